This is an optimization exercise on Yosys and OpenROAD, whose aim is small area, not a production implementation. In this exercise RTL edits were held to simulation tests only and were not proved equivalent to the original. The runs stand in the order in which they began. Some may have run side by side, so a run need not build on the results above it, and the first need not be the original design. Some runs may be left out. An edit can pass the tests and still lose a function that they never use. The clock cells of runs 5 to 18 come from the design's own scripts or RTL, not from TritonCTS. The clock input has no modelled driver; a real chip could not lean on it and would need a root buffer or a full tree. No activity file was given, so power comes from the tool's default toggle rates.

==> design/flow/run.sh <==
#!/bin/bash
# synth_recipe.tcl (not shown) runs the flow's synth.tcl, then flattens the netlist and writes it again
# the make line also repeats each setting of config.mk as NAME=value (left out here)
make -C /OpenROAD-flow-scripts/flow DESIGN_CONFIG=/design/flow/config.mk WORK_HOME=/design/flow/orfs CLKGATE_MAP_FILE= SYNTH_SCRIPT=/design/flow/synth_recipe.tcl finish
==> design/flow/config.mk <==
export PLATFORM = sky130hd
export DESIGN_NAME = piano_master
export DESIGN_NICKNAME = piano_master
export VERILOG_FILES = /design/flow/design.v
export SDC_FILE = /design/flow/constraint.sdc
export NUM_CORES = 4
export LEC_CHECK = 0
export CAP_MARGIN = 20
export CORE_MARGIN = 2
export CORE_UTILIZATION = 40
export PLACE_DENSITY = 0.6
export SLEW_MARGIN = 20
==> design/flow/constraint.sdc <==
create_clock -name core_clock -period 10.0 [get_ports {i_Clock}]
set_input_delay 2.0000 -clock core_clock [delete_from_list [all_inputs] [get_ports {i_Clock}]]
set_output_delay 2.0000 -clock core_clock [all_outputs]
set_load 0.01 [all_outputs]
==> design/flow/design.v <==
`timescale 1ns / 1ps
module UART_RX
  #(parameter CLKS_PER_BIT = 217)
  (
   input        i_Clock,
   input        i_Reset,
   input        i_RX_Serial,
   output       o_RX_DV,
   output [7:0] o_RX_Byte
   );
  localparam IDLE         = 3'b000;
  localparam RX_START_BIT = 3'b001;
  localparam RX_DATA_BITS = 3'b010;
  localparam RX_STOP_BIT  = 3'b011;
  localparam CLEANUP      = 3'b100;
  reg [9:0] r_Clock_Count;
  reg [2:0] r_Bit_Index  ;  
  reg [7:0] r_RX_Byte    ;
  reg       r_RX_DV      ;
  reg [2:0] r_SM_Main    ;
  always @(posedge i_Clock)
  begin
    if (i_Reset)
    begin
      r_Clock_Count <= 0;
      r_Bit_Index   <= 0;
      r_RX_Byte     <= 0;
      r_RX_DV       <= 1'b0;
      r_SM_Main     <= IDLE;
    end
    else
    case (r_SM_Main)
      IDLE :
        begin
          r_RX_DV       <= 1'b0;
          r_Clock_Count <= 0;
          r_Bit_Index   <= 0;
          if (i_RX_Serial == 1'b0)           
            r_SM_Main <= RX_START_BIT;
          else
            r_SM_Main <= IDLE;
        end
      RX_START_BIT :
        begin
          if (r_Clock_Count == (CLKS_PER_BIT-1)/2)
          begin
            if (i_RX_Serial == 1'b0)
            begin
              r_Clock_Count <= 0;   
              r_SM_Main     <= RX_DATA_BITS;
            end
            else
              r_SM_Main <= IDLE;
          end
          else
          begin
            r_Clock_Count <= r_Clock_Count + 1;
            r_SM_Main     <= RX_START_BIT;
          end
        end  
      RX_DATA_BITS :
        begin
          if (r_Clock_Count < CLKS_PER_BIT-1)
          begin
            r_Clock_Count <= r_Clock_Count + 1;
            r_SM_Main     <= RX_DATA_BITS;
          end
          else
          begin
            r_Clock_Count          <= 0;
            r_RX_Byte[r_Bit_Index] <= i_RX_Serial;
            if (r_Bit_Index < 7)
            begin
              r_Bit_Index <= r_Bit_Index + 1;
              r_SM_Main   <= RX_DATA_BITS;
            end
            else
            begin
              r_Bit_Index <= 0;
              r_SM_Main   <= RX_STOP_BIT;
            end
          end
        end  
      RX_STOP_BIT :
        begin
          if (r_Clock_Count < CLKS_PER_BIT-1)
          begin
            r_Clock_Count <= r_Clock_Count + 1;
     	    r_SM_Main     <= RX_STOP_BIT;
          end
          else
          begin
       	    r_RX_DV       <= 1'b1;
            r_Clock_Count <= 0;
            r_SM_Main     <= CLEANUP;
          end
        end  
      CLEANUP :
        begin
          r_SM_Main <= IDLE;
          r_RX_DV   <= 1'b0;
        end
      default :
        r_SM_Main <= IDLE;
    endcase
  end    
  assign o_RX_DV   = r_RX_DV;
  assign o_RX_Byte = r_RX_Byte;
endmodule  
`timescale 1ns / 1ps
module UART_TX 
  #(parameter CLKS_PER_BIT = 217)
  (
   input       i_Clock,
   input       i_Reset,
   input       i_TX_DV,
   input [7:0] i_TX_Byte, 
   output      o_TX_Active,
   output reg  o_TX_Serial,
   output      o_TX_Done
   );
  localparam IDLE         = 3'b000;
  localparam TX_START_BIT = 3'b001;
  localparam TX_DATA_BITS = 3'b010;
  localparam TX_STOP_BIT  = 3'b011;
  localparam CLEANUP      = 3'b100;
  reg [2:0] r_SM_Main    ;
  reg [9:0] r_Clock_Count;
  reg [2:0] r_Bit_Index  ;
  reg [7:0] r_TX_Data    ;
  reg       r_TX_Done    ;
  reg       r_TX_Active  ;
  always @(posedge i_Clock)
  begin
    if (i_Reset)
    begin
      o_TX_Serial   <= 1'b1;
      r_SM_Main     <= IDLE;
      r_Clock_Count <= 0;
      r_Bit_Index   <= 0;
      r_TX_Data     <= 0;
      r_TX_Done     <= 1'b0;
      r_TX_Active   <= 1'b0;
    end
    else
    case (r_SM_Main)
      IDLE :
        begin
          o_TX_Serial   <= 1'b1;          
          r_TX_Done     <= 1'b0;
          r_Clock_Count <= 0;
          r_Bit_Index   <= 0;
          if (i_TX_DV == 1'b1)
          begin
            r_TX_Active <= 1'b1;
            r_TX_Data   <= i_TX_Byte;
            r_SM_Main   <= TX_START_BIT;
          end
          else
            r_SM_Main <= IDLE;
        end  
      TX_START_BIT :
        begin
          o_TX_Serial <= 1'b0;
          if (r_Clock_Count < CLKS_PER_BIT-1)
          begin
            r_Clock_Count <= r_Clock_Count + 1;
            r_SM_Main     <= TX_START_BIT;
          end
          else
          begin
            r_Clock_Count <= 0;
            r_SM_Main     <= TX_DATA_BITS;
          end
        end  
      TX_DATA_BITS :
        begin
          o_TX_Serial <= r_TX_Data[r_Bit_Index];
          if (r_Clock_Count < CLKS_PER_BIT-1)
          begin
            r_Clock_Count <= r_Clock_Count + 1;
            r_SM_Main     <= TX_DATA_BITS;
          end
          else
          begin
            r_Clock_Count <= 0;
            if (r_Bit_Index < 7)
            begin
              r_Bit_Index <= r_Bit_Index + 1;
              r_SM_Main   <= TX_DATA_BITS;
            end
            else
            begin
              r_Bit_Index <= 0;
              r_SM_Main   <= TX_STOP_BIT;
            end
          end 
        end  
      TX_STOP_BIT :
        begin
          o_TX_Serial <= 1'b1;
          if (r_Clock_Count < CLKS_PER_BIT-1)
          begin
            r_Clock_Count <= r_Clock_Count + 1;
            r_SM_Main     <= TX_STOP_BIT;
          end
          else
          begin
            r_TX_Done     <= 1'b1;
            r_Clock_Count <= 0;
            r_SM_Main     <= CLEANUP;
            r_TX_Active   <= 1'b0;
          end 
        end  
      CLEANUP :
        begin
          r_TX_Done <= 1'b1;
          r_SM_Main <= IDLE;
        end
      default :
        r_SM_Main <= IDLE;
    endcase
  end
  assign o_TX_Active = r_TX_Active;
  assign o_TX_Done   = r_TX_Done;
endmodule
`timescale 1ns / 1ps
module piano_master #(parameter CLKS_PER_BIT = 16)
    (
        input i_Clock,
        input i_Reset,
        input i_RX_Serial,
        output o_TX_Serial
    );
 localparam prompt_size = 3;
 localparam prompt_data = "A\r\n";
 localparam flag_size = 21;
 localparam flag_data = "Py5er1al_is_aw9s0Me\r\n";
 localparam data_size = (prompt_size > flag_size) ? prompt_size : flag_size;
 localparam prompt_pad = (data_size - prompt_size)*8;
 localparam flag_pad = (data_size - flag_size)*8;
 localparam counter_size = $clog2(data_size);
 wire       rx_done;        
 wire [7:0] rx_data;        
 reg        tx_begin;      
 wire       tx_active;     
 wire       tx_done;       
 reg  [7:0] tx_data;      
 reg  [1:0] state;         
 reg  [7:0] recv_chr;
 reg  [counter_size-1:0] counter;
 reg  [counter_size-1:0] counter_max;
 reg  [4:0] note_counter;
 reg  [11:0] streak_counter;
 reg  [data_size*8-1:0] data;
 reg  [7:0] prompt_data_old;
 wire [(prompt_size*8)-1:0] prompt_data_wire;
 wire new_bit = note_counter[4] ^ note_counter[2] ^ 1;
 assign prompt_data_wire = {(8'd64+note_counter),"\r\n"};
 localparam SHOW = 2'b00;
 localparam ACTV = 2'b01;
 localparam TRNS = 2'b10;
 localparam RECV = 2'b11;
 UART_RX #(.CLKS_PER_BIT(CLKS_PER_BIT)) receiver
  (
   .i_Clock(i_Clock),
   .i_Reset(i_Reset),
   .i_RX_Serial(i_RX_Serial),
   .o_RX_DV(rx_done),
   .o_RX_Byte(rx_data)
   );
 UART_TX #(.CLKS_PER_BIT(CLKS_PER_BIT)) transmitter
  (
   .i_Clock(i_Clock),
   .i_Reset(i_Reset),
   .i_TX_DV(tx_begin),
   .i_TX_Byte(tx_data), 
   .o_TX_Active(tx_active),
   .o_TX_Serial(o_TX_Serial),
   .o_TX_Done(tx_done)
   );
always @(posedge i_Clock) begin
    if (i_Reset) begin
        state <= SHOW;
        tx_begin <= 1'b0;
        tx_data <= 8'd0;
        recv_chr <= 8'd0;
        counter <= {counter_size{1'b0}};
        counter_max <= {counter_size{1'b0}};
        note_counter <= 5'd0;
        streak_counter <= 12'd0;
        data <= {(data_size*8){1'b0}};
        prompt_data_old <= 8'd0;
    end else
        case (state)
            SHOW : begin
                state <= ACTV;
                tx_begin <= 1'b1;
                tx_data <= data[(data_size*8)-1:(data_size*8)-8];
				counter <= counter + 1'd1;     
				data <= data << 8;   
            end
            ACTV: begin         
                tx_begin <= 1'b0;   
                if(tx_begin == 1'b1) begin
                    state <= TRNS;
                end
                else begin
					if(counter <= counter_max) begin
						state <= SHOW;
					end
					else begin
                    	if(rx_done == 1'b1) begin
                        	state <= RECV;
                        	recv_chr <= rx_data;
                    	end
                    	else begin
                        	state <= ACTV;
                    	end
                	end
            	end
            end
            TRNS : begin
                if(tx_done == 1'b1) begin
                    state <= ACTV;
                end
                else begin
                    state <= TRNS;
                end
            end
            RECV : begin
                state <= SHOW;
                tx_begin <= 1'b0;
                tx_data <= 8'd0;
				counter <= counter_size*{1'd0};
                if(recv_chr == prompt_data_old) begin
                    if(streak_counter == 12'b1111_1111_1111) begin
                        data[(data_size*8)-1:flag_pad] <= flag_data;
					    counter_max <= flag_size;
					    note_counter <= 5'b10000;
					    streak_counter <= 4'd0;
                    end
                    else begin
					    data[(data_size*8)-1:prompt_pad] <= prompt_data_wire;
					    counter_max <= prompt_size;
					    note_counter <= {new_bit, note_counter[4:1]};
					    streak_counter <= streak_counter + 12'd1;
					    prompt_data_old <= prompt_data_wire[(prompt_size*8)-1:(prompt_size*8)-8];
                    end
                end
                else begin
                    data[(data_size*8)-1:prompt_pad] <= prompt_data_wire;
					counter_max <= prompt_size;
					note_counter <= 5'b10000;
					streak_counter <= 4'd0;
					prompt_data_old <= prompt_data_wire[(prompt_size*8)-1:(prompt_size*8)-8];
                end
            end
            default : begin
                state <= SHOW;
                tx_begin <= 1'b0;
                tx_data <= 8'd0;
				recv_chr <= 8'd0;
				counter <= counter_size*{1'd0};		
				data[(data_size*8)-1:prompt_pad] <= prompt_data_wire;
				counter_max <= prompt_size;
				note_counter <= 5'b10000;
				streak_counter <= 4'd0;
				prompt_data_old <= prompt_data_wire[(prompt_size*8)-1:(prompt_size*8)-8];
            end
        endcase
    end
endmodule
==> results of run 1 <==
-- how the worst min path moves through the flow --
stage,endpoint,depth (start not counted)
detailed placement,transmitter.r_TX_Data[2],2
floorplan,transmitter.r_TX_Data[0],2
global route,transmitter.r_TX_Data[3],2
finish,transmitter.r_TX_Data[2],2
CTS,transmitter.r_TX_Data[2],2
global placement,transmitter.r_TX_Data[2],2
-- final cells by class --
cell class	count	area share, %
Sequential cell	219	44.6
Clock buffer	35	7.35
Clock inverter	9	1.07
Multi-Input combinational cell	604	41.7
Timing Repair Buffer	11	0.890
Tap cell	280	3.56
Inverter	23	0.890
-- per-stage QoR --
stage               hold WS, ns  cell area [um2]
floorplan                 0.432             8830
global placement          0.441             9000
detailed placement        0.443             9010
CTS                       0.452             9840
global route              0.478             9840
finish                    0.450             9840
-- where the power goes --
part | leakage, nW | switching (mW) | internal [mW] | total (mW)
clock network | 0.409 | 0.354 | 0.555 | 0.908
logic | 1.51 | 0.0887 | 0.0596 | 0.148
registers | 1.78 | 0.0268 | 0.918 | 0.945
-- registers in the layout (all words and copies together), names as in the netlist, 5 cells and up --
signal and count:
data 120, streak_counter 12, receiver.r_Clock_Count 10, transmitter.r_Clock_Count 10, receiver.r_RX_Byte 8, recv_chr 8
transmitter.r_TX_Data 7, tx_data 7, prompt_data_old 6, counter 5, note_counter 5
-- per-layer routing --
metal / up-vias / share of wire (%) / GRT usage [%]
li1: 3308 / - / -
met1: 3106 / 50 / 20.5
met2: 87 / 45 / 23.8
met3: 31 / 3.2 / 2.45
met4: 0 / 2.2 / 4.14
met5: - / 0 / 0
-- cells in the mapped netlist, types with 7 or more instances --
cell type,count,area [um2]
xnor2_1,15,131
nor2b_1,11,68.8
inv_1,22,82.6
and3_1,25,156
nand4_1,7,43.8
xor2_1,11,96.3
a21oi_1,46,230
a31o_2,19,166
a22oi_1,18,135
buf_2,12,60.1
o21ai_0,18,90.1
clkbuf_1,46,173
o22ai_1,9,56.3
o221a_2,57,642
a32o_1,12,120
o32ai_1,7,61.3
nor2_1,93,349
nand3b_1,9,67.6
dfxtp_1,219,4380
mux2i_1,20,200
a31oi_1,7,43.8
nand2_1,80,300
buf_1,7,26.3
a221oi_1,9,78.8
nor3_1,18,90.1
nand3_1,27,135
ha_1,16,200
-- cell families (layout without fill, tap and decap cells) --
kind of cell / Yosys count / after routing / share of synthesized area, %
flops: 219 / 219 / 49.6
compound gates: 231 / 231 / 21.5
xor+xnor: 26 / 26 / 2.58
mux: 22 / 22 / 2.65
simple gates: 309 / 309 / 17.3
buf+inv: 90 / 78 / 4.12
fa+ha+maj: 16 / 16 / 2.27
==> flow_metrics.tcl, run 1 <==
set metrics [dict create \
    routed_wirelength_um 17400 \
    dp_hpwl_um 10000 \
    power.density_mw_per_mm2 203 \
    dp_slack_ns 6.11 \
    antenna_cells 0 \
    postCtsHoldBufs 0 \
    synthCells 913 \
    slew_headroom_pct 29.0 \
    initial_core_util_pct 40.6 \
    setup_viol 0 \
    yosysSeqAreaShare_pct 49.6 \
    post-cts-setup-buffers 0 \
    rows 54 \
    grt_pass1_vias 6065 \
    timing.final.ws_setup_ns 6.64 \
    cp-endpoint "o_TX_Serial" \
    port_buffers 3 \
    drt-vias-per-instance 5.53 \
    hold_violations 0 \
    cts_tree "yes" \
    fin_crit_ns 3.36 \
    track_usage_pct 14.8 \
    cts-root-buf "clkbuf_16" \
    syn-num-nets 932 \
    io_pins 4 \
    layout_commonest_cell "dfxtp_1" \
    rr_startpoint "state[1]" \
    synthFlopType "dfxtp_1" \
    worstPathBufferInverterCount 1 \
    crit_chain "clkdlybuf4s50_1" \
    post_cts_resized 0 \
    rrSetupSlack_ns 7.12 \
    finalSetupTns_ns 0 \
    power_mw 2.00 \
    synth_seq_cells 219 \
    clockBufferDepth 3 \
    seqCellArea_mm2 0.00438 \
    syn_area_mm2 0.00883 \
    crit_required_ns 8.00 \
    min_path_type "flop to flop" \
    drtAntennaViolNets 0 \
    clk-insertion-delay-late_ns 0.51 \
    nNetsFinal 902 \
    grt_max_degree 114 \
    drt_iter0_markers 511 \
    outcome "no timing/DRC/antenna violations" \
    maxCapViolations 0 \
    drive_gt1_share_pct 16.3 \
    crit_family "buffers and inverters" \
    drcViolationCount 0 \
    finalCritPeriodShare_pct 33.6 \
    synth.distinct_cells 64 \
    cp_slowest_cell "clkdlybuf4s50_1" \
    synthArstFlopShare_pct 0 \
    postSynthAreaPerCell_um2 9.68 \
    wl_per_cell_um 14.7 \
    worstPathArrival_ns 1.36 \
    area_growth_pct 11.3 \
    place_inst 1137 \
    worstSetupStartpoint "transmitter.o_TX_Serial" \
    power_leakage_nw 3.70 \
    worstMarginPinSlew_ns 1.07 \
    cp_max_fo 2 \
    grt_pass1_wl_um 30100 \
    crit_path_end_kind "output pin" \
    finalNonFillerCells 1181 \
    finClkSkew_ns 0.00882 \
    grt_setup_unrepaired "no" \
    slew_violations 0 \
    critPathMaxStageDelay_ns 0.53 \
    via_count 6532 \
    die_y_um 153 \
    fmax_mhz 297 \
    yosysWarnings 3 \
    multi_input_area_mm2 0.00410 \
    cp.depth 1 \
    min_from "transmitter.r_TX_Data[2]" \
    chipWidth_um 153 \
    dieArea_mm2 0.0233 \
    vdd_drop_max_mv 0.0958 \
    startpoint_type "flop" \
    grt.overflow.total 0 \
    routabilityCongestion 0.760 \
    most-common-layout-cells "dfxtp_1, nor2_1, nand2_1, o221a_2, a21oi_1" \
    first_pass_iters 5 \
    reg2reg_depth 5 \
    htreeDepth 1 \
    clk_pin_slew_worst_paths_ns 0.06 \
    utilization_pct 45.2 \
    r2r-end "data[146]" \
    cts_buffers 24 \
    fill_cells 2080 \
    core_area_mm2 0.0218 \
    synth_edf_count 0 \
    cts.sinks 219 \
    antenna_found_initial 0 \
    path_class "flop to output pin" \
]
==> inputs of run 2 (changes only) <==
==> design/flow/design.v (replaced) <==
`timescale 1ns / 1ps
module piano_master #(parameter CLKS_PER_BIT = 16)
    (
        input  i_Clock,
        input  i_Reset,
        input  i_RX_Serial,
        output o_TX_Serial
    );
    reg  [7:0] rp;
    reg        rm;                   
    wire r_idle  = rp[7] & ~rp[6] & rp[4] &  rp[0];
    wire r_done  = rp[7] & ~rp[6] & rp[4] & ~rp[0];
    wire r_stend = rp[7] &  rp[6] & rp[2] & rp[1] & rp[0];
    wire r_samp  = ~rp[7] & rp[3] & rp[2] & rp[1] & rp[0];
    reg  [4:0]  P;                   
    reg         z;                   
    reg         a;                   
    reg  [11:0] L;                   
    wire [7:0]  expb = {1'b0, ~z, 1'b0, P};
    wire [4:0]  note = a ? {~(P[4] ^ P[2]), P[4:1]} : 5'b10000;
    always @(posedge i_Clock) begin
        if (i_Reset)
            rp <= 8'd145;
        else if (r_idle)
            rp <= i_RX_Serial ? 8'd145 : 8'd248;
        else if (r_stend & i_RX_Serial)
            rp <= 8'd145;
        else
            rp <= rp + 8'd1;
        rm <= ~r_idle & (rm | (r_samp & (i_RX_Serial ^ expb[rp[6:4]])));
    end
    reg  [7:0] tc;
    reg  [4:0] tj;                   
    reg        tf;                   
    wire t_wait = tc[7] & ~tc[6] & tc[4] & ~tc[0];
    wire t_recv = tc[7] & ~tc[6] & tc[4] &  tc[0];
    wire t_end  = (tj == 5'd21);
    wire [12:0] tinc = {tj, tc} + 13'd1;
    reg [7:0] rom;
    always @* begin
        case (tj)
            5'd0:  rom = 8'h50; 5'd1:  rom = 8'h79; 5'd2:  rom = 8'h35; 5'd3:  rom = 8'h65;
            5'd4:  rom = 8'h72; 5'd5:  rom = 8'h31; 5'd6:  rom = 8'h61; 5'd7:  rom = 8'h6c;
            5'd8:  rom = 8'h5f; 5'd9:  rom = 8'h69; 5'd10: rom = 8'h73; 5'd11: rom = 8'h5f;
            5'd12: rom = 8'h61; 5'd13: rom = 8'h77; 5'd14: rom = 8'h39; 5'd15: rom = 8'h73;
            5'd16: rom = 8'h30; 5'd17: rom = 8'h4d; 5'd18: rom = tf ? 8'h65 : {3'b010, P};
            5'd19: rom = 8'h0d; 5'd20: rom = 8'h0a;
            default: rom = 8'h00;
        endcase
    end
    assign o_TX_Serial = tc[7] ? ~(tc[6] & tc[5] & tc[4]) : rom[tc[6:4]];
    wire correct = ~rm;
    wire term    = correct & (L == 12'd0) & a & (|P[3:0]);
    wire Lfb     = ~(L[11] ^ L[5] ^ L[3] ^ L[0]);
    always @(posedge i_Clock) begin
        if (i_Reset) begin
            tc <= 8'd237;
            tj <= 5'd20;
            z  <= 1'b1;
            a  <= 1'b0;
            L  <= 12'd0;
            P  <= 5'd0;
        end else begin
            if (t_recv | (t_wait & ~t_end))
                tc <= 8'd237;
            else if (t_wait & ~r_done)
                tc <= 8'd144;
            else
                {tj, tc} <= tinc;
            if (t_recv) begin
                tj <= term ? 5'd31 : 5'd17;
                tf <= term;
                z  <= 1'b0;
                a  <= correct & ~term;
                L  <= (correct & ~term) ? {L[10:0], Lfb} : 12'd0;
                if (~term)
                    P <= z ? 5'd0 : note;
            end
        end
    end
endmodule
==> flow_metrics.tcl, run 2 <==
set metrics [dict create \
    fmax_mhz 206 \
    layout_commonest_cell "dfxtp_1" \
    dieArea_mm2 0.00673 \
    synth_most_common_cell "dfxtp_1" \
    drt_iter0_markers 92 \
    yosysWarnings 1 \
    dpl_cell_area_mm2 0.00244 \
    crit_required_ns 8.00 \
    synthArstFlopShare_pct 0 \
    postCtsHoldBufs 0 \
    drive_gt1_share_pct 7.22 \
    syn-num-nets 293 \
    path_class "flop to output pin" \
    power_leakage_nw 0.835 \
    grt_pass1_vias 1794 \
    grt_use_met1_pct 24.5 \
    combPwrFrac_pct 9.6 \
    postSynthAreaPerCell_um2 8.46 \
    post-cts-setup-buffers 0 \
    power.density_mw_per_mm2 135 \
    die_y_um 82.0 \
    dp_slack_ns 5.48 \
    clk_pin_slew_worst_paths_ns 0.08 \
    drt-vias-per-instance 5.74 \
    hold_depth 1 \
    worstMarginPinSlew_ns 0.912 \
    routabilityCongestion 0.830 \
    via_count 2019 \
    slew_violations 0 \
    htreeDepth 2 \
    antenna_cells 0 \
    syn_area_mm2 0.00244 \
    setup_viol 0 \
    synthFlopType "dfxtp_1" \
    worstPathArrival_ns 2.86 \
    nNetsFinal 281 \
    utilization_pct 43.1 \
    finalNonFillerCells 352 \
    synth_edf_count 1 \
    outcome "no timing/DRC/antenna violations" \
    core_area_mm2 0.00592 \
    wl_per_cell_um 14.6 \
    cts-root-buf "clkbuf_8" \
    area_growth_pct 4.83 \
    most-common-layout-cells "dfxtp_1, nand2_1, nand3_1, o21ai_0" \
    largest_reg_flops 12 \
    synth.distinct_cells 59 \
    grt_use_met3_pct 3.08 \
    hold_violations 0 \
    vdd_drop_max_mv 0.0705 \
    initial_core_util_pct 41.1 \
    synthTopCellsByArea "dfxtp_1, a22o_1, nand3_1, nand2_1, xnor2_1" \
    cts_buffers 5 \
    min_path_type "flop to flop" \
    busiest_layer "met1" \
    antenna_found_initial 0 \
    reg.largest.list "L: 12 flops, rp: 8 flops, tc: 8 flops" \
    synth_top_area_share_pct 33.7 \
    reg2reg_depth 4 \
    finalSetupTns_ns 0 \
    track_usage_pct 16.7 \
    dp_hpwl_um 3470 \
    p_int_uw 259 \
    clockBufferDepth 2 \
    startpoint_type "flop" \
    power_frac_seq_pct 53.5 \
    synthCells 288 \
    p_clk_share_pct 37.0 \
    yosysSeqAreaShare_pct 34.9 \
    place_inst 344 \
    first_pass_iters 4 \
    clk-insertion-delay-late_ns 0.30 \
    grt_setup_unrepaired "no" \
    drtAntennaViolNets 0 \
    finalCritPeriodShare_pct 48.6 \
    ys_top_cells_by_count "dfxtp_1, nand2_1, nand3_1, o21ai_0" \
    io_pins 4 \
    grt_pass1_wl_um 8730 \
    routed_wirelength_um 5150 \
    synth_seq_cells 42 \
    drcViolationCount 0 \
    cts_tree "yes" \
    timing.final.ws_setup_ns 5.14 \
    sw_frac_of_total_pct 24.5 \
    cts.sinks 42 \
    top_register "L" \
    cp_max_fo 24 \
    chipWidth_um 82.0 \
    holdWs_ns 0.503 \
    grt_max_degree 25 \
    rows 28 \
    design_area_mm2 0.00255 \
    finClkSkew_ns 0.00759 \
    slew_headroom_pct 39.0 \
    port_buffers 3 \
    post_cts_resized 0 \
    maxCapViolations 0 \
    crit_path_end_kind "output pin" \
    grt.met2_usage_pct 24.4 \
    fin_crit_ns 4.86 \
    grt.overflow.total 0 \
    switchingPower_uw 84.3 \
    power_uw 344 \
    synth_area_leader_cell "dfxtp_1" \
]
[run 2: metal layers]
layer / part of all wire [%] / vias to the layer above
met4: 1.4 / 0
met3: 3.6 / 7
met2: 44 / 35
li1: - / 1037
met5: 0 / -
met1: 51 / 940
[run 2: area by class of cell]
cell class                 instances  area (um2)
fill                             596        3370
sequential                        42         851
inverter                           4        15.0
multi-input combinational        220        1450
tap                               75        93.8
timing repair buffer               3        30.0
clock buffer                       8         110
[run 2: path summary, 6_finish.rpt]
| check | startpoint | endpoint | slack (ns) |
|---|---|---|---|
| setup / recovery | tj[2] | o_TX_Serial | 5.14 |
| hold / removal | L[10] | L[11] | 0.50 |
| setup reg to reg | tc[4] | L[0] | 7.65 |
| hold reg to reg | L[10] | L[11] | 0.50 |
[run 2: kinds of logic (layout without fill, tap and decap cells)]
logic type / Yosys count / in the layout / share of synthesized area (%)
AO/OA/AOI/OAI: 87 / 87 / 24.7
buffers and inverters: 26 / 15 / 5.39
flip-flops: 42 / 42 / 34.9
adder cells (fa/ha/maj): 2 / 2 / 1.03
XOR/XNOR: 18 / 18 / 6.47
multiplexers: 2 / 2 / 0.873
AND/OR/NAND/NOR: 111 / 111 / 26.6
[run 2: power groups by stage]
stage	Sequential, mW	Combinational, mW	Clock [mW]
detailed placement	0.187	0.0329	0
CTS	0.184	0.0332	0.130
floorplan	0.181	0.0308	0
finish	0.184	0.0329	0.127
global placement	0.187	0.0325	0
global route	0.185	0.0379	0.137
[run 2: worst max-delay path: stages (launching register included)]
cell and delay [ns]:
dfxtp_1 0.89, nand2_2 0.22, xor2_1 0.21, a2bb2oi_1 0.15
o21ai_0 0.18, a211oi_1 0.07, o31ai_1 0.27, clkdlybuf4s50_1 0.58
==> inputs of run 3 (changes only) <==
--- a/design/flow/config.mk
+++ b/design/flow/config.mk
@@ -10,2 +10,5 @@
 export CORE_UTILIZATION = 40
+export CTS_BUF_LIST = sky130_fd_sc_hd__clkbuf_8
+export CTS_CLUSTER_DIAMETER = 300
+export CTS_CLUSTER_SIZE = 60
 export PLACE_DENSITY = 0.6
==> flow_metrics.tcl, run 3 <==
set metrics [dict create \
    p_int_uw 259 \
    grt_setup_unrepaired "no" \
    drt_iter0_markers 92 \
    synth_edf_count 1 \
    layout_commonest_cell "dfxtp_1" \
    slew_violations 0 \
    power_leakage_nw 0.835 \
    power_frac_seq_pct 53.5 \
    synth_most_common_cell "dfxtp_1" \
    wl_per_cell_um 14.6 \
    outcome "no timing/DRC/antenna violations" \
    nNetsFinal 281 \
    worstSetupStartpoint "tj[2]" \
    grt.overflow.total 0 \
    finClkSkew_ns 0.00759 \
    synth_top_area_share_pct 33.7 \
    synthArstFlopShare_pct 0 \
    htreeDepth 2 \
    reg.largest.list "L: 12 flops, rp: 8 flops, tc: 8 flops" \
    ys_top_cells_by_count "dfxtp_1, nand2_1, nand3_1, o21ai_0" \
    path_class "flop to output pin" \
    finalSetupTns_ns 0 \
    synth_area_leader_cell "dfxtp_1" \
    routabilityCongestion 0.830 \
    initial_core_util_pct 41.1 \
    die_y_um 82.0 \
    antenna_found_initial 0 \
    cts_buffers 5 \
    dp_hpwl_um 3470 \
    multi_input_area_mm2 0.00145 \
    postCtsHoldBufs 0 \
    min_path_type "flop to flop" \
    sw_frac_of_total_pct 24.5 \
    area_growth_pct 4.83 \
    grt_pass1_vias 1794 \
    clk-insertion-delay-late_ns 0.30 \
    postSynthAreaPerCell_um2 8.46 \
    maxCapViolations 0 \
    dpl_cell_area_mm2 0.00244 \
    p_clk_share_pct 37.0 \
    power.density_mw_per_mm2 135 \
    finalCritPeriodShare_pct 48.6 \
    clockBufferDepth 2 \
    synth.distinct_cells 59 \
    hold_depth 1 \
    startpoint_type "flop" \
    antenna_cells 0 \
    synthFlopType "dfxtp_1" \
    drtAntennaViolNets 0 \
    place_inst 344 \
    worstMarginPinSlew_ns 0.912 \
    crit_path_end_kind "output pin" \
    synthCells 288 \
    clk_pin_slew_worst_paths_ns 0.08 \
    finalNonFillerCells 352 \
    drcViolationCount 0 \
    hold_violations 0 \
    drive_gt1_share_pct 7.22 \
    chipWidth_um 82.0 \
    grt_max_degree 25 \
    switchingPower_uw 84.3 \
    drt-vias-per-instance 5.74 \
    reg2reg_depth 4 \
    crit_required_ns 8.00 \
    routed_wirelength_um 5150 \
    fmax_mhz 206 \
    worstPathArrival_ns 2.86 \
    rows 28 \
    via_count 2019 \
    fin_crit_ns 4.86 \
    largest_reg_flops 12 \
    min_from "L[10]" \
    fill_cells 596 \
    dieArea_mm2 0.00673 \
    track_usage_pct 16.7 \
    synthTopCellsByArea "dfxtp_1, a22o_1, nand3_1, nand2_1, xnor2_1" \
    cts_tree "yes" \
    core_area_mm2 0.00592 \
    combPwrFrac_pct 9.6 \
    setup_viol 0 \
    top_register "L" \
    design_area_mm2 0.00255 \
    grt_pass1_wl_um 8730 \
    post_cts_resized 0 \
    port_buffers 3 \
    yosysSeqAreaShare_pct 34.9 \
    io_pins 4 \
    dp_slack_ns 5.48 \
    yosysWarnings 1 \
    first_pass_iters 4 \
    slew_headroom_pct 39.0 \
    timing.final.ws_setup_ns 5.14 \
    syn_area_mm2 0.00244 \
    cts.sinks 42 \
    rr_startpoint "tc[4]" \
    most-common-layout-cells "dfxtp_1, nand2_1, nand3_1, o21ai_0" \
    synth_seq_cells 42 \
    cts-root-buf "clkbuf_8" \
    syn-num-nets 293 \
    vdd_drop_max_mv 0.0705 \
    post-cts-setup-buffers 0 \
    seqCellArea_um2 851 \
    cp_max_fo 24 \
]
## run 3: cell counts in the layout (fill, tap and decap cells not counted)
No cell type changed its count.
## run 3: path summary, 6_finish.rpt
path / to / slack (ns)
worst min register to register: L[11] / 0.50
worst min-delay path: L[11] / 0.50
worst max-delay path: o_TX_Serial / 5.14
worst max register to register: L[0] / 7.65
## run 3: cell type report
class / count / share of cell area, %
tap: 75 / 3.67
multi-input combinational: 220 / 56.9
inverter: 4 / 0.588
sequential: 42 / 33.3
timing repair buffer: 3 / 1.18
clock buffer: 8 / 4.31
## run 3: per-layer routing
metal / wire (um) / up-vias / track usage (%)
met5: 0 / - / 0
met4: 74 / 0 / 5.67
met3: 184 / 7 / 3.08
met2: 2260 / 35 / 24.4
met1: 2630 / 940 / 24.5
li1: - / 1037 / -
## run 3: cells by family (layout without fill, tap and decap cells)
| logic type | Yosys count | in the layout | synth area share (%) |
|---|---|---|---|
| simple gates | 111 | 111 | 26.6 |
| fa+ha+maj | 2 | 2 | 1.03 |
| buf+inv | 26 | 15 | 5.39 |
| flops | 42 | 42 | 34.9 |
| xor+xnor | 18 | 18 | 6.47 |
| compound gates | 87 | 87 | 24.7 |
| mux | 2 | 2 | 0.873 |
## run 3: metrics by stage
stage / util [%] / total power, mW / hold WS [ns]
global route: 43.1 / 0.360 / 0.520
global placement: 41.3 / 0.220 / 0.488
detailed placement: 41.3 / 0.220 / 0.487
floorplan: - / 0.212 / 0.465
CTS: 43.1 / 0.347 / 0.507
finish: 43.1 / 0.344 / 0.503
## run 3: worst max-delay path, cell delays in order, from the launching register on
cell,delay (ns)
dfxtp_1,0.89
nand2_2,0.22
xor2_1,0.21
a2bb2oi_1,0.15
o21ai_0,0.18
a211oi_1,0.07
o31ai_1,0.27
clkdlybuf4s50_1,0.58
## run 3: power by group through the flow
stage	clock network (mW)	logic [mW]	registers [mW]
after floorplan	0	0.0308	0.181
after global placement	0	0.0325	0.187
after detailed placement	0	0.0329	0.187
after CTS	0.130	0.0332	0.184
after global routing	0.137	0.0379	0.185
final	0.127	0.0329	0.184
==> inputs of run 4 (changes only) <==
--- a/design/flow/config.mk
+++ b/design/flow/config.mk
@@ -7,6 +7,6 @@
 export LEC_CHECK = 0
-export CAP_MARGIN = 20
+export CAP_MARGIN = 0
 export CORE_MARGIN = 2
 export CORE_UTILIZATION = 40
-export CTS_BUF_LIST = sky130_fd_sc_hd__clkbuf_8
+export CTS_BUF_LIST = sky130_fd_sc_hd__clkbuf_16
 export CTS_CLUSTER_DIAMETER = 300
@@ -14,2 +14,2 @@
 export PLACE_DENSITY = 0.6
-export SLEW_MARGIN = 20
+export SLEW_MARGIN = 0
==> flow_metrics.tcl, run 4 <==
set metrics [dict create \
    outcome "no timing/DRC/antenna violations" \
    dpl_cell_area_mm2 0.00244 \
    timing.final.ws_setup_ns 5.17 \
    drcViolationCount 0 \
    r2r-end "L[0]" \
    grt_pass1_wl_um 8650 \
    crit_path_end_kind "output pin" \
    crit_chain "nor3b_2 > nand4_1 > o2111ai_1 > o211ai_1 > o31ai_1 > clkdlybuf4s50_1" \
    finalSetupTns_ns 0 \
    chipWidth_um 82.0 \
    reg2reg_depth 4 \
    first_pass_iters 4 \
    top_register "L" \
    maxCapViolations 0 \
    antenna_found_initial 0 \
    vdd_drop_max_mv 0.0788 \
    dp_hpwl_um 3470 \
    synthCells 288 \
    synth_edf_count 1 \
    design_area_mm2 0.00258 \
    synth.distinct_cells 59 \
    reg.largest.list "L: 12 flops, rp: 8 flops, tc: 8 flops" \
    slew_violations 0 \
    antenna_cells 0 \
    dieArea_mm2 0.00673 \
    grt_max_degree 25 \
    worstMarginPinSlew_ns 0.892 \
    startpoint_type "flop" \
    postCtsHoldBufs 0 \
    postSynthAreaPerCell_um2 8.46 \
    area_growth_pct 5.91 \
    nNetsFinal 281 \
    grt_setup_unrepaired "no" \
    cp-endpoint "o_TX_Serial" \
    synth_top_area_share_pct 33.7 \
    holdWs_ns 0.498 \
    yosysWarnings 1 \
    synthTopCellsByArea "dfxtp_1, a22o_1, nand3_1, nand2_1, xnor2_1" \
    synth_area_leader_cell "dfxtp_1" \
    clk-insertion-delay-late_ns 0.28 \
    synthFlopType "dfxtp_1" \
    critPathMaxStageDelay_ns 0.75 \
    power_leakage_nw 0.844 \
    place_inst 344 \
    die_y_um 82.0 \
    path_class "flop to output pin" \
    synth_seq_cells 42 \
    power_uw 368 \
    min_path_type "flop to flop" \
    port_buffers 3 \
    syn-num-nets 293 \
    syn_area_mm2 0.00244 \
    worstSetupStartpoint "tj[4]" \
    drtAntennaViolNets 0 \
    clk_pin_slew_worst_paths_ns 0.06 \
    cp_max_fo 23 \
    rr_startpoint "tc[4]" \
    cts_buffers 5 \
    largest_reg_flops 12 \
    synth_most_common_cell "dfxtp_1" \
    setup_viol 0 \
    dp_slack_ns 5.48 \
    track_usage_pct 16.7 \
    io_pins 4 \
    rrSetupSlack_ns 7.65 \
    initial_core_util_pct 41.1 \
    fmax_mhz 207 \
    worstPathBufferInverterCount 1 \
    cts_tree "yes" \
    layout_commonest_cell "dfxtp_1" \
    drt-vias-per-instance 5.70 \
    fin_crit_ns 4.83 \
    ys_top_cells_by_count "dfxtp_1, nand2_1, nand3_1, o21ai_0" \
    drive_gt1_share_pct 6.14 \
    synthArstFlopShare_pct 0 \
    hold_violations 0 \
    worstPathArrival_ns 2.83 \
    via_count 2008 \
    yosysSeqAreaShare_pct 34.9 \
    cts.sinks 42 \
    crit_required_ns 8.00 \
    post_cts_resized 0 \
    core_area_mm2 0.00592 \
    htreeDepth 2 \
    grt_pass1_vias 1788 \
    post-cts-setup-buffers 0 \
    drt_iter0_markers 92 \
    grt.overflow.total 0 \
    cts-root-buf "clkbuf_16" \
    finalCritPeriodShare_pct 48.3 \
    power.density_mw_per_mm2 143 \
    most-common-layout-cells "dfxtp_1, nand2_1, nand3_1, o21ai_0" \
    slew_headroom_pct 40.3 \
    cp_slowest_cell "dfxtp_1" \
    finClkSkew_ns 0.00732 \
    clockBufferDepth 2 \
    routabilityCongestion 0.830 \
    wl_per_cell_um 14.5 \
    routed_wirelength_um 5100 \
    crit_family "flip-flops" \
    rows 28 \
    cp.depth 6 \
    utilization_pct 43.6 \
    finalNonFillerCells 352 \
]
## run 4: cell counts after synthesis
Identical to the previous run, type by type.
## run 4: area by class of cell
| class | instances | area [um2] |
|---|---|---|
| Fill cell | 595 | 3340 |
| Multi-Input combinational cell | 220 | 1450 |
| Inverter | 4 | 15.0 |
| Timing Repair Buffer | 3 | 30.0 |
| Tap cell | 75 | 93.8 |
| Clock inverter | 3 | 11.3 |
| Clock buffer | 5 | 125 |
| Sequential cell | 42 | 851 |
## run 4: logic make-up (layout without fill, tap and decap cells)
| group | after synthesis | after routing | synth area share [%] |
|---|---|---|---|
| compound gates | 87 | 87 | 24.7 |
| xor+xnor | 18 | 18 | 6.47 |
| fa+ha+maj | 2 | 2 | 1.03 |
| buf+inv | 26 | 15 | 5.39 |
| flops | 42 | 42 | 34.9 |
| mux | 2 | 2 | 0.873 |
| simple gates | 111 | 111 | 26.6 |
## run 4: layer usage
| layer | vias to the layer above | track usage (%) | routed length [um] | part of all wire, % |
|---|---|---|---|---|
| li1 | 1039 | - | - | - |
| met1 | 932 | 24.4 | 2600 | 51 |
| met2 | 31 | 24.1 | 2250 | 44 |
| met3 | 6 | 3.08 | 174 | 3.4 |
| met4 | 0 | 6.17 | 78 | 1.5 |
| met5 | - | 0 | 0 | 0 |
## run 4: how the worst min path moves through the flow
stage / startpoint / to / cells after the start
after global placement: L[10] / L[11] / 1
after CTS: L[10] / L[11] / 1
final: L[10] / L[11] / 1
after floorplan: L[2] / L[3] / 1
after global routing: L[10] / L[11] / 1
after detailed placement: L[6] / L[7] / 1
## run 4: worst reg2reg max path, stage by stage (launching register included)
cell and delay [ns]:
dfxtp_1 0.65, nand4b_1 0.59, nor4_4 0.74, a21o_1 0.19, a22o_1 0.12
## run 4: report_power, final
| part | switching (mW) | internal, mW | leakage, nW |
|---|---|---|---|
| clock network | 0.0613 | 0.0898 | 0.0663 |
| registers | 0.0105 | 0.173 | 0.342 |
| logic | 0.0164 | 0.0164 | 0.435 |
==> inputs of run 5 (changes only) <==
==> design/flow/flow/run.sh (new file) <==
#!/bin/bash
# Layout flow: the standard flow, with three changes.
#  1. After the standard synthesis, the combinational logic is re-mapped with a stronger ABC
#     script (flow/resyn.tcl); every register keeps its instance, name and cell.
#  2. Ports are buffered with buf_1 instead of the default buffer.
#  3. CTS is replaced by a few clock buffers driven by the clock port, each driving one cluster
#     of register clock pins (flow/cts_hook.tcl).
# Each tool's output goes to a log file of its own in this folder.
set -euo pipefail
F=$(pwd)
R=$F/orfs/results/$FLOW_PLATFORM/piano_master/base
LIB=$FLOW_HOME/platforms/$FLOW_PLATFORM/lib/sky130_fd_sc_hd__tt_025C_1v80.lib
CLKBUF_CELL=${CLKBUF_CELL:-sky130_fd_sc_hd__clkbuf_8}
CLKBUF_COUNT=${CLKBUF_COUNT:-3}
[ -f flow/clk.cfg ] && source flow/clk.cfg

bash standard.sh synth > log_1_synth.log 2>&1
cp $R/1_2_yosys.v $F/std_1_2_yosys.v
RESYN_LIB=$LIB RESYN_IN=$F/std_1_2_yosys.v RESYN_TOP=$FLOW_TOP \
  RESYN_SCRIPT=$F/flow/deep.script RESYN_DONTUSE="-dont_use sky130_fd_sc_hd__lpflow_*" \
  RESYN_OUT=$F/resyn_1_2_yosys.v yosys -c $F/flow/resyn.tcl > log_1_resyn.log 2>&1
cp $F/resyn_1_2_yosys.v $R/1_2_yosys.v
rm -f $R/1_synth.odb
bash standard.sh BUFFER_PORTS_ARGS="-buffer_cell sky130_fd_sc_hd__buf_1" \
  PRE_CTS_TCL=$F/flow/cts_hook.tcl CLKBUF_CELL=$CLKBUF_CELL CLKBUF_COUNT=$CLKBUF_COUNT \
  finish > log_2_layout.log 2>&1
==> design/flow/flow/clk.cfg (new file) <==
CLKBUF_CELL=sky130_fd_sc_hd__clkbuf_8; CLKBUF_COUNT=3
==> design/flow/flow/cts_hook.tcl (new file) <==
# Replace the H-tree by a few clock buffers, each driving one cluster of register clock pins
# directly from the clock port (every register sees exactly one buffer).
set cts_buf_cell [expr {[info exists ::env(CLKBUF_CELL)] ? $::env(CLKBUF_CELL) : "sky130_fd_sc_hd__clkbuf_4"}]
set nclu [expr {[info exists ::env(CLKBUF_COUNT)] ? $::env(CLKBUF_COUNT) : 3}]
set block [ord::get_db_block]
set clk_port_net [$block findNet i_Clock]
set master [[ord::get_db] findMaster $cts_buf_cell]
set sinks {}
foreach it [$clk_port_net getITerms] {
  set b [[$it getInst] getBBox]
  lappend sinks [list $it [expr {([$b xMin] + [$b xMax]) / 2.0}] [expr {([$b yMin] + [$b yMax]) / 2.0}]]
}
set sinks [lsort -real -index 1 $sinks]
set n [llength $sinks]
# k-means, seeded by splitting the x-sorted sinks into equal groups
set cent {}
for {set k 0} {$k < $nclu} {incr k} {
  set s [lindex $sinks [expr {int(($k + 0.5) * $n / $nclu)}]]
  lappend cent [list [lindex $s 1] [lindex $s 2]]
}
for {set iter 0} {$iter < 50} {incr iter} {
  set asg {}
  foreach s $sinks {
    set best 0; set bd 1e30
    for {set k 0} {$k < $nclu} {incr k} {
      set c [lindex $cent $k]
      set d [expr {abs([lindex $s 1] - [lindex $c 0]) + abs([lindex $s 2] - [lindex $c 1])}]
      if {$d < $bd} { set bd $d; set best $k }
    }
    lappend asg $best
  }
  set newc {}
  for {set k 0} {$k < $nclu} {incr k} {
    set sx 0; set sy 0; set m 0
    foreach s $sinks a $asg { if {$a == $k} { set sx [expr {$sx + [lindex $s 1]}]; set sy [expr {$sy + [lindex $s 2]}]; incr m } }
    if {$m > 0} { lappend newc [list [expr {$sx / $m}] [expr {$sy / $m}]] } else { lappend newc [lindex $cent $k] }
  }
  set cent $newc
}
for {set k 0} {$k < $nclu} {incr k} {
  set cbuf [odb::dbInst_create $block $master clkbuf_leaf_$k]
  set cnet [odb::dbNet_create $block clknet_leaf_$k]
  $cnet setSigType CLOCK
  set m 0
  foreach s $sinks a $asg {
    if {$a == $k} { set it [lindex $s 0]; $it disconnect; $it connect $cnet; incr m }
  }
  [$cbuf findITerm A] connect $clk_port_net
  [$cbuf findITerm X] connect $cnet
  set c [lindex $cent $k]
  $cbuf setLocation [expr {int([lindex $c 0])}] [expr {int([lindex $c 1])}]
  $cbuf setPlacementStatus PLACED
  puts "clock buffer $k: $cts_buf_cell drives $m clock pins"
}
proc clock_tree_synthesis { args } { puts "clock_tree_synthesis replaced by the clock buffers above: $args" }
set_propagated_clock [all_clocks]
==> design/flow/flow/deep.script (new file) <==
&get -n
&st
&deepsyn -T 30
&put
dch -f
map -a
topo
==> design/flow/flow/resyn.tcl (new file) <==
# Re-map the combinational logic of the standard synthesis netlist with a stronger ABC script.
# Registers (and every other sequential cell) stay as they are: same instances, names and cells.
yosys -import
set lib $::env(RESYN_LIB)
read_liberty -ignore_miss_func $lib
foreach m [yosys tee -q -s result.string select -list-mod =A:*] { }
set seq {}
foreach m [split [tee -q -s result.string select -list-mod =*] "\n"] {
  set m [string trim $m]
  if {[regexp {^sky130_fd_sc_hd__(df|edf|sdf|sedf|dl|sdl|lpflow_inputiso|lpflow_isobuf|conb)} $m]} { lappend seq $m }
}
foreach m $seq { blackbox $m }
read_verilog $::env(RESYN_IN)
hierarchy -top $::env(RESYN_TOP)
flatten
yosys rename -hide w:*.*
opt_clean -purge
opt -fast
tee -o $::env(RESYN_OUT).before.stat stat -liberty $lib
abc -script $::env(RESYN_SCRIPT) -liberty $lib {*}$::env(RESYN_DONTUSE)
opt_clean -purge
hilomap -singleton -hicell sky130_fd_sc_hd__conb_1 HI -locell sky130_fd_sc_hd__conb_1 LO
insbuf -buf sky130_fd_sc_hd__buf_4 A X
splitnets
opt_clean -purge
tee -o $::env(RESYN_OUT).after.stat stat -liberty $lib
select $::env(RESYN_TOP)
write_verilog -noattr -noexpr -nohex -nodec -selected $::env(RESYN_OUT)
==> design/flow/standard.sh (new file) <==
#!/bin/bash
# synth_recipe.tcl (not shown) runs the flow's synth.tcl, then flattens the netlist and writes it again
# the make line also repeats each setting of config.mk as NAME=value (left out here)
make -C /OpenROAD-flow-scripts/flow DESIGN_CONFIG=/design/flow/config.mk WORK_HOME=/design/flow/orfs CLKGATE_MAP_FILE= SYNTH_SCRIPT=/design/flow/synth_recipe.tcl "${@:-finish}"
==> design/flow/config.mk (replaced) <==
export PLATFORM = sky130hd
export DESIGN_NAME = piano_master
export DESIGN_NICKNAME = piano_master
export VERILOG_FILES = /design/flow/design.v
export SDC_FILE = /design/flow/constraint.sdc
export NUM_CORES = 4
export LEC_CHECK = 0
export CAP_MARGIN = 20
export CORE_MARGIN = 2
export CORE_UTILIZATION = 40
export PLACE_DENSITY = 0.6
export SLEW_MARGIN = 20
removed: design/flow/run.sh
==> flow_metrics.tcl, run 5 <==
set metrics [dict create \
    clk_pin_slew_worst_paths_ns 0.10 \
    min_from "rp[0]" \
    reg2reg_depth 10 \
    power.density_mw_per_mm2 131 \
    antenna_found_initial 0 \
    grt_setup_unrepaired "no" \
    finalNonFillerCells 349 \
    drtAntennaViolNets 0 \
    drcViolationCount 0 \
    postSynthAreaPerCell_um2 7.11 \
    track_usage_pct 16.2 \
    startpoint_type "flop" \
    core_area_mm2 0.00472 \
    cp_max_fo 7 \
    wl_per_cell_um 12.1 \
    dieArea_mm2 0.00548 \
    finClkSkew_ns 0.0192 \
    hold_depth 1 \
    synthCells 276 \
    slew_violations 0 \
    maxCapViolations 0 \
    syn-num-nets 279 \
    rr_startpoint "tc[4]" \
    post_cts_resized 0 \
    most-common-layout-cells "clkinv_1, nor2_1, dfxtp_1, nand2_1, o21ai_0" \
    worstPathArrival_ns 2.52 \
    crit_required_ns 8.00 \
    routed_wirelength_um 4210 \
    grt.overflow.total 0 \
    post-cts-setup-buffers 0 \
    rrSetupSlack_ns 7.28 \
    initial_core_util_pct 41.5 \
    chipWidth_um 74.0 \
    worstMarginPinSlew_ns 0.430 \
    drt-vias-per-instance 5.05 \
    fin_crit_ns 4.52 \
    grt_pass1_vias 1644 \
    r2r-end "P[0]" \
    largest_reg_flops 12 \
    yosysWarnings 1 \
    dp_hpwl_um 3330 \
    rows 25 \
    area_growth_pct 6.95 \
    path_class "flop to output pin" \
    top_register "L" \
    grt_pass1_wl_um 7250 \
    place_inst 346 \
    slew_headroom_pct 71.3 \
    crit_path_end_kind "output pin" \
    nNetsFinal 287 \
    min_to "rp[0]" \
    hold_violations 0 \
    outcome "no timing/DRC/antenna violations" \
    syn_area_mm2 0.00196 \
    min_path_type "flop to flop" \
    die_y_um 74.0 \
    via_count 1762 \
    finalCritPeriodShare_pct 45.2 \
    port_buffers 3 \
    setup_viol 0 \
    clk-insertion-delay-late_ns 0.16 \
    routabilityCongestion 0.913 \
    layout_commonest_cell "clkinv_1" \
    first_pass_iters 4 \
    drive_gt1_share_pct 1.77 \
    drt_iter0_markers 99 \
    postCtsHoldBufs 0 \
    grt_max_degree 17 \
    vdd_drop_max_mv 0.0704 \
    reg.largest.list "L: 12 flops, rp: 8 flops, tc: 8 flops" \
    antenna_cells 0 \
    fmax_mhz 221 \
    io_pins 4 \
    power_leakage_nw 0.733 \
    finalSetupTns_ns 0 \
]
-- run 5: worst max-delay path by stage --
stage / cells past startpoint / slack (ns) / endpoint / start
global route: 10 / 5.27 / o_TX_Serial / tj[4]
detailed placement: 10 / 5.67 / o_TX_Serial / tj[4]
floorplan: 9 / 6.08 / o_TX_Serial / tj[4]
CTS: 10 / 5.50 / o_TX_Serial / tj[4]
global placement: 10 / 5.60 / o_TX_Serial / tj[4]
finish: 10 / 5.48 / o_TX_Serial / tj[4]
-- run 5: worst max-delay path, cell delays in order, from the launching register on --
cell and delay [ns]:
dfxtp_1 0.46, clkinv_1 0.22, or2_2 0.33, nor3_1 0.29, clkinv_1 0.14, o221ai_1 0.20, a22oi_1 0.10, a221oi_1 0.26
nor3_1 0.09, a31oi_1 0.13, buf_1 0.16
-- run 5: per-layer routing --
metal	vias to the layer above	routed length, um	GRT usage, %
met5	-	0	0
li1	949	-	-
met3	15	123	1.49
met2	26	1900	27.4
met1	772	2050	22.1
met4	0	138	4.85
-- run 5: final cells by class --
class	instances	area [um2]
buffer	3	41.3
fill	501	2630
inverter	59	221
multi-input combinational	175	890
sequential	42	851
tap	67	83.8
timing repair buffer	3	11.3
-- run 5: power by group --
part	leakage, nW	total, mW	switching (mW)	internal, mW
registers	0.342	0.179	0.00547	0.173
clock network	0.0216	0.0692	0.0415	0.0276
logic	0.369	0.0261	0.0167	0.00932
-- run 5: per-stage QoR --
stage / utilization, % / area [um2] / hold slack, ns / total power, mW / setup slack, ns
finish: 44.4 / 2100 / 0.455 / 0.274 / 5.48
global placement: 43.5 / 2060 / 0.425 / 0.210 / 5.60
CTS: 44.4 / 2100 / 0.454 / 0.278 / 5.50
detailed placement: 43.5 / 2060 / 0.429 / 0.209 / 5.67
global route: 44.4 / 2100 / 0.490 / 0.290 / 5.27
floorplan: - / 1960 / 0.405 / 0.202 / 6.08
==> inputs of run 6 (changes only) <==
==> design/flow/design.v (replaced) <==
`timescale 1ns / 1ps
module piano_master #(parameter CLKS_PER_BIT = 16)
    (
        input  i_Clock,
        input  i_Reset,
        input  i_RX_Serial,
        output o_TX_Serial
    );
    reg  [7:0] rq;
    reg        rm;                   
    wire r_startchk = ~|{rq[7:4], rq[2:0]};             
    wire r_done     = rq[7] & rq[4] & rq[3] & rq[0];     
    wire r_samp     = (rq[3:0] == 4'b1000) & (rq[7] ? ~rq[4] : |rq[6:4]);
    reg  [4:0]  P;                   
    reg         z;                   
    reg         a;                   
    reg  [11:0] L;                   
    wire [7:0]  expsel = {~z, 1'b0, P, 1'b0};           
    wire        expbit = ~rq[7] & expsel[rq[6:4]];
    wire [4:0]  note = a ? {~(P[4] ^ P[2]), P[4:1]} : 5'b10000;
    always @(posedge i_Clock) begin
        if (i_Reset | (i_RX_Serial & r_startchk) | r_done)
            rq <= 8'd0;
        else
            rq <= rq + 8'd1;
        rm <= (rq != 8'd0) & (rm | (r_samp & (i_RX_Serial ^ expbit)));
    end
    reg  [7:0] tc;
    reg  [4:0] tj;
    wire t_wait = tc[7] & ~tc[6] & tc[4] & ~tc[0];
    wire t_recv = tc[7] & ~tc[6] & tc[4] &  tc[0];
    wire t_end  = ~tj[4] & ~tj[3] & tj[1] & ~tj[0];      
    wire [12:0] tinc = {tj, tc} + 13'd1;
    reg [7:0] rom;
    always @* begin
        case (tj)
            5'd0: rom = 8'h0d;
            5'd1: rom = 8'h0a;
            5'd3: rom = {3'b010, P};   
            5'd4: rom = 8'h0d;
            5'd5: rom = 8'h0a;
            5'd13: rom = 8'h50;
            5'd14: rom = 8'h79;
            5'd15: rom = 8'h35;
            5'd16: rom = 8'h65;
            5'd17: rom = 8'h72;
            5'd18: rom = 8'h31;
            5'd19: rom = 8'h61;
            5'd20: rom = 8'h6c;
            5'd21: rom = 8'h5f;
            5'd22: rom = 8'h69;
            5'd23: rom = 8'h73;
            5'd24: rom = 8'h5f;
            5'd25: rom = 8'h61;
            5'd26: rom = 8'h77;
            5'd27: rom = 8'h39;
            5'd28: rom = 8'h73;
            5'd29: rom = 8'h30;
            5'd30: rom = 8'h4d;
            5'd31: rom = 8'h65;
            default: rom = 8'h00;
        endcase
    end
    assign o_TX_Serial = tc[7] ? ~(tc[6] & tc[5] & tc[4]) : rom[tc[6:4]];
    wire correct = ~rm;
    wire term    = correct & (L == 12'd0) & a & (|P[3:0]);
    wire Lfb     = ~(L[11] ^ L[5] ^ L[3] ^ L[0]);
    always @(posedge i_Clock) begin
        if (i_Reset) begin
            tc <= 8'd237;
            tj <= 5'd5;
            z  <= 1'b1;
            a  <= 1'b0;
            L  <= 12'd0;
            P  <= 5'd0;
        end else begin
            if (t_recv | (t_wait & ~t_end))
                tc <= 8'd237;
            else if (t_wait & ~r_done)
                tc <= 8'd144;
            else
                {tj, tc} <= tinc;
            if (t_recv) begin
                tj <= term ? 5'd12 : 5'd2;
                z  <= 1'b0;
                a  <= correct & ~term;
                L  <= (correct & ~term) ? {L[10:0], Lfb} : 12'd0;
                if (~term)
                    P <= z ? 5'd0 : note;
            end
        end
    end
endmodule
==> design/flow/flow/deep.script (replaced) <==
&get -n
&st
&deepsyn -T 30
&put
dch -f
amap
topo
==> flow_metrics.tcl, run 6 <==
set metrics [dict create \
    reg.largest.list "L: 12 flops, rq: 8 flops, tc: 8 flops" \
    die_y_um 72.1 \
    syn_area_mm2 0.00186 \
    post_cts_resized 0 \
    port_buffers 3 \
    combPwrFrac_pct 7.5 \
    switchingPower_uw 57.7 \
    critPathMaxStageDelay_ns 0.46 \
    worstPathBufferInverterCount 2 \
    crit_required_ns 8.00 \
    largest_reg_flops 12 \
    drive_gt1_share_pct 1.19 \
    grt_max_degree 17 \
    p_clk_share_pct 26.7 \
    drt-vias-per-instance 5.44 \
    p_int_uw 202 \
    rows 24 \
    yosysWarnings 1 \
    dp_hpwl_um 2910 \
    dpl_cell_area_mm2 0.00193 \
    crit_chain "clkinv_1 > nor2_1 > a21oi_1 > a311oi_1 > a31oi_1 > nor2_1 > o32a_1 > nor2_1 > a311oi_1 > nor2_1 > a31oi_1 > buf_1" \
    power.density_mw_per_mm2 131 \
    dp_slack_ns 5.78 \
    power_leakage_nw 0.681 \
    finClkSkew_ns 0.0206 \
    nNetsFinal 258 \
    drcViolationCount 0 \
    finalSetupTns_ns 0 \
    postSynthAreaPerCell_um2 7.52 \
    most-common-layout-cells "clkinv_1, dfxtp_1, nor2_1, o21ai_0" \
    min_path_type "flop to flop" \
    grt_pass1_vias 1589 \
    power_frac_seq_pct 65.8 \
    post-cts-setup-buffers 0 \
    holdWs_ns 0.455 \
    slew_violations 0 \
    antenna_found_initial 0 \
    routed_wirelength_um 3850 \
    crit_family "compound AO/OA/AOI/OAI gates" \
    startpoint_type "flop" \
    hold_violations 0 \
    power_uw 259 \
    maxCapViolations 0 \
    worstMarginPinSlew_ns 0.695 \
    fin_crit_ns 4.48 \
    drtAntennaViolNets 0 \
    cp_slowest_cell "dfxtp_1" \
    drt_iter0_markers 108 \
    track_usage_pct 16.4 \
    top_register "L" \
    routabilityCongestion 0.974 \
    fill_cells 458 \
    path_class "flop to output pin" \
    grt_setup_unrepaired "no" \
    chipWidth_um 72.1 \
    finalCritPeriodShare_pct 44.8 \
    cp_max_fo 7 \
    grt.overflow.total 0 \
    antenna_cells 0 \
    design_area_mm2 0.00197 \
    initial_core_util_pct 42.1 \
    utilization_pct 44.7 \
    slew_headroom_pct 53.6 \
    core_area_mm2 0.00441 \
    worstPathArrival_ns 2.48 \
    clk_pin_slew_worst_paths_ns 0.10 \
    first_pass_iters 4 \
    timing.final.ws_setup_ns 5.52 \
    vdd_drop_max_mv 0.0961 \
    sw_frac_of_total_pct 22.2 \
    io_pins 4 \
    crit_top_cell "nor2_1" \
    outcome "no timing/DRC/antenna violations" \
    clk-insertion-delay-late_ns 0.15 \
    fmax_mhz 223 \
    synthCells 247 \
    via_count 1658 \
    setup_viol 0 \
    layout_commonest_cell "clkinv_1" \
    dieArea_mm2 0.00520 \
    crit_path_end_kind "output pin" \
    postCtsHoldBufs 0 \
    grt_pass1_wl_um 7220 \
    finalNonFillerCells 305 \
    place_inst 302 \
    wl_per_cell_um 12.6 \
    syn-num-nets 250 \
    area_growth_pct 6.33 \
]
[run 6: cell types whose count changed in the layout (fill, tap and decap cells not counted), moves of 4 or more]
| cell | delta |
|---|---|
| clkinv_1 | -13 |
| or2_0 | +4 |
| nor2_1 | -8 |
| o21ai_0 | -5 |
| nand3_1 | -4 |
| o31ai_1 | -4 |
| nand2_1 | -11 |
[run 6: final cells by class]
| type | count | area [um2] | share of cell area [%] |
|---|---|---|---|
| inverter | 46 | 173 | 8.75 |
| sequential | 41 | 821 | 41.6 |
| timing repair buffer | 3 | 11.3 | 0.570 |
| multi-input combinational | 160 | 863 | 43.7 |
| buffer | 3 | 41.3 | 2.09 |
| tap | 52 | 65.1 | 3.30 |
[run 6: final timing paths]
kind	endpoint	slack, ns	startpoint	depth (start not counted)
worst max register to register	a	7.21	L[0]	9
worst min register to register	L[9]	0.46	L[8]	2
worst max-delay path	o_TX_Serial	5.52	tj[0]	12
worst min-delay path	L[9]	0.46	L[8]	2
[run 6: power by group through the flow]
stage | clock network [mW] | registers, mW | logic (mW)
floorplan | 0 | 0.174 | 0.0151
global placement | 0 | 0.175 | 0.0193
detailed placement | 0 | 0.175 | 0.0193
CTS | 0.0730 | 0.171 | 0.0194
global route | 0.0782 | 0.172 | 0.0228
finish | 0.0693 | 0.171 | 0.0194
[run 6: metal layers]
metal | GRT usage [%] | up-vias | part of all wire (%)
met5 | 0 | - | 0
met4 | 1.47 | 0 | 1.3
met3 | 0.972 | 7 | 3.4
met2 | 27.9 | 36 | 46
met1 | 23.9 | 729 | 49
li1 | - | 886 | -
[run 6: worst reg2reg max path, cell delays in order, from the launching register on]
cell	delay (ns)
dfxtp_1	0.31
clkinv_1	0.07
nand2_1	0.07
or4_1	0.47
or4_1	0.41
o41ai_1	0.33
nor2_1	0.13
clkinv_1	0.12
or2_0	0.56
o21ai_0	0.18
==> inputs of run 7 (changes only) <==
--- a/design/flow/design.v
+++ b/design/flow/design.v
@@ -8,3 +8,11 @@
     );
-    reg  [7:0] rq;
+    localparam [7:0]  MQ = 8'h0;
+    localparam [7:0]  MC = 8'hff;
+    localparam [4:0]  MJ = 5'h1f;
+    localparam [4:0]  MP = 5'h0;
+    localparam [0:0]  MA = 1'h0;
+    localparam [0:0]  MZ = 1'h0;
+    localparam [11:0] ML = 12'hfff;
+    reg  [7:0] rq_s;
+    wire [7:0] rq = rq_s ^ MQ;
     reg        rm;                   
@@ -13,7 +21,10 @@
     wire r_samp     = (rq[3:0] == 4'b1000) & (rq[7] ? ~rq[4] : |rq[6:4]);
-    reg  [4:0]  P;                   
-    reg         z;                   
-    reg         a;                   
-    reg  [11:0] L;                   
-    wire [7:0]  expsel = {~z, 1'b0, P, 1'b0};           
+    reg  [4:0]  P_s;                 
+    reg         a_s;                 
+    reg  [11:0] L_s;                 
+    wire [4:0]  P = P_s ^ MP;
+    wire        z = (P == 5'd1);     
+    wire        a = a_s ^ MA;
+    wire [11:0] L = L_s ^ ML;
+    wire [7:0]  expsel = {~z, 1'b0, P[4:1], P[0] & ~z, 1'b0};   
     wire        expbit = ~rq[7] & expsel[rq[6:4]];
@@ -22,9 +33,11 @@
         if (i_Reset | (i_RX_Serial & r_startchk) | r_done)
-            rq <= 8'd0;
+            rq_s <= 8'd0 ^ MQ;
         else
-            rq <= rq + 8'd1;
+            rq_s <= (rq + 8'd1) ^ MQ;
         rm <= (rq != 8'd0) & (rm | (r_samp & (i_RX_Serial ^ expbit)));
     end
-    reg  [7:0] tc;
-    reg  [4:0] tj;
+    reg  [7:0] tc_s;
+    reg  [4:0] tj_s;
+    wire [7:0] tc = tc_s ^ MC;
+    wire [4:0] tj = tj_s ^ MJ;
     wire t_wait = tc[7] & ~tc[6] & tc[4] & ~tc[0];
@@ -69,22 +82,20 @@
         if (i_Reset) begin
-            tc <= 8'd237;
-            tj <= 5'd5;
-            z  <= 1'b1;
-            a  <= 1'b0;
-            L  <= 12'd0;
-            P  <= 5'd0;
+            tc_s <= 8'd237 ^ MC;
+            tj_s <= 5'd5 ^ MJ;
+            a_s  <= 1'b0 ^ MA;
+            L_s  <= 12'd0 ^ ML;
+            P_s  <= 5'd1 ^ MP;
         end else begin
             if (t_recv | (t_wait & ~t_end))
-                tc <= 8'd237;
+                tc_s <= 8'd237 ^ MC;
             else if (t_wait & ~r_done)
-                tc <= 8'd144;
+                tc_s <= 8'd144 ^ MC;
             else
-                {tj, tc} <= tinc;
+                {tj_s, tc_s} <= tinc ^ {MJ, MC};
             if (t_recv) begin
-                tj <= term ? 5'd12 : 5'd2;
-                z  <= 1'b0;
-                a  <= correct & ~term;
-                L  <= (correct & ~term) ? {L[10:0], Lfb} : 12'd0;
+                tj_s <= (term ? 5'd12 : 5'd2) ^ MJ;
+                a_s  <= (correct & ~term) ^ MA;
+                L_s  <= ((correct & ~term) ? {L[10:0], Lfb} : 12'd0) ^ ML;
                 if (~term)
-                    P <= z ? 5'd0 : note;
+                    P_s <= (z ? 5'd0 : note) ^ MP;
             end
--- a/design/flow/flow/run.sh
+++ b/design/flow/flow/run.sh
@@ -3,3 +3,4 @@
 #  1. After the standard synthesis, the combinational logic is re-mapped with a stronger ABC
-#     script (flow/resyn.tcl); every register keeps its instance, name and cell.
+#     script (flow/resyn.tcl, flow/deep.script; the smallest of several deepsyn seeds is kept);
+#     every register keeps its instance, name and cell.
 #  2. Ports are buffered with buf_1 instead of the default buffer.
@@ -12,4 +13,5 @@
 LIB=$FLOW_HOME/platforms/$FLOW_PLATFORM/lib/sky130_fd_sc_hd__tt_025C_1v80.lib
-CLKBUF_CELL=${CLKBUF_CELL:-sky130_fd_sc_hd__clkbuf_8}
-CLKBUF_COUNT=${CLKBUF_COUNT:-3}
+CLKBUF_CELL=sky130_fd_sc_hd__clkbuf_8
+CLKBUF_COUNT=3
+RESYN_SEEDS=8
 [ -f flow/clk.cfg ] && source flow/clk.cfg
@@ -18,5 +20,3 @@
 cp $R/1_2_yosys.v $F/std_1_2_yosys.v
-RESYN_LIB=$LIB RESYN_IN=$F/std_1_2_yosys.v RESYN_TOP=$FLOW_TOP \
-  RESYN_SCRIPT=$F/flow/deep.script RESYN_DONTUSE="-dont_use sky130_fd_sc_hd__lpflow_*" \
-  RESYN_OUT=$F/resyn_1_2_yosys.v yosys -c $F/flow/resyn.tcl > log_1_resyn.log 2>&1
+bash flow/resyn_best.sh $F/std_1_2_yosys.v $F/resyn_1_2_yosys.v $LIB $FLOW_TOP $RESYN_SEEDS 4 > log_1_resyn.log 2>&1
 cp $F/resyn_1_2_yosys.v $R/1_2_yosys.v
==> design/flow/flow/clk.cfg (replaced) <==
CLKBUF_CELL=sky130_fd_sc_hd__clkbuf_8; CLKBUF_COUNT=2
--- a/design/flow/flow/resyn.tcl
+++ b/design/flow/flow/resyn.tcl
@@ -5,3 +5,2 @@
 read_liberty -ignore_miss_func $lib
-foreach m [yosys tee -q -s result.string select -list-mod =A:*] { }
 set seq {}
==> design/flow/flow/resyn_best.sh (new file) <==
#!/bin/bash
# usage: resyn_best.sh IN.v OUT.v LIB TOP NSEEDS PAR
# Runs flow/resyn.tcl with the ABC script flow/deep.script under several deepsyn seeds and
# keeps the smallest result. Each run's yosys output goes to log_1_resyn_S.log.
set -euo pipefail
IN=$1; OUT=$2; LIB=$3; TOP=$4; N=${5:-8}; PAR=${6:-4}
D=$(dirname $(readlink -f $0))
mkdir -p resyn
for S in $(seq 0 $((N-1))); do
  sed "s/&deepsyn /\&deepsyn -S $S /" $D/deep.script > resyn/deep_$S.script
  ( RESYN_LIB=$LIB RESYN_IN=$IN RESYN_TOP=$TOP RESYN_SCRIPT=$PWD/resyn/deep_$S.script \
      RESYN_DONTUSE="-dont_use sky130_fd_sc_hd__lpflow_*" RESYN_OUT=$PWD/resyn/out_$S.v \
      yosys -c $D/resyn.tcl > log_1_resyn_$S.log 2>&1 || true ) &
  if (( (S + 1) % PAR == 0 )); then wait; fi
done
wait
best=""; bestA=1e99
for S in $(seq 0 $((N-1))); do
  f=resyn/out_$S.v.after.stat
  [ -f $f ] || continue
  A=$(grep "Chip area" $f | awk '{print $NF}')
  echo "seed $S area $A"
  if python3 -c "import sys; sys.exit(0 if $A < $bestA else 1)"; then best=$S; bestA=$A; fi
done
echo "best seed $best area $bestA"
cp resyn/out_$best.v $OUT
--- a/design/flow/config.mk
+++ b/design/flow/config.mk
@@ -9,4 +9,4 @@
 export CORE_MARGIN = 2
-export CORE_UTILIZATION = 40
-export PLACE_DENSITY = 0.6
+export CORE_UTILIZATION = 60
+export PLACE_DENSITY = 0.75
 export SLEW_MARGIN = 20
==> flow_metrics.tcl, run 7 <==
set metrics [dict create \
    largest_reg_flops 12 \
    power.density_mw_per_mm2 130 \
    drtAntennaViolNets 0 \
    grt.met2_usage_pct 40.3 \
    grt_max_degree 23 \
    clk-insertion-delay-late_ns 0.18 \
    slew_violations 0 \
    clk_pin_slew_worst_paths_ns 0.10 \
    startpoint_type "flop" \
    worstPathArrival_ns 2.28 \
    post_cts_resized 0 \
    sw_frac_of_total_pct 22.3 \
    rr_startpoint "L_s[0]" \
    wl_per_cell_um 14.3 \
    drt-vias-per-instance 6.33 \
    combPwrFrac_pct 7.5 \
    min_path_type "flop to flop" \
    syn-num-nets 230 \
    cp_max_fo 7 \
    top_register "L_s" \
    finalSetupTns_ns 0 \
    grt_pass1_wl_um 6430 \
    via_count 1664 \
    routed_wirelength_um 3750 \
    p_int_uw 188 \
    slew_headroom_pct 26.9 \
    place_inst 261 \
    drcViolationCount 0 \
    min_from "L_s[2]" \
    chipWidth_um 58.5 \
    setup_viol 0 \
    rows 19 \
    yosysWarnings 1 \
    fin_crit_ns 4.28 \
    p_clk_share_pct 23.5 \
    antenna_cells 0 \
    area_growth_pct 4.35 \
    dieArea_mm2 0.00343 \
    vdd_drop_max_mv 0.146 \
    grt_setup_unrepaired "no" \
    port_buffers 3 \
    most-common-layout-cells "dfxtp_1, nor2_1, clkinv_1, nand2_1, o21ai_0" \
    fmax_mhz 234 \
    power_frac_seq_pct 69.0 \
    track_usage_pct 23.1 \
    dp_hpwl_um 2940 \
    finalNonFillerCells 263 \
    path_class "flop to output pin" \
    synthCells 227 \
    routabilityCongestion 0.941 \
    post-cts-setup-buffers 0 \
    io_pins 4 \
    crit_path_end_kind "output pin" \
    drive_gt1_share_pct 0.862 \
    power_leakage_nw 0.640 \
    crit_required_ns 8.00 \
    switchingPower_uw 53.9 \
    maxCapViolations 0 \
    holdWs_ns 0.475 \
    first_pass_iters 5 \
    grt.overflow.total 0 \
    finalCritPeriodShare_pct 42.8 \
    nNetsFinal 237 \
    outcome "no timing/DRC/antenna violations" \
    core_area_mm2 0.00278 \
    antenna_found_initial 0 \
    reg.largest.list "L_s: 12 flops, rq_s: 8 flops, tc_s: 8 flops" \
    grt_use_met1_pct 30.4 \
    busiest_layer "met2" \
    die_y_um 58.5 \
    syn_area_mm2 0.00178 \
    grt_pass1_vias 1499 \
    finClkSkew_ns 0.0201 \
    drt_iter0_markers 103 \
    postSynthAreaPerCell_um2 7.86 \
    postCtsHoldBufs 0 \
    utilization_pct 66.9 \
    hold_violations 0 \
    worstSetupStartpoint "tj_s[1]" \
    grt_use_met3_pct 2.20 \
    worstMarginPinSlew_ns 1.08 \
    initial_core_util_pct 64.1 \
    power_uw 242 \
]
-- run 7: worst paths after layout --
path / endpoint / slack, ns / cells past startpoint
setup / recovery: o_TX_Serial / 5.72 / 8
hold / removal: L_s[2] / 0.48 / 2
setup reg to reg: a_s / 7.39 / 5
hold reg to reg: L_s[2] / 0.48 / 2
-- run 7: power groups by stage --
stage / sequential (mW) / clock [mW] / combinational (mW)
finish: 0.167 / 0.0570 / 0.0181
global placement: 0.170 / 0 / 0.0171
detailed placement: 0.171 / 0 / 0.0178
CTS: 0.167 / 0.0574 / 0.0179
floorplan: 0.170 / 0 / 0.0137
global route: 0.168 / 0.0628 / 0.0205
-- run 7: stage by stage --
step | setup WS, ns | cell area [um2]
after floorplan | 6.25 | 1780
after global placement | 6.01 | 1830
after detailed placement | 5.95 | 1830
after CTS | 5.75 | 1860
after global routing | 5.40 | 1860
final | 5.72 | 1860
-- run 7: worst max-delay path: stages, from the launching register on --
cell and delay (ns):
dfxtp_1 0.45, clkinv_1 0.24, nor3_1 0.30, or3_1 0.17, nor2_1 0.05, or4_1 0.46
a31oi_1 0.18, o21a_1 0.13, buf_1 0.14
-- run 7: area by class of cell --
class / count / area (um2)
tap: 31 / 38.8
fill: 243 / 920
multi-input combinational: 158 / 875
buffer: 2 / 27.5
timing repair buffer: 3 / 11.3
inverter: 29 / 109
sequential: 40 / 801
-- run 7: per-layer routing --
metal,vias to the layer above,wire [um]
met5,-,0
met4,0,129
met3,15,193
met2,48,1790
met1,757,1640
li1,844,-
==> inputs of run 8 (changes only) <==
--- a/design/flow/config.mk
+++ b/design/flow/config.mk
@@ -9,4 +9,4 @@
 export CORE_MARGIN = 2
-export CORE_UTILIZATION = 60
-export PLACE_DENSITY = 0.75
+export CORE_UTILIZATION = 40
+export PLACE_DENSITY = 0.6
 export SLEW_MARGIN = 20
removed: design/flow/flow/clk.cfg
==> flow_metrics.tcl, run 8 <==
set metrics [dict create \
    outcome "no timing/DRC/antenna violations" \
    cp_slowest_cell "dfxtp_1" \
    rr_startpoint "tc_s[0]" \
    drcViolationCount 0 \
    antenna_cells 0 \
    cp_max_fo 9 \
    path_class "flop to output pin" \
    startpoint_type "flop" \
    maxCapViolations 0 \
    worstMarginPinSlew_ns 0.654 \
    post-cts-setup-buffers 0 \
    seqCellArea_um2 801 \
    vdd_drop_max_mv 0.105 \
    antenna_found_initial 0 \
    fin_crit_ns 4.29 \
    reg2reg_depth 10 \
    largest_reg_flops 12 \
    critPathMaxStageDelay_ns 0.47 \
    rows 24 \
    power_leakage_nw 0.647 \
    die_y_um 70.8 \
    slew_violations 0 \
    worstPathArrival_ns 2.29 \
    slew_headroom_pct 55.9 \
    finalCritPeriodShare_pct 42.9 \
    dieArea_mm2 0.00501 \
    postCtsHoldBufs 0 \
    min_path_type "flop to flop" \
    postSynthAreaPerCell_um2 7.86 \
    nNetsFinal 238 \
    post_cts_resized 0 \
    clk_pin_slew_worst_paths_ns 0.08 \
    area_growth_pct 7.01 \
    grt.overflow.total 0 \
    port_buffers 3 \
    track_usage_pct 15.4 \
    synthCells 227 \
    clk-insertion-delay-late_ns 0.15 \
    grt_max_degree 16 \
    min_from "rq_s[1]" \
    syn_area_mm2 0.00178 \
    setup_viol 0 \
    routabilityCongestion 0.986 \
    crit_path_end_kind "output pin" \
    multi_input_area_um2 882 \
    finClkSkew_ns 0.00926 \
    top_register "L_s" \
    io_pins 4 \
    drive_gt1_share_pct 1.72 \
    first_pass_iters 4 \
    via_count 1631 \
    chipWidth_um 70.8 \
    syn-num-nets 230 \
    r2r-end "tj_s[4]" \
    most-common-layout-cells "dfxtp_1, nor2_1, clkinv_1, nand2_1, o21ai_0" \
    fmax_mhz 233 \
    drtAntennaViolNets 0 \
    yosysWarnings 1 \
    crit_chain "clkinv_1 > nor2_1 > clkinv_1 > nor2_1 > nor2_1 > nor3_1 > o22ai_1 > a21oi_1 > o21ai_0 > o2111ai_1 > o21a_1 > buf_1" \
    finalSetupTns_ns 0 \
    grt_pass1_wl_um 6690 \
    initial_core_util_pct 41.3 \
    hold_violations 0 \
    crit_top_cell "nor2_1" \
    drt-vias-per-instance 5.72 \
    power.density_mw_per_mm2 132 \
    drt_iter0_markers 99 \
    hold_depth 1 \
    grt_setup_unrepaired "no" \
    crit_required_ns 8.00 \
    core_area_mm2 0.00432 \
    fill_cells 462 \
    place_inst 282 \
    finalNonFillerCells 285 \
    grt_pass1_vias 1522 \
    min_to "rq_s[1]" \
    dp_hpwl_um 2810 \
    routed_wirelength_um 3740 \
    wl_per_cell_um 13.1 \
    rrSetupSlack_ns 7.72 \
    reg.largest.list "L_s: 12 flops, rq_s: 8 flops, tc_s: 8 flops" \
]
-- run 8: how the worst max path moves through the flow --
stage	from	endpoint	slack [ns]	cells after the start
after global placement	tj_s[3]	o_TX_Serial	6.02	12
after floorplan	tj_s[1]	o_TX_Serial	6.25	7
final	tj_s[3]	o_TX_Serial	5.71	12
after global routing	tj_s[3]	o_TX_Serial	5.45	12
after detailed placement	tj_s[3]	o_TX_Serial	5.92	12
after CTS	tj_s[3]	o_TX_Serial	5.76	12
-- run 8: per-stage QoR --
| stage | util, % | setup WS (ns) | area (um2) | total power [mW] | hold WS [ns] |
|---|---|---|---|---|---|
| floorplan | - | 6.25 | 1780 | 0.183 | 0.433 |
| global route | 44.2 | 5.45 | 1910 | 0.264 | 0.518 |
| detailed placement | 43.0 | 5.92 | 1860 | 0.189 | 0.455 |
| global placement | 43.0 | 6.02 | 1860 | 0.188 | 0.455 |
| finish | 44.2 | 5.71 | 1910 | 0.252 | 0.477 |
| CTS | 44.0 | 5.76 | 1900 | 0.254 | 0.471 |
-- run 8: worst max-delay path: cells and delay by family (launching register included) --
kind / cells / cell delay [ns]
buf+inv: 3 / 0.42
compound gates: 5 / 0.61
simple gates: 4 / 0.65
flops: 1 / 0.47
-- run 8: cell type report --
cell class	count	area share [%]
Inverter	29	5.70
Buffer	3	2.16
Tap cell	52	3.41
Multi-Input combinational cell	158	46.2
Sequential cell	40	41.9
Timing Repair Buffer	3	0.590
-- run 8: power breakdown --
part           switching [mW]  internal (mW)  total, mW
combinational          0.0118        0.00634     0.0182
sequential            0.00391          0.163      0.167
clock                  0.0393         0.0276     0.0669
total                  0.0550          0.197      0.252
-- run 8: routing by layer --
metal	share of wire (%)	track usage (%)	vias to the layer above	wire length, um
met3	3.4	1.42	7	127
met2	46	25.9	43	1700
met1	49	21.7	744	1840
met5	0	0	-	0
li1	-	-	837	-
met4	1.8	3.35	0	68
==> inputs of run 9 (changes only) <==
==> design/flow/flow/clk.cfg (new file) <==
CLKBUF_CELL=sky130_fd_sc_hd__clkbuf_8; CLKBUF_COUNT=2
--- a/design/flow/config.mk
+++ b/design/flow/config.mk
@@ -9,4 +9,4 @@
 export CORE_MARGIN = 2
-export CORE_UTILIZATION = 40
-export PLACE_DENSITY = 0.6
+export CORE_UTILIZATION = 80
+export PLACE_DENSITY = 0.9
 export SLEW_MARGIN = 20
==> flow_metrics.tcl, run 9 <==
set metrics [dict create \
    outcome "no timing/DRC/antenna violations" \
    vdd_drop_max_mv 0.192 \
    power_leakage_nw 0.645 \
    routabilityCongestion 1.02 \
    min_to "L_s[2]" \
    crit_chain "clkinv_1 > nand2_1 > o21ai_0 > nor2_1 > nor3_1 > o32a_1 > nor2_1 > o21ai_0 > o22ai_1 > o221ai_1 > buf_1" \
    cp_slowest_cell "dfxtp_1" \
    rrSetupSlack_ns 7.37 \
    nNetsFinal 240 \
    finalCritPeriodShare_pct 44.1 \
    track_usage_pct 34.5 \
    io_pins 4 \
    drcViolationCount 0 \
    grt_pass1_wl_um 7190 \
    initial_core_util_pct 83.4 \
    hold_depth 2 \
    power.density_mw_per_mm2 130 \
    worstMarginPinSlew_ns 0.550 \
    reg2reg_depth 10 \
    drive_gt1_share_pct 0.851 \
    reg.largest.list "L_s: 12 flops, rq_s: 8 flops, tc_s: 8 flops" \
    postSynthAreaPerCell_um2 7.87 \
    clk_pin_slew_worst_paths_ns 0.12 \
    rr_startpoint "tc_s[1]" \
    grt_pass1_vias 1743 \
    design_area_mm2 0.00188 \
    dpl_cell_area_mm2 0.00186 \
    routed_wirelength_um 4460 \
    core_area_mm2 0.00217 \
    grt.overflow.total 0 \
    area_growth_pct 4.08 \
    dieArea_mm2 0.00266 \
    crit_required_ns 8.00 \
    most-common-layout-cells "nor2_1, dfxtp_1, clkinv_1, o21ai_0, nand2_1" \
    grt_max_degree 21 \
    post_cts_resized 0 \
    first_pass_iters 19 \
    syn_area_mm2 0.00181 \
    maxCapViolations 0 \
    fin_crit_ns 4.41 \
    wl_per_cell_um 17.0 \
    worstPathBufferInverterCount 2 \
    chipWidth_um 51.6 \
    path_class "flop to output pin" \
    top_register "L_s" \
    drt-vias-per-instance 6.84 \
    fmax_mhz 227 \
    crit_family "compound AO/OA/AOI/OAI gates" \
    drtAntennaViolNets 0 \
    dp_hpwl_um 3090 \
    min_path_type "flop to flop" \
    largest_reg_flops 12 \
    synthCells 230 \
    drt_iter0_markers 98 \
    utilization_pct 86.8 \
    via_count 1799 \
    startpoint_type "flop" \
    post-cts-setup-buffers 0 \
    yosysWarnings 1 \
    power_uw 245 \
    postCtsHoldBufs 0 \
    clk-insertion-delay-late_ns 0.17 \
    syn-num-nets 233 \
    hold_violations 0 \
    r2r-end "tj_s[4]" \
    port_buffers 3 \
    worstPathArrival_ns 2.41 \
    antenna_found_initial 0 \
    finClkSkew_ns 0.0115 \
    min_from "L_s[2]" \
    slew_headroom_pct 62.9 \
    critPathMaxStageDelay_ns 0.43 \
    cp_max_fo 6 \
    antenna_cells 0 \
    grt_setup_unrepaired "no" \
    layout_commonest_cell "nor2_1" \
    setup_viol 0 \
    crit_path_end_kind "output pin" \
    finalSetupTns_ns 0 \
    die_y_um 51.6 \
    slew_violations 0 \
    rows 17 \
]
run 9: power breakdown:
part | internal, mW | total, mW | switching, mW
combinational | 0.00658 | 0.0184 | 0.0118
clock | 0.0188 | 0.0588 | 0.0400
sequential | 0.163 | 0.167 | 0.00434
total | 0.189 | 0.245 | 0.0562
run 9: final cells by class:
class                           count  area, um2
Buffer                              2       27.5
Multi-Input combinational cell    163        907
Inverter                           27        101
Tap cell                           28       35.0
Fill cell                         121        287
Sequential cell                    40        801
Timing Repair Buffer                3       11.3
run 9: per-stage QoR:
stage               hold WS, ns  setup WS (ns)  cells
global placement          0.446           6.10    261
global route              0.505           5.50    263
detailed placement        0.459           5.95    261
floorplan                 0.427           6.32    230
finish                    0.476           5.59    263
CTS                       0.481           5.72    263
run 9: how the worst max path moves through the flow:
stage	slack, ns	start	to	cells past startpoint
2_1_floorplan	6.32	tj_s[0]	o_TX_Serial	10
3_3_place_gp	6.10	tj_s[2]	o_TX_Serial	9
3_5_place_dp	5.95	tj_s[0]	o_TX_Serial	11
4_1_cts	5.72	tj_s[0]	o_TX_Serial	11
5_1_grt	5.50	tj_s[0]	o_TX_Serial	11
6_report	5.59	tj_s[0]	o_TX_Serial	11
run 9: metal layers:
metal | global-route usage, % | up-vias | share of wire, %
met5 | 0 | - | 0
met2 | 66.2 | 108 | 52
met1 | 37.9 | 809 | 40
met4 | 15.8 | 0 | 3.1
met3 | 3.16 | 25 | 5.7
li1 | - | 857 | -
run 9: worst register-to-register path, delay by kind of cell, from the launching register on:
family | cells | cell delay (ns)
and+or+nand+nor | 7 | 1.85
buffers and inverters | 2 | 0.17
AOI/OAI and AO/OA | 1 | 0.17
DFF | 1 | 0.36
==> inputs of run 10 (changes only) <==
--- a/design/flow/flow/run.sh
+++ b/design/flow/flow/run.sh
@@ -15,3 +15,3 @@
 CLKBUF_COUNT=3
-RESYN_SEEDS=8
+RESYN_SEEDS=16
 [ -f flow/clk.cfg ] && source flow/clk.cfg
==> design/flow/flow/clk.cfg (replaced) <==
CLKBUF_CELL=sky130_fd_sc_hd__clkbuf_4; CLKBUF_COUNT=4
==> design/flow/flow/deep.script (replaced) <==
&get -n
&st
&deepsyn -J 200 -T 300
&put
dch -f
amap
topo
==> flow_metrics.tcl, run 10 <==
set metrics [dict create \
    outcome "no timing/DRC/antenna violations" \
    drtAntennaViolNets 0 \
    rr_startpoint "tc_s[0]" \
    via_count 1818 \
    track_usage_pct 35.7 \
    fill_cells 124 \
    largest_reg_flops 12 \
    vdd_drop_max_mv 0.132 \
    grt_max_degree 14 \
    grt_setup_unrepaired "no" \
    slew_violations 0 \
    fin_crit_ns 4.35 \
    clk_pin_slew_worst_paths_ns 0.12 \
    hold_violations 0 \
    post-cts-setup-buffers 0 \
    port_buffers 3 \
    worstSetupStartpoint "tj_s[3]" \
    top_register "L_s" \
    routed_wirelength_um 4390 \
    most-common-layout-cells "dfxtp_1, nor2_1, clkinv_1, nand2_1, o21ai_0" \
    yosysWarnings 1 \
    path_class "flop to output pin" \
    dp_hpwl_um 2920 \
    slew_headroom_pct 51.4 \
    io_pins 4 \
    finalCritPeriodShare_pct 43.5 \
    reg2reg_depth 10 \
    chipWidth_um 51.2 \
    hold_depth 1 \
    min_path_type "flop to flop" \
    post_cts_resized 0 \
    place_inst 258 \
    nNetsFinal 239 \
    worstMarginPinSlew_ns 0.721 \
    synthCells 227 \
    min_to "rq_s[0]" \
    worstPathArrival_ns 2.35 \
    dieArea_mm2 0.00262 \
    finalNonFillerCells 262 \
    die_y_um 51.2 \
    wl_per_cell_um 16.7 \
    routabilityCongestion 0.990 \
    crit_path_end_kind "output pin" \
    syn_area_mm2 0.00178 \
    drive_gt1_share_pct 2.14 \
    utilization_pct 86.1 \
    syn-num-nets 230 \
    setup_viol 0 \
    cp_max_fo 9 \
    postCtsHoldBufs 0 \
    drt-vias-per-instance 6.94 \
    clk-insertion-delay-late_ns 0.17 \
    initial_core_util_pct 82.2 \
    r2r-end "tj_s[3]" \
    grt.overflow.total 0 \
    crit_required_ns 8.00 \
    startpoint_type "flop" \
    postSynthAreaPerCell_um2 7.86 \
    min_from "rq_s[0]" \
    power.density_mw_per_mm2 132 \
    finalSetupTns_ns 0 \
    drt_iter0_markers 138 \
    power_leakage_nw 0.644 \
    first_pass_iters 6 \
    grt_pass1_vias 1619 \
    rrSetupSlack_ns 7.63 \
    rows 17 \
    reg.largest.list "L_s: 12 flops, rq_s: 8 flops, tc_s: 8 flops" \
    area_growth_pct 4.70 \
    antenna_cells 0 \
    fmax_mhz 230 \
    drcViolationCount 0 \
    finClkSkew_ns 0.0181 \
    maxCapViolations 0 \
    grt_pass1_wl_um 7250 \
    core_area_mm2 0.00217 \
    antenna_found_initial 0 \
]
[run 10: where the power goes]
group          leakage [nW]  switching [mW]  internal [mW]
registers             0.325         0.00398          0.163
logic                 0.301          0.0122        0.00635
clock network        0.0184          0.0414         0.0192
[run 10: critical path, stage by stage, from the launching register on]
cell,delay [ns]
dfxtp_1,0.49
clkinv_1,0.18
nor2_1,0.16
clkinv_1,0.10
nor2_1,0.14
nor2_1,0.07
nor3_1,0.27
o22ai_1,0.14
a21oi_1,0.11
o21ai_0,0.10
o2111ai_1,0.12
o21a_1,0.15
buf_1,0.14
[run 10: how the worst max path moves through the flow]
stage | end | slack [ns] | cells past startpoint
detailed placement | o_TX_Serial | 5.92 | 12
global placement | o_TX_Serial | 6.07 | 12
finish | o_TX_Serial | 5.65 | 12
CTS | o_TX_Serial | 5.70 | 12
floorplan | o_TX_Serial | 6.25 | 7
global route | o_TX_Serial | 5.48 | 12
[run 10: layout make-up]
type	instances	area [um2]	area share (%)
Sequential cell	40	801	42.9
Multi-Input combinational cell	158	882	47.2
Inverter	29	109	5.83
Buffer	4	30.0	1.61
Timing Repair Buffer	3	11.3	0.603
Tap cell	28	35.0	1.88
[run 10: per-stage QoR]
step	setup WS (ns)	instance area, um2	hold WS (ns)	power [mW]
after floorplan	6.25	1780	0.433	0.183
after global placement	6.07	1830	0.442	0.187
after detailed placement	5.92	1830	0.457	0.189
after CTS	5.70	1860	0.475	0.244
after global routing	5.48	1870	0.502	0.252
final	5.65	1870	0.478	0.246
[run 10: routing by layer]
layer  track usage [%]  share of wire [%]  up-vias
met4              8.33                3.2        0
met3              2.63                7.4       21
met5                 0                  0        -
met2              65.4                 49      113
li1                  -                  -      842
met1              45.7                 40      842
==> inputs of run 11 (changes only) <==
--- a/design/flow/design.v
+++ b/design/flow/design.v
@@ -8,3 +8,3 @@
     );
-    localparam [7:0]  MQ = 8'h0;
+    localparam [7:0]  MQ = 8'hff;
     localparam [7:0]  MC = 8'hff;
@@ -44,3 +44,3 @@
     wire t_recv = tc[7] & ~tc[6] & tc[4] &  tc[0];
-    wire t_end  = ~tj[4] & ~tj[3] & tj[1] & ~tj[0];      
+    wire t_end  = (tj == 5'd2) | (tj == 5'd6);    
     wire [12:0] tinc = {tj, tc} + 13'd1;
--- a/design/flow/config.mk
+++ b/design/flow/config.mk
@@ -7,6 +7,6 @@
 export LEC_CHECK = 0
-export CAP_MARGIN = 20
+export CAP_MARGIN = 0
 export CORE_MARGIN = 2
-export CORE_UTILIZATION = 80
-export PLACE_DENSITY = 0.9
-export SLEW_MARGIN = 20
+export CORE_UTILIZATION = 40
+export PLACE_DENSITY = 0.6
+export SLEW_MARGIN = 0
removed: design/flow/flow/clk.cfg
==> flow_metrics.tcl, run 11 <==
set metrics [dict create \
    routabilityCongestion 0.876 \
    layout_commonest_cell "dfxtp_1" \
    setup_viol 0 \
    finalCritPeriodShare_pct 41.9 \
    postSynthAreaPerCell_um2 7.75 \
    fin_crit_ns 4.19 \
    routed_wirelength_um 3520 \
    timing.final.ws_setup_ns 5.81 \
    design_area_mm2 0.00189 \
    p_int_uw 197 \
    synthCells 228 \
    chipWidth_um 70.5 \
    place_inst 283 \
    critPathMaxStageDelay_ns 0.36 \
    slew_violations 0 \
    power_frac_seq_pct 66.2 \
    switchingPower_uw 54.3 \
    utilization_pct 43.9 \
    startpoint_type "flop" \
    worstMarginPinSlew_ns 0.889 \
    wl_per_cell_um 12.3 \
    via_count 1520 \
    area_growth_pct 6.65 \
    largest_reg_flops 12 \
    crit_chain "clkinv_1 > nor2_1 > clkinv_1 > o311ai_0 > o21ai_0 > nand3_1 > o311ai_0 > a31oi_1 > nor2_1 > a21oi_1 > buf_1" \
    dpl_cell_area_mm2 0.00184 \
    syn-num-nets 231 \
    antenna_found_initial 0 \
    port_buffers 3 \
    postCtsHoldBufs 0 \
    grt_max_degree 19 \
    initial_core_util_pct 41.2 \
    drt-vias-per-instance 5.31 \
    sw_frac_of_total_pct 21.6 \
    hold_violations 0 \
    nNetsFinal 239 \
    clk-insertion-delay-late_ns 0.16 \
    combPwrFrac_pct 7.4 \
    die_y_um 70.5 \
    top_register "L_s" \
    dp_slack_ns 6.00 \
    post-cts-setup-buffers 0 \
    track_usage_pct 14.9 \
    grt_setup_unrepaired "no" \
    finClkSkew_ns 0.0300 \
    dr_wl_met3_um 74 \
    power_leakage_nw 0.662 \
    core_area_mm2 0.00429 \
    dieArea_mm2 0.00497 \
    drcViolationCount 0 \
    path_class "flop to output pin" \
    clk_pin_slew_worst_paths_ns 0.10 \
    finalNonFillerCells 286 \
    dp_hpwl_um 2690 \
    finalSetupTns_ns 0 \
    p_clk_share_pct 26.5 \
    crit_path_end_kind "output pin" \
    fill_cells 442 \
    crit_required_ns 8.00 \
    antenna_cells 0 \
    drt_iter0_markers 79 \
    wl_met1_um 1780 \
    yosysWarnings 1 \
    cp_max_fo 7 \
    syn_area_mm2 0.00177 \
    outcome "no timing/DRC/antenna violations" \
    vdd_drop_max_mv 0.0743 \
    routed.top_layer "met4" \
    cp_slowest_cell "dfxtp_1" \
    fmax_mhz 239 \
    post_cts_resized 0 \
    min_path_type "flop to flop" \
    first_pass_iters 4 \
    reg.largest.list "L_s: 12 flops, rq_s: 8 flops, tc_s: 8 flops" \
    wl_met2_um 1620 \
    io_pins 4 \
    grt.overflow.total 0 \
    power.density_mw_per_mm2 133 \
    slew_headroom_pct 39.9 \
    rrSetupSlack_ns 7.62 \
    holdWs_ns 0.428 \
    drtAntennaViolNets 0 \
    most-common-layout-cells "dfxtp_1, nor2_1, clkinv_1, o21ai_0, nand2_1" \
    maxCapViolations 0 \
    grt_pass1_vias 1427 \
    worstPathArrival_ns 2.19 \
    power_uw 252 \
    rows 24 \
    drive_gt1_share_pct 1.28 \
    grt_pass1_wl_um 6400 \
]
==> run 11: cell type report <==
class | count | area, um2 | share of cell area [%]
buffer | 3 | 41.3 | 2.19
inverter | 30 | 113 | 5.97
multi-input combinational | 158 | 855 | 45.3
sequential | 40 | 801 | 42.5
tap | 52 | 65.1 | 3.45
timing repair buffer | 3 | 11.3 | 0.597
==> run 11: critical path, delay by kind of cell, from the launching register on <==
kind / cells / cell delay (ns)
AND/OR/NAND/NOR: 3 / 0.35
flip-flops: 1 / 0.36
AO/OA/AOI/OAI: 5 / 0.84
buffers and inverters: 3 / 0.47
==> run 11: power groups by stage <==
stage               Sequential, mW  Combinational, mW  Clock, mW
floorplan                    0.169             0.0143          0
global placement             0.170             0.0187          0
detailed placement           0.170             0.0187          0
CTS                          0.166             0.0187     0.0695
global route                 0.167             0.0216     0.0754
finish                       0.166             0.0185     0.0666
==> run 11: per-layer routing <==
| metal | vias up | track usage [%] |
|---|---|---|
| met3 | 4 | 0.866 |
| met1 | 668 | 21.3 |
| met4 | 0 | 1.71 |
| met5 | - | 0 |
| li1 | 830 | - |
| met2 | 18 | 25.6 |
==> run 11: worst paths after layout <==
path / startpoint / to / cells after the start
max: tj_s[3] / o_TX_Serial / 11
min: rq_s[0] / rq_s[0] / 1
max reg2reg: L_s[0] / a_s / 6
min reg2reg: rq_s[0] / rq_s[0] / 1
==> inputs of run 12 (changes only) <==
==> design/flow/flow/clk.cfg (new file) <==
CLKBUF_CELL=sky130_fd_sc_hd__clkbuf_4; CLKBUF_COUNT=4
--- a/design/flow/config.mk
+++ b/design/flow/config.mk
@@ -9,4 +9,4 @@
 export CORE_MARGIN = 2
-export CORE_UTILIZATION = 40
-export PLACE_DENSITY = 0.6
+export CORE_UTILIZATION = 80
+export PLACE_DENSITY = 0.9
 export SLEW_MARGIN = 0
==> flow_metrics.tcl, run 12 <==
set metrics [dict create \
    seqCellArea_um2 801 \
    slew_violations 0 \
    reg.largest.list "L_s: 12 flops, rq_s: 8 flops, tc_s: 8 flops" \
    vdd_drop_max_mv 0.137 \
    crit_path_end_kind "output pin" \
    cp_max_fo 7 \
    drcViolationCount 0 \
    largest_reg_flops 12 \
    layout_commonest_cell "dfxtp_1" \
    grt_setup_unrepaired "no" \
    dieArea_mm2 0.00260 \
    dp_slack_ns 5.96 \
    finalNonFillerCells 263 \
    port_buffers 3 \
    first_pass_iters 5 \
    postSynthAreaPerCell_um2 7.75 \
    clk-insertion-delay-late_ns 0.18 \
    via_count 1643 \
    power_leakage_nw 0.658 \
    power.density_mw_per_mm2 131 \
    drt-vias-per-instance 6.25 \
    dp_hpwl_um 2990 \
    finalSetupTns_ns 0 \
    path_class "flop to output pin" \
    fmax_mhz 235 \
    startpoint_type "flop" \
    worstMarginPinSlew_ns 0.983 \
    dpl_cell_area_mm2 0.00181 \
    place_inst 259 \
    syn_area_mm2 0.00177 \
    utilization_pct 85.8 \
    grt.overflow.total 0 \
    finClkSkew_ns 0.0381 \
    post-cts-setup-buffers 0 \
    rows 17 \
    synthCells 228 \
    grt_max_degree 14 \
    hold_violations 0 \
    post_cts_resized 0 \
    antenna_found_initial 0 \
    clk_pin_slew_worst_paths_ns 0.11 \
    outcome "no timing/DRC/antenna violations" \
    io_pins 4 \
    chipWidth_um 51.0 \
    wl_per_cell_um 14.5 \
    multi_input_area_um2 855 \
    postCtsHoldBufs 0 \
    holdWs_ns 0.442 \
    nNetsFinal 240 \
    core_area_mm2 0.00215 \
    finalCritPeriodShare_pct 42.6 \
    setup_viol 0 \
    worstPathArrival_ns 2.26 \
    routed_wirelength_um 3820 \
    slew_headroom_pct 33.6 \
    power_uw 242 \
    fill_cells 128 \
    antenna_cells 0 \
    crit_required_ns 8.00 \
    min_path_type "flop to flop" \
    track_usage_pct 31.9 \
    timing.final.ws_setup_ns 5.74 \
    fin_crit_ns 4.26 \
    grt_pass1_wl_um 6570 \
    die_y_um 51.0 \
    most-common-layout-cells "dfxtp_1, nor2_1, clkinv_1, o21ai_0, nand2_1" \
    drt_iter0_markers 51 \
    maxCapViolations 0 \
    syn-num-nets 231 \
    design_area_mm2 0.00184 \
    top_register "L_s" \
    area_growth_pct 4.32 \
    grt_pass1_vias 1541 \
    drive_gt1_share_pct 1.70 \
    rrSetupSlack_ns 7.52 \
    initial_core_util_pct 82.3 \
    drtAntennaViolNets 0 \
    yosysWarnings 1 \
    routabilityCongestion 0.791 \
]
[run 12: power breakdown]
| group | internal (mW) | switching, mW | leakage [nW] |
|---|---|---|---|
| clock network | 0.0192 | 0.0373 | 0.0184 |
| registers | 0.163 | 0.00379 | 0.325 |
| logic | 0.00688 | 0.0124 | 0.315 |
| total | 0.189 | 0.0535 | 0.658 |
[run 12: cell type report]
type                    count  share of cell area, %
inverters                  30                   6.11
repair buffers              3                  0.611
well taps                  28                   1.90
multi-input cells         158                   46.3
flip-flops and latches     40                   43.4
plain buffers               4                   1.63
[run 12: worst paths after layout]
path,depth (start not counted),startpoint,to
setup / recovery,11,tj_s[3],o_TX_Serial
hold reg to reg,1,rq_s[0],rq_s[0]
setup reg to reg,7,a_s,a_s
hold / removal,1,rq_s[0],rq_s[0]
[run 12: routing by layer]
layer  global-route usage [%]  wire length (um)  vias up
met2                     60.6              2030       44
li1                         -                 -      837
met4                     7.21                57        0
met5                        0                 0        -
met3                     3.22               129        7
met1                     38.3              1610      755
[run 12: worst max-delay path, cell delays in order (launching register included)]
cell,delay [ns]
dfxtp_1,0.36
clkinv_1,0.18
nor2_1,0.23
clkinv_1,0.16
o311ai_0,0.33
o21ai_0,0.13
nand3_1,0.09
o311ai_0,0.11
a31oi_1,0.19
nor2_1,0.06
a21oi_1,0.11
buf_1,0.16
==> inputs of run 13 (changes only) <==
==> design/flow/flow/clk.cfg (replaced) <==
CLKBUF_CELL=sky130_fd_sc_hd__buf_8; CLKBUF_COUNT=2
==> flow_metrics.tcl, run 13 <==
set metrics [dict create \
    outcome "no timing/DRC/antenna violations" \
    fmax_mhz 236 \
    core_area_mm2 0.00215 \
    grt_pass1_vias 1516 \
    grt_setup_unrepaired "no" \
    cp_slowest_cell "dfxtp_1" \
    grt_max_degree 25 \
    cp_max_fo 7 \
    dp_slack_ns 5.96 \
    combPwrFrac_pct 7.9 \
    finalSetupTns_ns 0 \
    area_growth_pct 4.32 \
    critPathMaxStageDelay_ns 0.36 \
    power_leakage_nw 0.655 \
    routabilityCongestion 0.791 \
    fin_crit_ns 4.24 \
    initial_core_util_pct 82.3 \
    power.density_mw_per_mm2 134 \
    post-cts-setup-buffers 0 \
    worstMarginPinSlew_ns 0.977 \
    drive_gt1_share_pct 0.858 \
    drt-vias-per-instance 6.33 \
    dp_hpwl_um 2990 \
    die_y_um 51.0 \
    yosysWarnings 1 \
    grt_pass1_wl_um 6690 \
    grt.overflow.total 0 \
    routed_wirelength_um 3910 \
    dr_wl_met3_um 121 \
    maxCapViolations 0 \
    clk_pin_slew_worst_paths_ns 0.12 \
    nNetsFinal 238 \
    syn-num-nets 231 \
    syn_area_mm2 0.00177 \
    holdWs_ns 0.451 \
    antenna_cells 0 \
    layout_commonest_cell "dfxtp_1" \
    drtAntennaViolNets 0 \
    most-common-layout-cells "dfxtp_1, nor2_1, clkinv_1, o21ai_0, nand2_1" \
    path_class "flop to output pin" \
    sw_frac_of_total_pct 22.3 \
    drcViolationCount 0 \
    slew_headroom_pct 34.0 \
    via_count 1653 \
    postCtsHoldBufs 0 \
    reg.largest.list "L_s: 12 flops, rq_s: 8 flops, tc_s: 8 flops" \
    wl_met1_um 1700 \
    worstPathArrival_ns 2.24 \
    crit_path_end_kind "output pin" \
    min_path_type "flop to flop" \
    finalCritPeriodShare_pct 42.4 \
    wl_per_cell_um 15.0 \
    slew_violations 0 \
    finClkSkew_ns 0.0284 \
    rows 17 \
    p_int_uw 193 \
    crit_chain "clkinv_1 > nor2_1 > clkinv_1 > o311ai_0 > o21ai_0 > nand3_1 > o311ai_0 > a31oi_1 > nor2_1 > a21oi_1 > buf_1" \
    track_usage_pct 32.6 \
    wl_met2_um 2000 \
    p_clk_share_pct 24.9 \
    post_cts_resized 0 \
    switchingPower_uw 55.3 \
    largest_reg_flops 12 \
    hold_violations 0 \
    antenna_found_initial 0 \
    startpoint_type "flop" \
    drt_iter0_markers 58 \
    chipWidth_um 51.0 \
    first_pass_iters 4 \
    timing.final.ws_setup_ns 5.76 \
    postSynthAreaPerCell_um2 7.75 \
    io_pins 4 \
    routed.top_layer "met4" \
    dieArea_mm2 0.00260 \
    crit_required_ns 8.00 \
    reg2reg_depth 7 \
    port_buffers 3 \
    synthCells 228 \
    setup_viol 0 \
    power_frac_seq_pct 67.2 \
    hold_depth 1 \
    vdd_drop_max_mv 0.137 \
    top_register "L_s" \
    clk-insertion-delay-late_ns 0.14 \
]
==> run 13: path summary, 6_finish.rpt <==
kind | from | end | slack (ns)
setup / recovery | tj_s[3] | o_TX_Serial | 5.76
hold / removal | rq_s[0] | rq_s[0] | 0.45
setup reg to reg | L_s[0] | L_s[8] | 7.51
hold reg to reg | rq_s[0] | rq_s[0] | 0.45
==> run 13: routing by layer <==
metal | GRT usage (%) | up-vias
met2 | 61.5 | 47
li1 | - | 829
met1 | 39.8 | 764
met3 | 2.92 | 13
met5 | 0 | -
met4 | 7.66 | 0
==> run 13: final cells by class <==
class	count	area (um2)
Tap cell	28	35.0
Multi-Input combinational cell	158	855
Inverter	30	113
Fill cell	123	304
Buffer	2	30.0
Timing Repair Buffer	3	11.3
Sequential cell	40	801
==> run 13: through the flow <==
stage,std cells,instance area [um2],power [mW],util [%]
finish,261,1840,0.248,85.8
global route,261,1840,0.254,85.8
CTS,261,1840,0.247,85.8
detailed placement,259,1810,0.189,84.4
global placement,259,1810,0.187,84.4
floorplan,228,1770,0.184,-
==> run 13: power groups by stage <==
stage                     clock, mW  combinational [mW]  sequential [mW]
final                        0.0617              0.0196            0.167
after global routing         0.0652              0.0218            0.167
after CTS                    0.0610              0.0191            0.167
after detailed placement          0              0.0190            0.170
after global placement            0              0.0176            0.170
after floorplan                   0              0.0143            0.169
==> run 13: critical path, delay by kind of cell, from the launching register on <==
| family | cells | cell delay, ns |
|---|---|---|
| compound gates | 5 | 0.89 |
| buf+inv | 3 | 0.50 |
| flops | 1 | 0.36 |
| simple gates | 3 | 0.38 |
==> inputs of run 14 (changes only) <==
==> design/flow/flow/clk.cfg (replaced) <==
CLKBUF_CELL=sky130_fd_sc_hd__buf_4; CLKBUF_COUNT=4
--- a/design/flow/config.mk
+++ b/design/flow/config.mk
@@ -9,3 +9,3 @@
 export CORE_MARGIN = 2
-export CORE_UTILIZATION = 80
+export CORE_UTILIZATION = 50
 export PLACE_DENSITY = 0.9
==> flow_metrics.tcl, run 14 <==
set metrics [dict create \
    outcome "no timing/DRC/antenna violations" \
    grt_max_degree 14 \
    rows 21 \
    io_pins 4 \
    setup_viol 0 \
    syn-num-nets 231 \
    syn_area_mm2 0.00177 \
    fin_crit_ns 4.33 \
    dp_hpwl_um 2640 \
    vdd_drop_max_mv 0.0849 \
    fmax_mhz 231 \
    dieArea_mm2 0.00403 \
    sw_frac_of_total_pct 21.6 \
    combPwrFrac_pct 7.7 \
    post-cts-setup-buffers 0 \
    drt_iter0_markers 96 \
    worstMarginPinSlew_ns 0.970 \
    layout_commonest_cell "dfxtp_1" \
    worstPathArrival_ns 2.33 \
    finClkSkew_ns 0.0230 \
    startpoint_type "flop" \
    clk_pin_slew_worst_paths_ns 0.10 \
    routed_wirelength_um 3540 \
    switchingPower_uw 52.5 \
    p_clk_share_pct 23.9 \
    holdWs_ns 0.440 \
    maxCapViolations 0 \
    slew_headroom_pct 34.5 \
    finalSetupTns_ns 0 \
    drive_gt1_share_pct 1.70 \
    via_count 1595 \
    finalCritPeriodShare_pct 43.3 \
    chipWidth_um 63.5 \
    clk-insertion-delay-late_ns 0.14 \
    post_cts_resized 0 \
    rrSetupSlack_ns 7.54 \
    grt_pass1_vias 1513 \
    antenna_cells 0 \
    grt.overflow.total 0 \
    grt_setup_unrepaired "no" \
    yosysWarnings 1 \
    grt_pass1_wl_um 6420 \
    top_register "L_s" \
    initial_core_util_pct 52.6 \
    crit_required_ns 8.00 \
    die_y_um 63.5 \
    power_leakage_nw 0.659 \
    hold_violations 0 \
    p_int_uw 191 \
    core_area_mm2 0.00336 \
    postSynthAreaPerCell_um2 7.75 \
    power_frac_seq_pct 68.5 \
    track_usage_pct 18.5 \
    drtAntennaViolNets 0 \
    largest_reg_flops 12 \
    min_path_type "flop to flop" \
    drt-vias-per-instance 5.68 \
    port_buffers 3 \
    power.density_mw_per_mm2 130 \
    area_growth_pct 5.59 \
    postCtsHoldBufs 0 \
    wl_per_cell_um 12.6 \
    first_pass_iters 4 \
    synthCells 228 \
    antenna_found_initial 0 \
    cp_max_fo 7 \
    routabilityCongestion 0.979 \
    slew_violations 0 \
    drcViolationCount 0 \
    path_class "flop to output pin" \
    most-common-layout-cells "dfxtp_1, nor2_1, clkinv_1, o21ai_0, nand2_1" \
    nNetsFinal 240 \
    crit_path_end_kind "output pin" \
    reg.largest.list "L_s: 12 flops, rq_s: 8 flops, tc_s: 8 flops" \
]
==> run 14: critical path, cell delays in order (launching register included) <==
cell	delay [ns]
dfxtp_1	0.38
clkinv_1	0.18
nor2_1	0.21
clkinv_1	0.15
o311ai_0	0.38
o21ai_0	0.18
nand3_1	0.11
o311ai_0	0.11
a31oi_1	0.18
nor2_1	0.05
a21oi_1	0.10
buf_1	0.16
==> run 14: path summary, 6_finish.rpt <==
path | cells after the start | from | endpoint
max reg2reg | 7 | a_s | a_s
min reg2reg | 1 | rq_s[0] | rq_s[0]
min | 1 | rq_s[0] | rq_s[0]
max | 11 | tj_s[3] | o_TX_Serial
==> run 14: through the flow <==
step	area (um2)	utilization (%)	cells	setup WS [ns]	power [mW]
after floorplan	1770	-	228	6.21	0.184
after global placement	1840	54.6	277	6.06	0.188
after detailed placement	1840	54.6	277	5.92	0.188
after CTS	1870	55.5	281	5.75	0.243
after global routing	1870	55.5	281	5.52	0.254
final	1870	55.5	281	5.67	0.243
==> run 14: power groups by stage <==
stage	registers, mW	clock network (mW)	logic [mW]
floorplan	0.169	0	0.0143
global placement	0.170	0	0.0179
detailed placement	0.170	0	0.0183
CTS	0.167	0.0585	0.0184
global route	0.167	0.0657	0.0212
finish	0.167	0.0581	0.0187
==> run 14: final cells by class <==
cell class | instances | area [um2]
fillers | 326 | 1500
multi-input cells | 158 | 855
flip-flops and latches | 40 | 801
inverters | 30 | 113
well taps | 46 | 57.6
plain buffers | 4 | 30.0
repair buffers | 3 | 11.3
==> run 14: layer usage <==
layer	vias up	part of all wire [%]	global-route usage, %
met4	0	1.9	5.98
met1	717	47	24.6
met5	-	0	0
met2	34	47	31.4
li1	836	-	-
met3	8	4.2	1.96
==> inputs of run 15 (changes only) <==
--- a/design/flow/config.mk
+++ b/design/flow/config.mk
@@ -9,3 +9,3 @@
 export CORE_MARGIN = 2
-export CORE_UTILIZATION = 50
+export CORE_UTILIZATION = 45
 export PLACE_DENSITY = 0.9
==> flow_metrics.tcl, run 15 <==
set metrics [dict create \
    outcome "no timing/DRC/antenna violations" \
    routabilityCongestion 0.952 \
    sw_frac_of_total_pct 21.7 \
    path_class "flop to output pin" \
    min_path_type "flop to flop" \
    reg2reg_depth 7 \
    rr_startpoint "L_s[0]" \
    grt_setup_unrepaired "no" \
    worstPathArrival_ns 2.22 \
    rows 22 \
    routed_wirelength_um 3350 \
    syn_area_mm2 0.00177 \
    startpoint_type "flop" \
    yosysWarnings 1 \
    design_area_mm2 0.00187 \
    most-common-layout-cells "dfxtp_1, nor2_1, clkinv_1, o21ai_0, nand2_1" \
    combPwrFrac_pct 7.6 \
    finClkSkew_ns 0.0420 \
    dp_hpwl_um 2580 \
    crit_required_ns 8.00 \
    clk_pin_slew_worst_paths_ns 0.11 \
    crit_path_end_kind "output pin" \
    postSynthAreaPerCell_um2 7.75 \
    maxCapViolations 0 \
    power.density_mw_per_mm2 130 \
    power_frac_seq_pct 68.3 \
    p_clk_share_pct 24.1 \
    grt_max_degree 14 \
    top_register "L_s" \
    core_area_mm2 0.00372 \
    grt.overflow.total 0 \
    fmax_mhz 237 \
    timing.final.ws_setup_ns 5.78 \
    dieArea_mm2 0.00445 \
    chipWidth_um 66.7 \
    power_leakage_nw 0.659 \
    min_to "rq_s[0]" \
    finalSetupTns_ns 0 \
    critPathMaxStageDelay_ns 0.36 \
    worstMarginPinSlew_ns 0.890 \
    clk-insertion-delay-late_ns 0.15 \
    drcViolationCount 0 \
    holdWs_ns 0.464 \
    setup_viol 0 \
    vdd_drop_max_mv 0.0599 \
    area_growth_pct 5.73 \
    r2r-end "L_s[8]" \
    dpl_cell_area_mm2 0.00184 \
    layout_commonest_cell "dfxtp_1" \
    post_cts_resized 0 \
    io_pins 4 \
    finalCritPeriodShare_pct 42.2 \
    cp_slowest_cell "dfxtp_1" \
    hold_violations 0 \
    first_pass_iters 4 \
    grt_pass1_wl_um 6040 \
    die_y_um 66.7 \
    drive_gt1_share_pct 1.70 \
    crit_chain "clkinv_1 > nor2_1 > clkinv_1 > o311ai_0 > o21ai_0 > nand3_1 > o311ai_0 > a31oi_1 > nor2_1 > a21oi_1 > buf_1" \
    reg.largest.list "L_s: 12 flops, rq_s: 8 flops, tc_s: 8 flops" \
    rrSetupSlack_ns 7.61 \
    p_int_uw 191 \
    hold_depth 1 \
    nNetsFinal 240 \
    port_buffers 3 \
    cp_max_fo 7 \
    switchingPower_uw 52.9 \
    wl_per_cell_um 11.8 \
    postCtsHoldBufs 0 \
    largest_reg_flops 12 \
    slew_violations 0 \
    slew_headroom_pct 39.9 \
    drt-vias-per-instance 5.57 \
    syn-num-nets 231 \
    track_usage_pct 16.6 \
    via_count 1576 \
    fin_crit_ns 4.22 \
    dp_slack_ns 5.95 \
    post-cts-setup-buffers 0 \
    antenna_cells 0 \
    initial_core_util_pct 47.6 \
    drt_iter0_markers 109 \
    grt_pass1_vias 1436 \
    min_from "rq_s[0]" \
    drtAntennaViolNets 0 \
    synthCells 228 \
    antenna_found_initial 0 \
    fill_cells 377 \
]
## run 15: critical path, delay by kind of cell (launching register included)
| kind | cells | cell delay [ns] |
|---|---|---|
| simple gates | 3 | 0.38 |
| buf+inv | 3 | 0.47 |
| compound gates | 5 | 0.87 |
| flops | 1 | 0.36 |
## run 15: per-stage QoR
stage | utilization (%) | std cells | total power, mW
after CTS | 50.3 | 283 | 0.246
after detailed placement | 49.5 | 279 | 0.189
after global placement | 49.5 | 279 | 0.188
after global routing | 50.3 | 283 | 0.257
after floorplan | - | 228 | 0.184
final | 50.3 | 283 | 0.244
## run 15: power by group through the flow
| stage | logic (mW) | clock network [mW] | registers (mW) |
|---|---|---|---|
| after detailed placement | 0.0185 | 0 | 0.170 |
| after CTS | 0.0186 | 0.0608 | 0.167 |
| after global routing | 0.0213 | 0.0681 | 0.167 |
| after global placement | 0.0179 | 0 | 0.170 |
| after floorplan | 0.0143 | 0 | 0.169 |
| final | 0.0185 | 0.0587 | 0.166 |
## run 15: metal layers
| layer | wire, um | up-vias | global-route usage, % |
|---|---|---|---|
| met5 | 0 | - | 0 |
| met4 | 56 | 0 | 3.57 |
| met3 | 137 | 5 | 1.35 |
| met2 | 1520 | 31 | 27.9 |
| met1 | 1640 | 713 | 23.3 |
| li1 | - | 827 | - |
## run 15: worst max path at each step
stage / startpoint / endpoint / slack [ns] / cells after the start
final: tj_s[3] / o_TX_Serial / 5.78 / 11
after global routing: tj_s[3] / o_TX_Serial / 5.57 / 11
after CTS: tj_s[3] / o_TX_Serial / 5.77 / 11
after detailed placement: tj_s[3] / o_TX_Serial / 5.95 / 11
after global placement: tj_s[3] / o_TX_Serial / 6.09 / 11
after floorplan: tj_s[3] / o_TX_Serial / 6.21 / 10
## run 15: area by class of cell
class	count	area [um2]	area share [%]
repair buffers	3	11.3	0.602
multi-input cells	158	855	45.7
well taps	48	60.1	3.21
plain buffers	4	30.0	1.61
inverters	30	113	6.02
flip-flops and latches	40	801	42.8
==> inputs of run 16 (changes only) <==
--- a/design/flow/design.v
+++ b/design/flow/design.v
@@ -11,3 +11,3 @@
     localparam [4:0]  MJ = 5'h1f;
-    localparam [4:0]  MP = 5'h0;
+    localparam [4:0]  MP = 5'h1f;
     localparam [0:0]  MA = 1'h0;
@@ -54,2 +54,8 @@
             5'd5: rom = 8'h0a;
+            5'd7: rom = 8'h73;
+            5'd8: rom = 8'h5f;
+            5'd9: rom = 8'h61;
+            5'd10: rom = 8'h77;
+            5'd11: rom = 8'h39;
+            5'd12: rom = 8'h73;
             5'd13: rom = 8'h50;
--- a/design/flow/flow/run.sh
+++ b/design/flow/flow/run.sh
@@ -15,3 +15,3 @@
 CLKBUF_COUNT=3
-RESYN_SEEDS=16
+RESYN_SEEDS=32
 [ -f flow/clk.cfg ] && source flow/clk.cfg
--- a/design/flow/flow/resyn_best.sh
+++ b/design/flow/flow/resyn_best.sh
@@ -1,3 +1,3 @@
 #!/bin/bash
-# usage: resyn_best.sh IN.v OUT.v LIB TOP NSEEDS PAR
+# usage: resyn_best.sh IN.v OUT.v LIB TOP NSEEDS PAR [FIRST_SEED]
 # Runs flow/resyn.tcl with the ABC script flow/deep.script under several deepsyn seeds and
@@ -5,6 +5,6 @@
 set -euo pipefail
-IN=$1; OUT=$2; LIB=$3; TOP=$4; N=${5:-8}; PAR=${6:-4}
+IN=$1; OUT=$2; LIB=$3; TOP=$4; N=${5:-8}; PAR=${6:-4}; S0=${7:-0}
 D=$(dirname $(readlink -f $0))
 mkdir -p resyn
-for S in $(seq 0 $((N-1))); do
+for S in $(seq $S0 $((S0+N-1))); do
   sed "s/&deepsyn /\&deepsyn -S $S /" $D/deep.script > resyn/deep_$S.script
@@ -13,3 +13,3 @@
       yosys -c $D/resyn.tcl > log_1_resyn_$S.log 2>&1 || true ) &
-  if (( (S + 1) % PAR == 0 )); then wait; fi
+  if (( (S - S0 + 1) % PAR == 0 )); then wait; fi
 done
@@ -17,3 +17,3 @@
 best=""; bestA=1e99
-for S in $(seq 0 $((N-1))); do
+for S in $(seq $S0 $((S0+N-1))); do
   f=resyn/out_$S.v.after.stat
--- a/design/flow/config.mk
+++ b/design/flow/config.mk
@@ -9,3 +9,3 @@
 export CORE_MARGIN = 2
-export CORE_UTILIZATION = 45
+export CORE_UTILIZATION = 50
 export PLACE_DENSITY = 0.9
==> flow_metrics.tcl, run 16 <==
set metrics [dict create \
    outcome "no timing/DRC/antenna violations" \
    startpoint_type "flop" \
    die_y_um 63.4 \
    top_register "L_s" \
    largest_reg_flops 12 \
    via_count 1539 \
    wl_per_cell_um 12.1 \
    grt_max_degree 15 \
    fill_cells 342 \
    switchingPower_uw 53.0 \
    yosysWarnings 1 \
    rows 21 \
    slew_violations 0 \
    synthCells 224 \
    crit_chain "clkinv_1 > nor2_1 > clkinv_1 > nor3_1 > a2111oi_0 > nor2_1 > o31ai_1 > a311oi_1 > o32a_1 > buf_1" \
    combPwrFrac_pct 8.5 \
    place_inst 273 \
    r2r-end "P_s[3]" \
    fmax_mhz 241 \
    initial_core_util_pct 52.4 \
    clk_pin_slew_worst_paths_ns 0.10 \
    dieArea_mm2 0.00401 \
    drive_gt1_share_pct 1.73 \
    holdWs_ns 0.433 \
    rr_startpoint "L_s[5]" \
    post_cts_resized 0 \
    hold_violations 0 \
    finalCritPeriodShare_pct 41.4 \
    hold_depth 1 \
    grt.overflow.total 0 \
    p_int_uw 192 \
    utilization_pct 55.3 \
    setup_viol 0 \
    crit_required_ns 8.00 \
    power_frac_seq_pct 67.9 \
    postCtsHoldBufs 0 \
    clk-insertion-delay-late_ns 0.14 \
    post-cts-setup-buffers 0 \
    cp_slowest_cell "dfxtp_1" \
    antenna_cells 0 \
    routabilityCongestion 0.884 \
    power.density_mw_per_mm2 132 \
    power_uw 245 \
    worstSetupStartpoint "tj_s[2]" \
    multi_input_area_um2 848 \
    p_clk_share_pct 23.7 \
    cp.depth 10 \
    reg2reg_depth 7 \
    drt-vias-per-instance 5.56 \
    cp_max_fo 7 \
    grt_setup_unrepaired "no" \
    drt_iter0_markers 116 \
    io_pins 4 \
    rrSetupSlack_ns 7.68 \
    syn-num-nets 227 \
    antenna_found_initial 0 \
    chipWidth_um 63.4 \
    min_path_type "flop to flop" \
    finalNonFillerCells 277 \
    nNetsFinal 236 \
    layout_commonest_cell "dfxtp_1" \
    power_leakage_nw 0.675 \
    area_growth_pct 5.61 \
    seqCellArea_um2 801 \
    reg.largest.list "L_s: 12 flops, rq_s: 8 flops, tc_s: 8 flops" \
    drtAntennaViolNets 0 \
    finalSetupTns_ns 0 \
    routed_wirelength_um 3360 \
    postSynthAreaPerCell_um2 7.86 \
    slew_headroom_pct 50.9 \
    dp_hpwl_um 2530 \
    critPathMaxStageDelay_ns 0.44 \
    worstMarginPinSlew_ns 0.729 \
    core_area_mm2 0.00336 \
    fin_crit_ns 4.14 \
    vdd_drop_max_mv 0.0771 \
    grt_pass1_vias 1373 \
    worstPathArrival_ns 2.14 \
    port_buffers 3 \
    drcViolationCount 0 \
    maxCapViolations 0 \
    worstPathBufferInverterCount 3 \
    sw_frac_of_total_pct 21.7 \
    cp-endpoint "o_TX_Serial" \
    syn_area_mm2 0.00176 \
    crit_family "compound AO/OA/AOI/OAI gates" \
    track_usage_pct 16.7 \
    most-common-layout-cells "dfxtp_1, nor2_1, clkinv_1, o21ai_0, nand2_1" \
    grt_pass1_wl_um 5750 \
    finClkSkew_ns 0.0240 \
    crit_path_end_kind "output pin" \
    path_class "flop to output pin" \
    first_pass_iters 4 \
]
==> run 16: worst min-delay path by stage <==
stage / from / endpoint / slack, ns
CTS: rq_s[0] / rq_s[0] / 0.44
global placement: rq_s[0] / rq_s[0] / 0.41
global route: rq_s[0] / rq_s[0] / 0.45
detailed placement: rq_s[0] / rq_s[0] / 0.41
finish: rq_s[0] / rq_s[0] / 0.43
floorplan: rq_s[0] / rq_s[0] / 0.39
==> run 16: cell type report <==
class / count / area share (%)
Sequential cell: 40 / 43.0
Inverter: 30 / 6.05
Timing Repair Buffer: 3 / 0.605
Multi-Input combinational cell: 154 / 45.6
Tap cell: 46 / 3.09
Buffer: 4 / 1.61
==> run 16: metrics by stage <==
step,instance area (um2),setup WS [ns]
finish,1860,5.86
global placement,1830,6.14
floorplan,1760,6.33
global route,1860,5.61
detailed placement,1830,6.06
CTS,1860,5.88
==> run 16: power groups by stage <==
stage | clock [mW] | sequential (mW) | combinational [mW]
3_5_place_dp | 0 | 0.170 | 0.0204
6_report | 0.0579 | 0.166 | 0.0207
3_3_place_gp | 0 | 0.170 | 0.0198
4_1_cts | 0.0600 | 0.166 | 0.0206
5_1_grt | 0.0665 | 0.167 | 0.0235
2_1_floorplan | 0 | 0.169 | 0.0162
==> run 16: per-layer routing <==
metal | wire [um] | global-route usage [%] | share of wire, %
met1 | 1750 | 23.4 | 52
met3 | 123 | 1.25 | 3.7
met5 | 0 | 0 | 0
met2 | 1440 | 28.3 | 43
met4 | 48 | 2.99 | 1.4
==> inputs of run 17 (changes only) <==
==> design/flow/flow/clk.cfg (replaced) <==
CLKBUF_CELL=sky130_fd_sc_hd__clkbuf_8; CLKBUF_COUNT=3
--- a/design/flow/config.mk
+++ b/design/flow/config.mk
@@ -9,4 +9,4 @@
 export CORE_MARGIN = 2
-export CORE_UTILIZATION = 50
-export PLACE_DENSITY = 0.9
+export CORE_UTILIZATION = 40
+export PLACE_DENSITY = 0.6
 export SLEW_MARGIN = 0
==> flow_metrics.tcl, run 17 <==
set metrics [dict create \
    path_class "flop to output pin" \
    dpl_cell_area_mm2 0.00184 \
    core_area_mm2 0.00429 \
    area_growth_pct 6.68 \
    drt_iter0_markers 74 \
    worstPathArrival_ns 2.10 \
    busiest_layer "met2" \
    grt_pass1_vias 1395 \
    finalSetupTns_ns 0 \
    fmax_mhz 244 \
    top_register "L_s" \
    clk_pin_slew_worst_paths_ns 0.08 \
    antenna_found_initial 0 \
    slew_violations 0 \
    critPathMaxStageDelay_ns 0.43 \
    slew_headroom_pct 50.7 \
    vdd_drop_max_mv 0.0776 \
    outcome "no timing/DRC/antenna violations" \
    fin_crit_ns 4.10 \
    drive_gt1_share_pct 1.30 \
    rr_startpoint "L_s[5]" \
    wl_per_cell_um 12.3 \
    r2r-end "P_s[3]" \
    most-common-layout-cells "dfxtp_1, nor2_1, clkinv_1, o21ai_0, nand2_1" \
    clk-insertion-delay-late_ns 0.15 \
    crit_path_end_kind "output pin" \
    cp_slowest_cell "dfxtp_1" \
    cp_max_fo 7 \
    io_pins 4 \
    power.density_mw_per_mm2 135 \
    syn-num-nets 227 \
    chipWidth_um 70.4 \
    setup_viol 0 \
    grt_use_met3_pct 0.722 \
    initial_core_util_pct 41.0 \
    dp_slack_ns 6.06 \
    cp-endpoint "o_TX_Serial" \
    postSynthAreaPerCell_um2 7.86 \
    port_buffers 3 \
    hold_violations 0 \
    finClkSkew_ns 0.0199 \
    routabilityCongestion 0.863 \
    timing.final.ws_setup_ns 5.90 \
    fill_cells 436 \
    via_count 1557 \
    grt.overflow.total 0 \
    yosysWarnings 1 \
    maxCapViolations 0 \
    worstSetupStartpoint "tj_s[2]" \
    rows 24 \
    dp_hpwl_um 2660 \
    first_pass_iters 4 \
    die_y_um 70.4 \
    drtAntennaViolNets 0 \
    power_leakage_nw 0.677 \
    grt_use_met1_pct 21.5 \
    antenna_cells 0 \
    finalCritPeriodShare_pct 41.0 \
    reg.largest.list "L_s: 12 flops, rq_s: 8 flops, tc_s: 8 flops" \
    track_usage_pct 14.4 \
    rrSetupSlack_ns 7.65 \
    dieArea_mm2 0.00495 \
    routed_wirelength_um 3470 \
    layout_commonest_cell "dfxtp_1" \
    startpoint_type "flop" \
    grt.met2_usage_pct 23.1 \
    grt_pass1_wl_um 6210 \
    post_cts_resized 0 \
    reg2reg_depth 7 \
    design_area_mm2 0.00188 \
    worstMarginPinSlew_ns 0.732 \
    grt_setup_unrepaired "no" \
    largest_reg_flops 12 \
    crit_chain "clkinv_1 > nor2_1 > clkinv_1 > nor3_1 > a2111oi_0 > nor2_1 > o31ai_1 > a311oi_1 > o32a_1 > buf_1" \
    postCtsHoldBufs 0 \
    drt-vias-per-instance 5.52 \
    grt_max_degree 17 \
    drcViolationCount 0 \
    syn_area_mm2 0.00176 \
    min_path_type "flop to flop" \
    synthCells 224 \
    nNetsFinal 235 \
    crit_required_ns 8.00 \
    post-cts-setup-buffers 0 \
]
==> run 17: per-stage QoR <==
stage / total power, mW / util, % / cells / hold slack [ns]
4_1_cts: 0.256 / 43.8 / 282 / 0.436
3_3_place_gp: 0.190 / 42.8 / 279 / 0.421
6_report: 0.254 / 43.8 / 282 / 0.428
5_1_grt: 0.266 / 43.8 / 282 / 0.462
3_5_place_dp: 0.190 / 42.8 / 279 / 0.414
2_1_floorplan: 0.185 / - / 224 / 0.391
==> run 17: worst min path at each step <==
stage | start | endpoint | slack (ns) | cells after the start
2_1_floorplan | rq_s[0] | rq_s[0] | 0.39 | 1
3_3_place_gp | rq_s[0] | rq_s[0] | 0.42 | 1
3_5_place_dp | rq_s[0] | rq_s[0] | 0.41 | 1
4_1_cts | rq_s[0] | rq_s[0] | 0.44 | 1
5_1_grt | rq_s[0] | rq_s[0] | 0.46 | 1
6_report | rq_s[0] | rq_s[0] | 0.43 | 1
==> run 17: area by class of cell <==
type	count	area, um2	share of cell area (%)
Buffer	3	41.3	2.20
Inverter	30	113	5.99
Multi-Input combinational cell	154	848	45.1
Sequential cell	40	801	42.6
Tap cell	52	65.1	3.46
Timing Repair Buffer	3	11.3	0.599
==> run 17: layer usage <==
| layer | up-vias | part of all wire [%] | wire (um) |
|---|---|---|---|
| met5 | - | 0 | 0 |
| met4 | 0 | 2.2 | 75 |
| met2 | 23 | 44 | 1520 |
| met1 | 702 | 51 | 1770 |
| met3 | 9 | 3.2 | 111 |
| li1 | 823 | - | - |
==> run 17: power breakdown <==
| part | internal [mW] | switching (mW) |
|---|---|---|
| Sequential | 0.163 | 0.00319 |
| Clock | 0.0276 | 0.0397 |
| Combinational | 0.00785 | 0.0126 |
| Total | 0.198 | 0.0555 |
==> run 17: worst max-delay path, delay by kind of cell, from the launching register on <==
| family | cells | cell delay (ns) |
|---|---|---|
| AOI/OAI and AO/OA | 4 | 0.56 |
| and+or+nand+nor | 3 | 0.52 |
| buffers and inverters | 3 | 0.44 |
| DFF | 1 | 0.43 |
==> inputs of run 18 (changes only) <==
--- a/design/flow/flow/run.sh
+++ b/design/flow/flow/run.sh
@@ -3,3 +3,4 @@
 #  1. After the standard synthesis, the combinational logic is re-mapped with a stronger ABC
-#     script (flow/resyn.tcl, flow/deep.script; the smallest of several deepsyn seeds is kept);
+#     script (flow/resyn.tcl, flow/deep.script): the smallest of several deepsyn seeds is kept,
+#     then the result is re-mapped again the same way for a few more rounds while it shrinks;
 #     every register keeps its instance, name and cell.
@@ -16,2 +17,4 @@
 RESYN_SEEDS=32
+RESYN_MORE_SEEDS=16
+RESYN_ROUNDS=4
 [ -f flow/clk.cfg ] && source flow/clk.cfg
@@ -20,3 +23,14 @@
 cp $R/1_2_yosys.v $F/std_1_2_yosys.v
-bash flow/resyn_best.sh $F/std_1_2_yosys.v $F/resyn_1_2_yosys.v $LIB $FLOW_TOP $RESYN_SEEDS 4 > log_1_resyn.log 2>&1
+mkdir -p $F/resyn_r1
+(cd $F/resyn_r1 && bash $F/flow/resyn_best.sh $F/std_1_2_yosys.v $F/resyn_r1/best.v $LIB $FLOW_TOP $RESYN_SEEDS 4) > log_1_resyn_r1.log 2>&1
+cur=$F/resyn_r1/best.v
+curA=$(grep "^best" log_1_resyn_r1.log | awk '{print $NF}')
+for r in $(seq 2 $RESYN_ROUNDS); do
+  mkdir -p $F/resyn_r$r
+  (cd $F/resyn_r$r && bash $F/flow/resyn_best.sh $cur $F/resyn_r$r/best.v $LIB $FLOW_TOP $RESYN_MORE_SEEDS 4) > log_1_resyn_r$r.log 2>&1
+  A=$(grep "^best" log_1_resyn_r$r.log | awk '{print $NF}')
+  if python3 -c "import sys; sys.exit(0 if $A < $curA else 1)"; then cur=$F/resyn_r$r/best.v; curA=$A; else break; fi
+done
+echo "kept $cur area $curA" > log_1_resyn.log
+cp $cur $F/resyn_1_2_yosys.v
 cp $F/resyn_1_2_yosys.v $R/1_2_yosys.v
==> design/flow/flow/clk.cfg (replaced) <==
CLKBUF_CELL=sky130_fd_sc_hd__buf_4; CLKBUF_COUNT=4
--- a/design/flow/config.mk
+++ b/design/flow/config.mk
@@ -9,4 +9,4 @@
 export CORE_MARGIN = 2
-export CORE_UTILIZATION = 40
-export PLACE_DENSITY = 0.6
+export CORE_UTILIZATION = 50
+export PLACE_DENSITY = 0.9
 export SLEW_MARGIN = 0
==> flow_metrics.tcl, run 18 <==
set metrics [dict create \
    outcome "no timing/DRC/antenna violations" \
    routabilityCongestion 0.901 \
    rows 21 \
    fmax_mhz 254 \
    dieArea_mm2 0.00397 \
    rr_startpoint "L_s[3]" \
    slew_headroom_pct 51.5 \
    r2r-end "P_s[3]" \
    yosysWarnings 1 \
    grt_pass1_vias 1380 \
    finalCritPeriodShare_pct 39.4 \
    syn-num-nets 222 \
    chipWidth_um 63.0 \
    syn_area_mm2 0.00174 \
    nNetsFinal 231 \
    grt_max_degree 15 \
    hold_depth 1 \
    startpoint_type "flop" \
    first_pass_iters 5 \
    min_from "rq_s[0]" \
    power.density_mw_per_mm2 133 \
    wl_per_cell_um 12.6 \
    finClkSkew_ns 0.0425 \
    die_y_um 63.0 \
    track_usage_pct 17.7 \
    synthCells 219 \
    power_leakage_nw 0.651 \
    min_path_type "flop to flop" \
    via_count 1574 \
    top_register "L_s" \
    rrSetupSlack_ns 7.70 \
    dpl_cell_area_mm2 0.00181 \
    fill_cells 313 \
    layout_commonest_cell "dfxtp_1" \
    drt-vias-per-instance 5.79 \
    holdWs_ns 0.449 \
    drtAntennaViolNets 0 \
    grt.overflow.total 0 \
    clk_pin_slew_worst_paths_ns 0.11 \
    most-common-layout-cells "dfxtp_1, nor2_1, clkinv_1, o21ai_0" \
    reg2reg_depth 7 \
    core_area_mm2 0.00334 \
    postCtsHoldBufs 0 \
    postSynthAreaPerCell_um2 7.95 \
    worstPathArrival_ns 1.94 \
    drive_gt1_share_pct 1.77 \
    post_cts_resized 0 \
    drcViolationCount 0 \
    crit_required_ns 8.00 \
    post-cts-setup-buffers 0 \
    routed_wirelength_um 3420 \
    grt_pass1_wl_um 6040 \
    grt_setup_unrepaired "no" \
    hold_violations 0 \
    fin_crit_ns 3.94 \
    path_class "flop to output pin" \
    clk-insertion-delay-late_ns 0.15 \
    min_to "rq_s[0]" \
    crit_path_end_kind "output pin" \
    maxCapViolations 0 \
    antenna_cells 0 \
    drt_iter0_markers 79 \
    slew_violations 0 \
    worstMarginPinSlew_ns 0.719 \
    io_pins 4 \
    initial_core_util_pct 52.2 \
    port_buffers 3 \
    largest_reg_flops 12 \
    area_growth_pct 5.68 \
    dp_hpwl_um 2610 \
    cp_max_fo 7 \
    setup_viol 0 \
    vdd_drop_max_mv 0.0759 \
    finalSetupTns_ns 0 \
    antenna_found_initial 0 \
    design_area_mm2 0.00184 \
    reg.largest.list "L_s: 12 flops, rq_s: 8 flops, tc_s: 8 flops" \
]
## run 18: cell types whose count changed in the layout (fill, tap and decap cells not counted), moves of 2 or more
| cell | change |
|---|---|
| nor2_1 | -7 |
| buf_4 | +4 |
| a21oi_1 | +3 |
| clkbuf_8 | -3 |
| clkinv_1 | -3 |
| or2_0 | +3 |
| a211oi_1 | -2 |
| nand3_1 | +2 |
| o31ai_1 | -2 |
| o32a_1 | -2 |
## run 18: power by group
group          internal, mW  switching (mW)
Combinational       0.00713          0.0123
Sequential            0.163         0.00355
Clock                0.0210          0.0386
Total                 0.191          0.0544
## run 18: worst max-delay path by stage
stage	endpoint	cells past startpoint	start	slack, ns
final	o_TX_Serial	8	tj_s[0]	6.06
after global routing	o_TX_Serial	8	tj_s[1]	5.91
after CTS	o_TX_Serial	8	tj_s[0]	6.08
after detailed placement	o_TX_Serial	8	tj_s[1]	6.25
after global placement	o_TX_Serial	8	tj_s[0]	6.32
after floorplan	o_TX_Serial	7	tj_s[1]	6.54
## run 18: worst max-delay path, stage by stage (launching register included)
cell and delay (ns):
dfxtp_1 0.48, clkinv_1 0.17, nor2_1 0.17, nor2_1 0.07, a221oi_1 0.30, o221ai_1 0.15
a31oi_1 0.19, o21a_1 0.13, buf_1 0.14
## run 18: metal layers
| metal | part of all wire (%) | up-vias | track usage, % |
|---|---|---|---|
| met4 | 2.5 | 0 | 4.44 |
| met2 | 44 | 39 | 27.3 |
| li1 | - | 812 | - |
| met5 | 0 | - | 0 |
| met1 | 50 | 713 | 26.6 |
| met3 | 4.1 | 10 | 1.26 |
## run 18: stage by stage
stage	cells	setup WS, ns	power [mW]	util (%)
floorplan	219	6.54	0.184	-
global placement	268	6.32	0.189	54.3
detailed placement	268	6.25	0.189	54.3
CTS	272	6.08	0.246	55.2
global route	272	5.91	0.257	55.2
finish	272	6.06	0.245	55.2
## run 18: layout make-up
class / count / area (um2) / area share (%)
plain buffers: 4 / 30.0 / 1.63
well taps: 46 / 57.6 / 3.13
inverters: 27 / 101 / 5.51
repair buffers: 3 / 11.3 / 0.612
flip-flops and latches: 40 / 801 / 43.5
multi-input cells: 152 / 840 / 45.6

## static timing again, ports no longer ideal
In the flow no input, the clock included, has a driving cell. The finished layouts below were timed again as built, in two steps. Step 1 (the two cells are an assumption about what drives the block):
set clk [get_ports {i_Clock}]
set_driving_cell -lib_cell sky130_fd_sc_hd__clkbuf_16 $clk
set_driving_cell -lib_cell sky130_fd_sc_hd__buf_2 [delete_from_list [all_inputs] $clk]
Step 2 moves the port delays by t, midway between the first and last clock arrival at a register: inputs arrive t later, outputs are due t later. That takes back most of the time a late clock gives input paths. Three values: ideal ports, drivers, drivers and shift; two values: the first two.
run | t, ns | slack for setup (ns) | worst setup path at the end | worst data-port slew with drivers (ns)
run 1 | 0.550 | 6.636 / 6.591 / 6.157 | input to register | 0.03
run 2 | 0.320 | 5.140 / 5.113 / 5.433 | register to output | 0.03
run 3 | 0.320 | 5.140 / 5.113 / 5.433 | register to output | 0.03
run 4 | 0.310 | 5.170 / 5.138 / 5.449 | register to output | 0.03
run 5 | 0.191 | 5.477 / 5.432 / 5.622 | register to output | 0.03
run 6 | 0.186 | 5.523 / 5.481 / 5.667 | register to output | 0.03
run 7 | 0.205 | 5.723 / 5.684 / 5.889 | register to output | 0.03
run 8 | 0.185 | 5.706 / 5.663 / 5.848 | register to output | 0.03
run 9 | 0.199 | 5.587 / 5.557 / 5.756 | register to output | 0.03
run 10 | 0.204 | 5.649 / 5.609 / 5.813 | register to output | 0.03
run 11 | 0.189 | 5.814 / 5.768 / 5.957 | register to output | 0.03
run 12 | 0.199 | 5.740 / 5.698 / 5.897 | register to output | 0.03
run 13 | 0.173 | 5.764 / 5.720 / 5.894 | register to output | 0.03
run 14 | 0.179 | 5.666 / 5.617 / 5.796 | register to output | 0.03
run 15 | 0.171 | 5.783 / 5.737 / 5.908 | register to output | 0.03
run 16 | 0.178 | 5.857 / 5.808 / 5.986 | register to output | 0.03
run 17 | 0.188 | 5.899 / 5.856 / 6.044 | register to output | 0.03
run 18 | 0.169 | 6.058 / 6.016 / 6.185 | register to output | 0.03
After both steps setup and hold are still met in every run listed. For run 1, which loses most, drivers alone change the setup slack by -0.045 ns; drivers and shift together by -0.479 ns.
